This is an optimization exercise on Yosys and OpenROAD, whose aim is small area, not a production implementation. Where RTL was checked, it was by simulation tests only, not by an equivalence proof against the original. Order is by start time. A run may have started before the one above it ended, and the first run may already hold edits. Some runs may be left out. An edit can pass the tests and still lose a function that they never use. The RTL of runs 6, 7 and 10 was laid out without a check of its function. In runs 7 to 10 the design's own scripts or RTL, not TritonCTS, make the clock network. The flow treats the clock pin as an ideal source. Dropping or thinning the clock tree relies on that and would not hold on a real chip. No activity file was given, so power comes from the tool's default toggle rates.

--- flow/run.sh ---
#!/bin/bash
# synth_recipe.tcl (not shown) runs the flow's synth.tcl, then flattens the netlist and writes it again
# the make line also repeats each setting of config.mk as NAME=value (left out here)
make -C /OpenROAD-flow-scripts/flow DESIGN_CONFIG=/design/flow/config.mk WORK_HOME=/design/flow/orfs CLKGATE_MAP_FILE= SYNTH_SCRIPT=/design/flow/synth_recipe.tcl finish
--- flow/config.mk ---
export PLATFORM = sky130hd
export DESIGN_NAME = spi_regbank
export DESIGN_NICKNAME = spi_regbank
export VERILOG_FILES = /design/flow/design.v
export SDC_FILE = /design/flow/constraint.sdc
export NUM_CORES = 4
export LEC_CHECK = 0
export CAP_MARGIN = 20
export CORE_MARGIN = 2
export CORE_UTILIZATION = 40
export PLACE_DENSITY = 0.6
export SLEW_MARGIN = 20
--- flow/constraint.sdc ---
create_clock -name core_clock -period 5.0 [get_ports {spi_clk}]
set_input_delay 1.0000 -clock core_clock [delete_from_list [all_inputs] [get_ports {spi_clk}]]
set_output_delay 1.0000 -clock core_clock [all_outputs]
set_load 0.01 [all_outputs]
--- flow/design.v ---
module regfile
(
    input clk,
    input rst_n,
    input cs,
    input wren,
    input[4:0] reg_addr,
    input[15:0] data_in,
    output reg [15:0] data_out
);
    reg  [15:0] reg0;
    reg  [15:0] reg1;
    reg  [15:0] reg2;
    reg  [15:0] reg3;
    reg  [15:0] reg4;
    reg  [15:0] reg5;
    wire  [1:0] byte_cs;
    assign byte_cs = 2'b11;
always @(posedge clk or negedge rst_n)
begin
    if(~rst_n) reg0<= 16'h0000;
    else
	if((cs==1'b1)&& (reg_addr==5'h00) && (wren==1'b1))  
        begin
            if(byte_cs[0]==1'b1)  reg0[7:0]<= data_in[7:0];
            if(byte_cs[1]==1'b1)  reg0[15:8]<= data_in[15:8];
	end 
end	 
always @(posedge clk or negedge rst_n)
begin
    if(~rst_n) reg1<= 16'h0000;
    else
	if((cs==1'b1)&& (reg_addr==5'h01) && (wren==1'b1))  
        begin
            if(byte_cs[0]==1'b1)  reg1[7:0]<= data_in[7:0];
            if(byte_cs[1]==1'b1)  reg1[15:8]<= data_in[15:8];
	end 
end	 
always @(posedge clk or negedge rst_n)
begin
    if(~rst_n) reg2<= 16'h0000;
    else
	if((cs==1'b1)&& (reg_addr==5'h02) && (wren==1'b1))  
        begin
            if(byte_cs[0]==1'b1)  reg2[7:0]<= data_in[7:0];
            if(byte_cs[1]==1'b1)  reg2[15:8]<= data_in[15:8];
	end 
end	
always @(posedge clk or negedge rst_n)
begin
    if(~rst_n) reg3<= 16'h0000;
    else
	if((cs==1'b1)&& (reg_addr==5'h03) && (wren==1'b1))  
        begin
            if(byte_cs[0]==1'b1)  reg3[7:0]<= data_in[7:0];
            if(byte_cs[1]==1'b1)  reg3[15:8]<= data_in[15:8];
	end 
end	
always @(posedge clk or negedge rst_n)
begin
    if(~rst_n) reg4<= 16'h0000;
    else
	if((cs==1'b1)&& (reg_addr==5'h04) && (wren==1'b1))  
        begin
            if(byte_cs[0]==1'b1)  reg4[7:0]<= data_in[7:0];
            if(byte_cs[1]==1'b1)  reg4[15:8]<= data_in[15:8];
	end 
end	
always @(posedge clk or negedge rst_n)
begin
    if(~rst_n) reg5<= 16'h0000;
    else
	if((cs==1'b1)&& (reg_addr==5'h05) && (wren==1'b1))  
        begin
            if(byte_cs[0]==1'b1)  reg5[7:0]<= data_in[7:0];
            if(byte_cs[1]==1'b1)  reg5[15:8]<= data_in[15:8];
	end 
end	
always @(posedge clk or negedge rst_n)
begin
    if(~rst_n) data_out<= 16'h0000;
    else
	if((cs==1'b1) && (wren==1'b0))
	begin
            case(reg_addr)
	 	5'h0:	data_out<= reg0;
	 	5'h1:	data_out<= reg1;
	 	5'h2:	data_out<= reg2;
	 	5'h3:	data_out<= reg3;
	 	5'h4:	data_out<= reg4;
	 	5'h5:	data_out<= reg5;
		default:data_out<= 16'h0;
	    endcase
	end
end	 
endmodule
module spi_s2p
(
   input                                  spi_clk                   ,
   input                                  rst_n                     ,
   input                                  spi_ss_n                  ,
   input                                  spi_di                    ,
   output reg                             spi_do                    ,
   output      [4            : 0]         reg_addr                  ,
   input       [15           : 0]         data_in                   ,
   output      [15           : 0]         data_out                  ,
   output reg                             cs                        ,
   output                                 wren
);
   parameter                              WIDTH_DATA    = 'd16      ;
   parameter                              WIDTH_ADDR    = 'd17      ;
   parameter                              IDLE_NUM      = 'd6       ;
   parameter                              COMMAND_NUM   = 'd1       ;
   parameter                              RST           = 'd1       ;
   reg          [14           : 0]        spi_sspsr_in              ;
   reg          [18           : 0]        spi_sspsr_out             ;
   reg          [6            : 0]        r_scl_cnt                 ;
   reg          [4            : 0]        address                   ;
   reg                                    command                   ;
   reg          [15           : 0]        wdata                     ;
   reg                                    rd_begin                  ;
   wire load_wr_rst       = r_scl_cnt   == 0                                                    ;
   wire load_command1     = r_scl_cnt   == WIDTH_ADDR                                           ;
   wire load_rd_rst       = r_scl_cnt   == WIDTH_ADDR + COMMAND_NUM + RST                       ;
   wire load_wdata1       = r_scl_cnt   == WIDTH_ADDR + COMMAND_NUM + IDLE_NUM + WIDTH_DATA - 1 ;
always @(posedge spi_clk or negedge rst_n)
begin
    if (!rst_n)
        r_scl_cnt        <= 0                                   ;
    else if (!spi_ss_n)
        r_scl_cnt        <= r_scl_cnt + 1'b1                    ;
    else
        r_scl_cnt        <= 0                                   ;
end
always @(posedge spi_clk ) begin
    if( !spi_ss_n) begin
        spi_sspsr_in     <= {spi_sspsr_in[13:0], spi_di}        ;
    end
end
always @(posedge spi_clk or negedge rst_n) begin
    if (!rst_n) begin
        cs               <= 1'b0                                ;
        rd_begin         <= 1'b0                                ;
        command          <= 1'b0                                ;
    end
    else if (!spi_ss_n) begin
        if (load_wr_rst) begin
            cs           <= 1'b0                                ;
            rd_begin     <= 1'b0                                ;
        end
        else if (load_command1) begin
            command      <= spi_di                              ;
            cs           <= 1'b1                                ;
        end
        else if (load_rd_rst && command) begin
            rd_begin     <= 1'b1                                ;
            cs           <= 1'b0                                ;
        end
    end
end
always @(posedge spi_clk ) begin
    if (!spi_ss_n && load_wr_rst) begin
    end
    else if (!spi_ss_n && load_command1) begin
        address          <= spi_sspsr_in [4:0]                  ;
    end
    else if (!spi_ss_n && load_rd_rst && command) begin
        spi_sspsr_out    <= {3'b0,data_in[15:0]}                ;
    end
    else begin
        spi_sspsr_out    <= {spi_sspsr_out [17:0],1'b0}         ;
        if (!spi_ss_n && load_wdata1) begin
        wdata            <= {spi_sspsr_in [14:0], spi_di}       ;
        end
    end
end
always @(posedge spi_clk or negedge rst_n) begin
    if (!rst_n)
        spi_do           <= 1'b0                                ;
    else if( !spi_ss_n && rd_begin) begin
        spi_do           <= spi_sspsr_out [18]                  ;
    end else
        spi_do           <= 1'b0                                ;
end
assign data_out = wdata        ;
assign wren     = !command      ;
assign reg_addr = address       ;
endmodule
module spi_regbank
(
    input  spi_clk,
    input  rst_n,
    input  spi_ss_n,
    input  spi_di,
    output spi_do
);
    wire        cs;
    wire        wren;
    wire [4:0]  reg_addr;
    wire [15:0] wr_data;
    wire [15:0] rd_data;
    regfile regfile_top
    (
        .clk(spi_clk),
        .rst_n(rst_n),
        .cs(cs),
        .wren(wren),
        .reg_addr(reg_addr),
        .data_in(wr_data),
        .data_out(rd_data)
    );
    spi_s2p spi_stp
    (
        .spi_clk  (spi_clk),
        .rst_n    (rst_n),
        .spi_ss_n (spi_ss_n),
        .spi_di   (spi_di),
        .spi_do   (spi_do),
        .reg_addr (reg_addr),
        .data_in  (rd_data),
        .data_out (wr_data),
        .cs       (cs),
        .wren     (wren)
    );
endmodule
==> results of run 1 <==
final cells by class:
type	count	area, sq um	area share
Clock inverter	14	209	0.0253
Multi-Input combinational cell	261	2490	0.302
Clock buffer	18	439	0.0532
Inverter	5	18.8	0.00227
Sequential cell	178	4730	0.573
Tap cell	229	287	0.0347
Timing Repair Buffer	10	82.6	0.0100
path summary, 6_finish.rpt:
check | slack, ps | depth (start not counted) | from | endpoint
min in group asynchronous | 640 | 1 | rst_n | spi_stp.r_scl_cnt[4]$_DFF_PN0_
max in group asynchronous | 3380 | 2 | rst_n | regfile_top.reg2[15]$_DFFE_PN0P_
min | 430 | 0 | spi_stp.spi_sspsr_in[14]$_DFFE_PN_ | spi_stp.wdata[15]$_DFFE_PP_
max reg2reg | 1790 | 4 | spi_stp.address[2]$_DFFE_PP_ | regfile_top.reg3[9]$_DFFE_PN0P_
min reg2reg | 430 | 0 | spi_stp.spi_sspsr_in[14]$_DFFE_PN_ | spi_stp.wdata[15]$_DFFE_PP_
max | 1790 | 4 | spi_stp.address[2]$_DFFE_PP_ | regfile_top.reg3[9]$_DFFE_PN0P_
Yosys cell counts (all sizes together) (7+ instances only):
cell type	number
buf	18
mux2i	11
o21ai	14
a22o	7
nor2	16
mux4	9
clkbuf	8
edfxtp	55
dfrtp	123
a21oi	12
nand2	15
a221oi	7
mux2	119
cells by family after synthesis:
| family | share of synthesized area |
|---|---|
| adders and majority gates | 0.00508 |
| xor gates and xnor gates | 0.00356 |
| muxes | 0.229 |
| and+or+nand+nor | 0.0479 |
| buffers and inverters | 0.0229 |
| DFF | 0.640 |
| AOI/OAI and AO/OA | 0.0521 |
critical path, delay by kind of cell, from the launching register on:
| kind | cells | cell delay, ps |
|---|---|---|
| multiplexers | 1 | 420 |
| flip-flops | 1 | 670 |
| AND/OR/NAND/NOR | 3 | 1990 |
report_power, final:
part	switching [uW]	leakage [uW]	internal, uW
Clock	550	0.000308	898
Combinational	42.3	0.00116	31.1
Sequential	18.2	0.00225	1560
metrics by stage:
stage	total power [uW]	area, sq um	hold slack [ps]	cells
after CTS	3130	8260	427	715
after detailed placement	1680	7610	409	683
after floorplan	1640	7390	400	470
final	3100	8260	425	715
after global placement	1680	7610	405	683
after global routing	3210	8260	427	715
metal layers:
layer  wire [um]  GRT usage
met5           0          0
met4         187     0.0511
met3         458     0.0417
met2        7230      0.260
met1        6770      0.215
==> flow_summary.yaml, run 1 <==
die:
  die-area_sq_um: 19600
  ioPinCount: 5
  std_cell_rows: 49
  die_h_um: 140
  die_w_um: 140
  start_util: 0.410
  core_area_sq_um: 18000
clock_network:
  cts_sinks: 178
  cts-htree-levels: 4
  cts_hold_buf: 0
  clk_path_buf_depth: 2
  numCtsBuffers: 17
  root_buffer: "clkbuf_16"
  clock_latency_ps: 420
  cts_tree: "yes"
  cts.reportedPaths.clkPinSlew_ps: 60
  post_cts_buffers: 0
  ctsResizeCount: 0
power_and_ir_drop:
  p_per_area_nw_per_um2: 375
  p_leak_uw: 0.00372
  peakVddDrop_uv: 215
synth:
  async_flop_share: 0.691
  synth_nets: 477
  synth-edff-count: 55
  synth_area_sq_um: 7390
  synth_top_cell_area_share: 0.416
  ys_types: 43
  seq_area_frac_synth: 0.640
  avgSynthCellArea_sq_um: 15.7
  yosys_warnings: 2
  synth_seq_cells: 178
  synth-main-ff-cell: "dfrtp_1"
  synthCells: 470
  yosys-top-cells-area: "dfrtp_1, edfxtp_1, mux2_2"
  synth_top_area_cell: "dfrtp_1"
layout:
  fill_cells: 1557
  drive_above_1_share: 0.354
  layout_commonest_cell: "dfrtp_1"
  area_delta_synth_final_pct: 11.7
  largest_reg_flops: 19
  diodes: 0
  post-route-util: 0.458
  final_cell_mix: "dfrtp_1, mux2_2, edfxtp_1"
  regMostFlops: "spi_stp.spi_sspsr_out"
  nNetsFinal: 480
global_route:
  grt_first_pass_wirelength_um: 23900
  grt_pass1_vias: 4153
  gr-total-overflow: 0
  grt_use_total: 0.161
  grt_antenna_before_repair: 0
  grt_max_degree: 57
drt:
  ant_nets: 0
  drc: 0
  wl_per_cell_um: 20.5
  wirelength_um: 14600
  post_drt_via_cell_ratio: 5.49
  dr.pass1.iters: 4
  vias: 3928
  drtIter0Drc: 231
timing:
  fmax_ghz: 0.311
  tns_ps: 0
  grt_setup_unrepaired: "false"
  hold_viol: 0
  finalCritPeriodShare: 0.642
  maxSlewHeadroom: 0.282
  layout_min_cycle_time_ps: 3210
  worst_slack_ps: 1790
  fin_skew_ps: 11.8
  final-setup-viol-count: 0
  tightest_slew_ps: 1080
  finalMaxSlewViolations: 0
critical_path:
  critPathSlowestCell: "and3_1"
  crit_path_end_kind: "flop"
  critPathMaxFanout: 17
  critPathLaunchType: "flop"
  slowest_delay_ps: 910
  crit_type: "flop to flop"
  worstPathRequired_ps: 5300
  worstPathArrival_ps: 3510
  cp_cell_sequence: "nor3_4 -> and3b_1 -> and3_1 -> mux2_2"
min_path:
  min_path_type: "flop to flop"
placement:
  dp_slack_ps: 1500
  dp.final_hpwl_um: 9150
  place.port_buffers: 4
  place.gp.congestion: 0.723
run_status:
  outcome: "timing/DRC/antenna clean"
job:
  maxCapViolations: 0
==> run 2: changes to the inputs <==
==> flow/design.v (replaced) <==
module spi_regbank
(
    input  spi_clk,
    input  rst_n,
    input  spi_ss_n,
    input  spi_di,
    output spi_do
);
    localparam [5:0] CNT_OFS = 6'd8;
    reg  [5:0]  cnt;
    reg  [5:0]  hdr;           
    reg  [5:0]  valid;
    reg  [15:0] r0, r1, r2, r3, r4, r5;
    always @(posedge spi_clk or negedge rst_n)
        if (!rst_n)        cnt <= CNT_OFS;
        else if (spi_ss_n) cnt <= CNT_OFS;
        else               cnt <= cnt + 6'd1;
    wire data_ph = (cnt >= CNT_OFS + 6'd24) && (cnt <= CNT_OFS + 6'd39);
    wire hdr_ph  = (cnt <= CNT_OFS + 6'd17);
    always @(posedge spi_clk)
        if (hdr_ph) hdr <= {hdr[4:0], spi_di};
    wire [4:0] addr = hdr[5:1];
    wire       rd   = hdr[0];
    wire [5:0] sel;
    assign sel[0] = (addr == 5'd0);
    assign sel[1] = (addr == 5'd1);
    assign sel[2] = (addr == 5'd2);
    assign sel[3] = (addr == 5'd3);
    assign sel[4] = (addr == 5'd4);
    assign sel[5] = (addr == 5'd5);
    wire [5:0] top = {r5[15], r4[15], r3[15], r2[15], r1[15], r0[15]};
    wire       rbit = |(sel & valid & top);
    wire       d0   = rd ? rbit : spi_di;
    assign spi_do = data_ph & rd & rbit;
    always @(posedge spi_clk or negedge rst_n)
        if (!rst_n) valid <= 6'd0;
        else if (data_ph && !rd) valid <= valid | sel;
    always @(posedge spi_clk) if (data_ph && sel[0]) r0 <= {r0[14:0], d0};
    always @(posedge spi_clk) if (data_ph && sel[1]) r1 <= {r1[14:0], d0};
    always @(posedge spi_clk) if (data_ph && sel[2]) r2 <= {r2[14:0], d0};
    always @(posedge spi_clk) if (data_ph && sel[3]) r3 <= {r3[14:0], d0};
    always @(posedge spi_clk) if (data_ph && sel[4]) r4 <= {r4[14:0], d0};
    always @(posedge spi_clk) if (data_ph && sel[5]) r5 <= {r5[14:0], d0};
endmodule
--- a/flow/config.mk
+++ b/flow/config.mk
@@ -8,5 +8,6 @@
 export CAP_MARGIN = 20
 export CORE_MARGIN = 2
 export CORE_UTILIZATION = 40
+export CTS_BUF_LIST = sky130_fd_sc_hd__clkbuf_2 sky130_fd_sc_hd__clkbuf_4
 export PLACE_DENSITY = 0.6
 export SLEW_MARGIN = 20
==> run 2 against run 1 <==
Effect of this change: register-to-register slack better by 1000 ps; first-iteration DRC count is 68% lower; largest power group unchanged; critical endpoint is now spi_do; cell area is 48% lower.
==> flow_summary.yaml, run 2 <==
run_status:
  outcome: "timing/DRC/antenna clean"
global_route:
  use_met3: 0.0663
  grt.busiest_layer: "met1"
  grt_first_pass_wirelength_um: 7560
  grt_pass1_vias: 1519
  grt_max_degree: 17
  grt_antenna_before_repair: 0
  use_met2: 0.136
  grt_use_total: 0.106
  gr-total-overflow: 0
  grt_util_met1: 0.140
layout:
  final_cell_mix: "edfxtp_1, clkbuf_4, dfrtp_1"
  drive_above_1_share: 0.209
  diodes: 0
  multiInputGateArea_sq_um: 465
  layout_commonest_cell: "edfxtp_1"
  fill_cells: 768
  seqCellArea_sq_um: 3360
  area_delta_synth_final_pct: 13.0
  nNetsFinal: 201
clock_network:
  cts_sinks: 114
  cts_hold_buf: 0
  cts_tree: "yes"
  numCtsBuffers: 17
  clk_path_buf_depth: 2
  root_buffer: "clkbuf_4"
  cts-htree-levels: 4
  cts.reportedPaths.clkPinSlew_ps: 100
  clock_latency_ps: 490
  ctsResizeCount: 0
  post_cts_buffers: 0
power_and_ir_drop:
  p_per_area_nw_per_um2: 387
  p_leak_uw: 0.00143
  peakVddDrop_uv: 221
timing:
  grt_setup_unrepaired: "false"
  final-setup-viol-count: 0
  fin_skew_ps: 10.4
  hold_viol: 0
  fmax_ghz: 0.292
  worst_hold_slack_ps: 421
  finalMaxSlewViolations: 0
  maxSlewHeadroom: 0.431
  layout_min_cycle_time_ps: 3430
  tightest_slew_ps: 842
  tns_ps: 0
  finalCritPeriodShare: 0.686
drt:
  vias: 1541
  post_drt_via_cell_ratio: 4.60
  ant_nets: 0
  dr.pass1.iters: 4
  wirelength_um: 4770
  wl_per_cell_um: 14.2
  drtIter0Drc: 73
  drc: 0
synth:
  synth_seq_cells: 114
  async_flop_share: 0.105
  yosys_warnings: 1
  synthCells: 173
  synth-edff-count: 102
  synth.most_common_cell: "edfxtp_1"
  synth-main-ff-cell: "edfxtp_1"
  seq_area_frac_synth: 0.885
  yosys-top-cells-area: "edfxtp_1, dfrtp_1, nor4b_4"
  avgSynthCellArea_sq_um: 22.0
  synth_area_sq_um: 3800
  synth_nets: 180
  synthTopCellsByCount: "edfxtp_1, dfrtp_1, nor2_1, nor3_1"
  synth_top_cell_area_share: 0.806
  synth_top_area_cell: "edfxtp_1"
  ys_types: 30
die:
  die_w_um: 101
  start_util: 0.411
  ioPinCount: 5
  die-area_sq_um: 10300
  core_area_sq_um: 9240
  die_h_um: 101
  std_cell_rows: 35
placement:
  dp.final_hpwl_um: 2770
  place.gp.congestion: 0.778
  place.port_buffers: 4
critical_path:
  critPathSlowestCell: "edfxtp_1"
  slowest_delay_ps: 600
  crit_path_end_kind: "primary output"
  worstPathRequired_ps: 4000
  critPathLaunchType: "flop"
  cp_cell_sequence: "nor4b_4 -> o21ai_2 -> a311oi_2 -> clkdlybuf4s50_1"
  critPathMaxFanout: 11
  worstPathArrival_ps: 2430
  path_buf_inv: 1
  crit_type: "flop to primary output"
  r2r_slack_ps: 2810
  crit_family: "flip-flops"
job:
  maxCapViolations: 0
min_path:
  min_path_type: "flop to flop"
-- run 2: cell types whose count changed after synthesis, moves of 13 or more --
| cell | previous run | this run |
|---|---|---|
| dfrtp_1 | 123 | 11 |
| edfxtp_1 | 55 | 102 |
| mux2_2 | 109 | 0 |
| o21ai_0 | 14 | 1 |
-- run 2: final cells by class --
cell class                 instances  area share
sequential                       114       0.783
timing repair buffer               4     0.00932
inverter                           4     0.00349
tap                              129      0.0376
clock inverter                    14      0.0285
clock buffer                      17      0.0297
multi-input combinational         53       0.108
-- run 2: worst paths after layout --
kind,from,endpoint,cells past startpoint
hold reg to reg,r0[4]$_DFFE_PP_,r0[5]$_DFFE_PP_,0
setup / recovery,hdr[3]$_DFFE_PP_,spi_do,4
hold / removal,r0[4]$_DFFE_PP_,r0[5]$_DFFE_PP_,0
min in group asynchronous,rst_n,valid[5]$_DFFE_PN0P_,1
setup reg to reg,hdr[3]$_DFFE_PP_,r3[0]$_DFFE_PP_,3
max in group asynchronous,rst_n,cnt[4]$_DFF_PN0_,1
-- run 2: logic make-up after synthesis --
group | after synthesis | share of synthesized area
adders and majority gates | 3 | 0.00988
AOI/OAI and AO/OA | 15 | 0.0309
buffers and inverters | 6 | 0.00658
and+or+nand+nor | 32 | 0.0606
xor gates and xnor gates | 3 | 0.00691
DFF | 114 | 0.885
-- run 2: stage by stage --
step	power, uW	cells	setup WS, ps	util	instance area [sq um]
finish	1660	335	1570	0.465	4300
global route	1730	335	1410	0.465	4300
CTS	1680	335	1580	0.461	4260
detailed placement	1080	304	2150	0.434	4010
global placement	1080	304	2150	0.434	4010
floorplan	1070	173	2580	-	3800
-- run 2: report_power, final --
part	leakage [uW]	internal (uW)	switching, uW	total [uW]
Clock	0.000133	282	321	603
Combinational	0.000207	8.91	11.0	19.9
Sequential	0.00109	1030	9.73	1040
-- run 2: routing by layer --
metal | up-vias | part of all wire
met1 | 790 | 0.51
li1 | 725 | -
met2 | 22 | 0.43
met5 | - | 0
met4 | 0 | 0.0080
met3 | 4 | 0.046
-- run 2: worst register-to-register path: stages, from the launching register on --
cell and delay (ps):
edfxtp_1 600, nor4b_4 410, o21ai_2 130, a41oi_1 730
==> run 3: changes to the inputs <==
--- a/flow/config.mk
+++ b/flow/config.mk
@@ -8,6 +8,5 @@
 export CAP_MARGIN = 20
 export CORE_MARGIN = 2
 export CORE_UTILIZATION = 40
-export CTS_BUF_LIST = sky130_fd_sc_hd__clkbuf_2 sky130_fd_sc_hd__clkbuf_4
 export PLACE_DENSITY = 0.6
 export SLEW_MARGIN = 20
==> run 3 against run 2 <==
Effect of this change: hold slack got worse by 9.0 ps; clock-buffer cell count unchanged; non-clock buffer count did not move; sequential power is essentially flat; cell area rose by 6.7%; largest cell class unchanged; die area unchanged; clock power is 77% higher; critical path type unchanged; worst setup slack gained 4.5 ps; still clean on timing, DRC and antenna; combinational power barely moved.
==> flow_summary.yaml, run 3 <==
critical_path:
  critPathSlowestCell: "edfxtp_1"
  cp_cell_sequence: "nor4b_4 -> o21ai_2 -> a311oi_2 -> clkdlybuf4s50_1"
  worstPathArrival_ps: 2430
  crit_path_end_kind: "primary output"
  worstPathRequired_ps: 4000
  critPathMaxFanout: 11
  worst-path-stages: 4
  path_buf_inv: 1
  slowest_delay_ps: 590
  crit_family: "flip-flops"
  crit_type: "flop to primary output"
  critPathLaunchType: "flop"
  reg2reg_depth: 3
synth:
  synthCells: 173
  yosys-top-cells-area: "edfxtp_1, dfrtp_1, nor4b_4"
  async_flop_share: 0.105
  synth-main-ff-cell: "edfxtp_1"
  synth.most_common_cell: "edfxtp_1"
  yosys_warnings: 1
  synth_compound_area_frac: 0.0309
  ys_types: 30
  synth_xor_area_frac: 0.00691
  synth_top_area_cell: "edfxtp_1"
  synthTopCellsByCount: "edfxtp_1, dfrtp_1, nor2_1, nor3_1"
  avgSynthCellArea_sq_um: 22.0
  synth_area_sq_um: 3800
  synth-edff-count: 102
  seq_area_frac_synth: 0.885
  synth_top_family_by_area: "simple AND/OR/NAND/NOR gates"
  synth_top_cell_area_share: 0.806
  synth_nets: 180
  synth_seq_cells: 114
  synth-simple-area-share: 0.0606
  synthAdderAreaFrac: 0.00987
  synthMuxAreaShare: 0
placement:
  place_inst: 304
  dp_slack_ps: 2150
  place.port_buffers: 4
  place.gp.congestion: 0.778
  dp.final_hpwl_um: 2770
layout:
  fill_cells: 732
  drive_above_1_share: 0.209
  area_delta_synth_final_pct: 20.6
  layout.cells.non_filler: 335
  diodes: 0
  nNetsFinal: 201
  final_cell_mix: "edfxtp_1, clkbuf_16, dfrtp_1"
  layout_commonest_cell: "edfxtp_1"
clock_network:
  cts_tree: "yes"
  numCtsBuffers: 17
  root_buffer: "clkbuf_8"
  clock_latency_ps: 500
  cts.reportedPaths.clkPinSlew_ps: 60
  cts-htree-levels: 4
  ctsResizeCount: 0
  post_cts_buffers: 0
  cts_sinks: 114
  cts_hold_buf: 0
  clk_path_buf_depth: 2
global_route:
  grt_pass1_vias: 1543
  grt_max_degree: 17
  grt_first_pass_wirelength_um: 7730
  grt_use_total: 0.108
  gr-total-overflow: 0
  grt_antenna_before_repair: 0
power_and_ir_drop:
  combinationalPowerShare: 0.009
  pwr-share-seq: 0.488
  p_sw_uw: 404
  p_int_uw: 1730
  p_clk_frac: 0.503
  peakVddDrop_uv: 281
  p_leak_uw: 0.00155
  p_per_area_nw_per_um2: 466
  switching_share: 0.189
drt:
  met1Wirelength_um: 2510
  post_drt_via_cell_ratio: 4.57
  wirelength_um: 4800
  vias: 1531
  ant_nets: 0
  drc: 0
  dr.pass1.iters: 4
  wl_per_cell_um: 14.3
  drtIter0Drc: 86
  route.met2.wl_um: 2050
  dr_wl_met3_um: 175
  top_layer: "met4"
timing:
  worst_slack_ps: 1570
  maxSlewHeadroom: 0.443
  final-setup-viol-count: 0
  finalMaxSlewViolations: 0
  tns_ps: 0
  fmax_ghz: 0.292
  worst_hold_slack_ps: 412
  hold_viol: 0
  finalCritPeriodShare: 0.685
  layout_min_cycle_time_ps: 3430
  grt_setup_unrepaired: "false"
  fin_skew_ps: 6.54
  tightest_slew_ps: 825
die:
  core_area_sq_um: 9240
  ioPinCount: 5
  die_h_um: 101
  start_util: 0.411
  die_w_um: 101
  std_cell_rows: 35
  die-area_sq_um: 10300
min_path:
  hold_depth: 0
  min_path_type: "flop to flop"
job:
  maxCapViolations: 0
run_status:
  outcome: "timing/DRC/antenna clean"
run 3: cell counts after synthesis:
Identical to the previous run, type by type.
run 3: metrics by stage:
step                total power (uW)   util  area (sq um)
global placement                1080  0.434          4010
floorplan                       1070      -          3800
CTS                             2160  0.492          4550
finish                          2140  0.496          4580
global route                    2210  0.496          4580
detailed placement              1080  0.434          4010
run 3: worst paths after layout:
path / startpoint / slack, ps / endpoint
setup / recovery: hdr[3]$_DFFE_PP_ / 1570 / spi_do
hold / removal: r0[4]$_DFFE_PP_ / 410 / r0[5]$_DFFE_PP_
setup reg to reg: hdr[3]$_DFFE_PP_ / 2840 / r3[0]$_DFFE_PP_
hold reg to reg: r0[4]$_DFFE_PP_ / 410 / r0[5]$_DFFE_PP_
max in group asynchronous: rst_n / 3740 / cnt[2]$_DFF_PN0_
min in group asynchronous: rst_n / 880 / valid[3]$_DFFE_PN0P_
run 3: logic make-up (layout without fill, tap and decap cells):
group	Yosys count	after routing
adders and majority gates	3	3
and+or+nand+nor	32	32
xor gates and xnor gates	3	3
buffers and inverters	6	39
AOI/OAI and AO/OA	15	15
DFF	114	114
run 3: cell type report:
class | instances | area, sq um | area share
Clock buffer | 17 | 414 | 0.0904
Multi-Input combinational cell | 53 | 465 | 0.102
Tap cell | 129 | 161 | 0.0352
Timing Repair Buffer | 4 | 40.0 | 0.00874
Sequential cell | 114 | 3360 | 0.734
Inverter | 4 | 15.0 | 0.00328
Clock inverter | 14 | 123 | 0.0268
run 3: worst register-to-register path: cells and delay by family (launching register included):
family	cells	cell delay (ps)
flops	1	590
simple gates	1	410
compound gates	2	850
run 3: power by group through the flow:
stage	logic, uW	registers [uW]	clock network, uW
6_report	19.8	1040	1070
3_3_place_gp	19.0	1060	0
5_1_grt	22.4	1040	1150
4_1_cts	19.5	1040	1100
3_5_place_dp	19.4	1060	0
2_1_floorplan	13.3	1060	0
run 3: layer usage:
layer | track usage | up-vias
met3 | 0.0518 | 7
li1 | - | 723
met1 | 0.143 | 782
met2 | 0.138 | 19
met4 | 0.0748 | 0
met5 | 0 | -
==> run 4: changes to the inputs <==
--- a/flow/config.mk
+++ b/flow/config.mk
@@ -5,8 +5,12 @@
 export SDC_FILE = /design/flow/constraint.sdc
 export NUM_CORES = 4
 export LEC_CHECK = 0
+export ABC_AREA = 1
 export CAP_MARGIN = 20
 export CORE_MARGIN = 2
 export CORE_UTILIZATION = 40
+export CTS_BUF_LIST = sky130_fd_sc_hd__clkbuf_4
+export CTS_CLUSTER_DIAMETER = 100
+export CTS_CLUSTER_SIZE = 30
 export PLACE_DENSITY = 0.6
 export SLEW_MARGIN = 20
==> run 4 against run 3 <==
Effect of this change: clock skew increased by 9.5 ps; synthesized area fell by 0.72%; sequential share of layout area grew 4.9 points; global-route usage down 0.42 points; register-to-register slack better by 270 ps.
==> flow_summary.yaml, run 4 <==
drt:
  drtIter0Drc: 57
  dr.pass1.iters: 4
  wirelength_um: 4640
  drc: 0
  vias: 1612
  post_drt_via_cell_ratio: 4.66
  wl_per_cell_um: 13.4
  ant_nets: 0
clock_network:
  cts.reportedPaths.clkPinSlew_ps: 110
  post_cts_buffers: 0
  cts-htree-levels: 4
  clock_latency_ps: 490
  ctsResizeCount: 0
  clk_path_buf_depth: 2
  numCtsBuffers: 17
  cts_tree: "yes"
  cts_sinks: 114
  cts_hold_buf: 0
  root_buffer: "clkbuf_4"
die:
  die_h_um: 101
  core_area_sq_um: 9200
  die-area_sq_um: 10200
  start_util: 0.410
  die_w_um: 101
  std_cell_rows: 35
  ioPinCount: 5
timing:
  worst_hold_slack_ps: 409
  hold_viol: 0
  finalMaxSlewViolations: 0
  finalCritPeriodShare: 0.643
  layout_min_cycle_time_ps: 3210
  maxSlewHeadroom: 0.478
  tns_ps: 0
  final-setup-viol-count: 0
  fmax_ghz: 0.311
  fin_skew_ps: 16.1
  grt_setup_unrepaired: "false"
  tightest_slew_ps: 783
global_route:
  grt_first_pass_wirelength_um: 7650
  grt_antenna_before_repair: 0
  grt_max_degree: 17
  grt_use_total: 0.104
  gr-total-overflow: 0
  grt_pass1_vias: 1552
synth:
  synth_nets: 204
  yosys-top-cells-area: "edfxtp_1, dfrtp_1, nand2_1"
  ys_types: 17
  synth-main-ff-cell: "edfxtp_1"
  synthCells: 197
  synth_seq_cells: 114
  seq_area_frac_synth: 0.892
  yosys_warnings: 1
  synth.most_common_cell: "edfxtp_1"
  synthTopCellsByCount: "edfxtp_1, nand2_1, nor2_1, inv_1, dfrtp_1"
  synth_area_sq_um: 3770
  synth-edff-count: 102
  synth_top_area_cell: "edfxtp_1"
  avgSynthCellArea_sq_um: 19.2
  async_flop_share: 0.105
  synth_top_cell_area_share: 0.812
power_and_ir_drop:
  power_uw: 1790
  peakVddDrop_uv: 222
  p_leak_uw: 0.00147
  p_per_area_nw_per_um2: 416
critical_path:
  crit_type: "flop to primary output"
  r2r_start: "hdr[4]$_DFFE_PP_"
  critPathLaunchType: "flop"
  worstReg2RegEnd: "r0[3]$_DFFE_PP_"
  reg2reg_depth: 3
  worstPathRequired_ps: 4000
  r2r_slack_ps: 3110
  critPathMaxFanout: 6
  crit_path_end_kind: "primary output"
  worstPathArrival_ps: 2210
  crit_path_start: "hdr[2]$_DFFE_PP_"
layout:
  nNetsFinal: 229
  fill_cells: 775
  layout_commonest_cell: "edfxtp_1"
  area_delta_synth_final_pct: 13.8
  final_cell_mix: "edfxtp_1, clkbuf_4, nand2_1"
  diodes: 0
  drive_above_1_share: 0.179
min_path:
  min_from: "r2[5]$_DFFE_PP_"
  hold-path-endpoint: "r2[6]$_DFFE_PP_"
  min_path_type: "flop to flop"
  hold_depth: 0
placement:
  place.gp.congestion: 0.810
  place.port_buffers: 4
  dp.final_hpwl_um: 2650
job:
  maxCapViolations: 0
run_status:
  outcome: "timing/DRC/antenna clean"
-- run 4: cell count changes after synthesis, sizes merged, moves of 4 or more --
cell | previous run | this run
nand4 | 0 | 4
nand3 | 2 | 7
a31o | 5 | 1
nor2 | 5 | 20
o21bai | 2 | 7
inv | 4 | 15
nor3 | 5 | 0
nand2 | 4 | 18
-- run 4: routing by layer --
layer,routed length [um],global-route usage
met3,198,0.0455
met5,0,0
met1,2500,0.145
met2,1860,0.129
met4,80,0.0686
-- run 4: final cells by class --
cell class              count  area [sq um]  area share
clock buffers              20           150      0.0350
clock inverters            12           166      0.0388
inverters                  15          56.3      0.0131
multi-input cells          68           363      0.0845
flip-flops and latches    114          3360       0.784
well taps                 111           139      0.0323
repair buffers              6          55.1      0.0128
-- run 4: where the power goes --
part	leakage (uW)	switching [uW]	total (uW)	internal (uW)
logic	0.000228	11.6	18.1	6.54
clock network	0.000158	327	735	408
registers	0.00109	5.74	1030	1030
-- run 4: cell families after synthesis --
kind of cell    after synthesis  synth area share
flops                       114             0.892
fa+ha+maj                     3           0.00995
buf+inv                      15            0.0149
simple gates                 49            0.0564
compound gates               16            0.0272
-- run 4: through the flow --
| stage | setup WS [ps] | instance area, sq um | instances | utilization |
|---|---|---|---|---|
| detailed placement | 2310 | 3970 | 314 | 0.432 |
| global route | 1590 | 4290 | 346 | 0.467 |
| floorplan | 2890 | 3770 | 197 | - |
| global placement | 2370 | 3960 | 313 | 0.431 |
| CTS | 1750 | 4290 | 346 | 0.466 |
| finish | 1790 | 4290 | 346 | 0.467 |
-- run 4: how the worst max path moves through the flow --
stage	endpoint	depth (start not counted)
after floorplan	spi_do	5
after global placement	spi_do	6
after detailed placement	spi_do	6
after CTS	spi_do	6
after global routing	spi_do	6
final	spi_do	6
-- run 4: critical path, stage by stage (launching register included) --
cell and delay, ps:
edfxtp_1 480, nor2_1 230, nand3_1 160, nor2_1 110
nor2_1 60, a21oi_1 140, clkdlybuf4s50_1 550
==> run 5: changes to the inputs <==
--- a/flow/config.mk
+++ b/flow/config.mk
@@ -9,8 +9,8 @@
 export CAP_MARGIN = 20
 export CORE_MARGIN = 2
 export CORE_UTILIZATION = 40
-export CTS_BUF_LIST = sky130_fd_sc_hd__clkbuf_4
-export CTS_CLUSTER_DIAMETER = 100
-export CTS_CLUSTER_SIZE = 30
+export CTS_BUF_LIST = sky130_fd_sc_hd__clkbuf_8
+export CTS_CLUSTER_DIAMETER = 200
+export CTS_CLUSTER_SIZE = 50
 export PLACE_DENSITY = 0.6
 export SLEW_MARGIN = 20
==> run 5 against run 4 <==
Effect of this change: sequential cell count unchanged; via count unchanged; critical path type unchanged; largest power group unchanged; critical endpoint unchanged; synthesized cell count unchanged; still clean; synthesized area unchanged.
==> flow_summary.yaml, run 5 <==
drt:
  route.met2.wl_um: 1950
  top_layer: "met4"
  post_drt_via_cell_ratio: 4.66
  dr.pass1.iters: 4
  ant_nets: 0
  dr_wl_met3_um: 204
  drtIter0Drc: 89
  wl_per_cell_um: 13.5
  wirelength_um: 4670
  drc: 0
  met1Wirelength_um: 2460
  vias: 1612
clock_network:
  cts.reportedPaths.clkPinSlew_ps: 70
  clk_path_buf_depth: 2
  cts_hold_buf: 0
  clock_latency_ps: 420
  cts-htree-levels: 4
  post_cts_buffers: 0
  root_buffer: "clkbuf_8"
  cts_tree: "yes"
  ctsResizeCount: 0
  numCtsBuffers: 17
  cts_sinks: 114
timing:
  finalMaxSlewViolations: 0
  maxSlewHeadroom: 0.472
  layout_min_cycle_time_ps: 3130
  finalCritPeriodShare: 0.626
  grt_setup_unrepaired: "false"
  final-setup-viol-count: 0
  fin_skew_ps: 13.1
  hold_viol: 0
  tightest_slew_ps: 791
  tns_ps: 0
  fmax_ghz: 0.320
synth:
  ys_types: 17
  seq_area_frac_synth: 0.892
  synth-edff-count: 102
  synthTopCellsByCount: "edfxtp_1, nand2_1, nor2_1, inv_1, dfrtp_1"
  synthCells: 197
  yosys_warnings: 1
  synth-main-ff-cell: "edfxtp_1"
  synth.most_common_cell: "edfxtp_1"
  avgSynthCellArea_sq_um: 19.2
  async_flop_share: 0.105
  synth_top_cell_area_share: 0.812
  synth_area_sq_um: 3770
  synth_top_area_cell: "edfxtp_1"
  synth_seq_cells: 114
  yosys-top-cells-area: "edfxtp_1, dfrtp_1, nand2_1"
  synth_nets: 204
layout:
  final_area_sq_um: 4420
  fill_cells: 764
  layout.cells.non_filler: 346
  drive_above_1_share: 0.179
  final_cell_mix: "edfxtp_1, clkbuf_8, inv_1, nand2_1, nor2_1"
  layout_commonest_cell: "edfxtp_1"
  nNetsFinal: 229
  area_delta_synth_final_pct: 17.1
  multiInputGateArea_sq_um: 363
  post-route-util: 0.481
  seqCellArea_sq_um: 3360
  diodes: 0
placement:
  place.gp.congestion: 0.810
  dp.final_hpwl_um: 2650
  postPlaceCellArea_sq_um: 3970
  place.port_buffers: 4
  place_inst: 314
die:
  die_h_um: 101
  std_cell_rows: 35
  start_util: 0.410
  die_w_um: 101
  core_area_sq_um: 9200
  ioPinCount: 5
  die-area_sq_um: 10200
run_status:
  outcome: "timing/DRC/antenna clean"
critical_path:
  reg2reg_depth: 3
  crit_type: "flop to primary output"
  crit_path_end_kind: "primary output"
  worstPathArrival_ps: 2130
  worstPathRequired_ps: 4000
  critPathMaxFanout: 6
  critPathLaunchType: "flop"
global_route:
  grt_first_pass_wirelength_um: 7800
  gr-total-overflow: 0
  grt_max_degree: 17
  grt_antenna_before_repair: 0
  grt_pass1_vias: 1561
  grt_use_total: 0.106
power_and_ir_drop:
  p_per_area_nw_per_um2: 448
  p_leak_uw: 0.00154
  power_uw: 1980
  peakVddDrop_uv: 248
job:
  maxCapViolations: 0
min_path:
  hold_depth: 0
  min_path_type: "flop to flop"
[run 5: worst paths after layout]
| kind | start | slack, ps | endpoint |
|---|---|---|---|
| worst max-delay path | hdr[2]$_DFFE_PP_ | 1870 | spi_do |
| worst min-delay path | r2[5]$_DFFE_PP_ | 400 | r2[6]$_DFFE_PP_ |
| worst max register to register | hdr[4]$_DFFE_PP_ | 3110 | r0[0]$_DFFE_PP_ |
| worst min register to register | r2[5]$_DFFE_PP_ | 400 | r2[6]$_DFFE_PP_ |
| max in group asynchronous | rst_n | 3680 | valid[4]$_DFFE_PN0P_ |
| min in group asynchronous | rst_n | 950 | cnt[0]$_DFF_PN0_ |
[run 5: cell type report]
cell class / instances / area share
inverter: 15 / 0.0127
sequential: 114 / 0.761
clock inverter: 12 / 0.0377
timing repair buffer: 6 / 0.0125
clock buffer: 20 / 0.0623
multi-input combinational: 68 / 0.0821
tap: 111 / 0.0314
[run 5: power by group]
| part | leakage [uW] | switching, uW | internal (uW) |
|---|---|---|---|
| Combinational | 0.000228 | 11.5 | 6.54 |
| Sequential | 0.00109 | 5.68 | 1030 |
| Clock | 0.000221 | 351 | 577 |
[run 5: kinds of logic (layout without fill, tap and decap cells)]
kind of cell,after synthesis,count (layout),synth area share
fa+ha+maj,3,3,0.00995
compound gates,16,16,0.0272
buf+inv,15,53,0.0149
flops,114,114,0.892
simple gates,49,49,0.0564
[run 5: through the flow]
stage | hold slack, ps | setup WS [ps]
2_1_floorplan | 400 | 2890
3_3_place_gp | 402 | 2370
3_5_place_dp | 405 | 2310
4_1_cts | 407 | 1850
5_1_grt | 409 | 1680
6_report | 405 | 1870
[run 5: metal layers]
metal / GRT usage / up-vias
met5: 0 / -
met4: 0.0655 / 0
met3: 0.0559 / 4
met2: 0.131 / 20
met1: 0.146 / 811
li1: - / 777
[run 5: critical path, cell delays in order (launching register included)]
cell and delay, ps:
edfxtp_1 470, nor2_1 230, nand3_1 160, nor2_1 110
nor2_1 60, a21oi_1 140, clkdlybuf4s50_1 550
==> run 6: changes to the inputs <==
==> flow/design.v (replaced) <==
module spi_regbank
(
    input  spi_clk,
    input  rst_n,
    input  spi_ss_n,
    input  spi_di,
    output spi_do
);
    reg  [5:0]  cnt;
    reg         clr;
    reg  [5:0]  hdr;           
    reg  [15:0] r0, r1, r2, r3, r4, r5;
    always @(posedge spi_clk or negedge rst_n)
        if (!rst_n)        cnt <= 6'd8;
        else if (spi_ss_n) cnt <= 6'd8;
        else               cnt <= cnt + 6'd1;
    wire data_ph = cnt[5] & ~cnt[4];
    wire hold    = cnt[5] | (cnt[4] & cnt[3] & (cnt[2] | cnt[1]));
    always @(posedge spi_clk or negedge rst_n)
        if (!rst_n) clr <= 1'b1;
        else if (hold) clr <= 1'b0;
    always @(posedge spi_clk)
        if (!hold) hdr <= {hdr[4:0], spi_di};
    wire [4:0] a  = hdr[5:1];
    wire       rd = hdr[0];
    wire g = data_ph & ~a[4] & ~a[3];
    wire [5:0] m;
    assign m[0] = ~a[2] & ~a[1] & ~a[0];
    assign m[1] = ~a[2] & ~a[1] &  a[0];
    assign m[2] = ~a[2] &  a[1] & ~a[0];
    assign m[3] = ~a[2] &  a[1] &  a[0];
    assign m[4] =  a[2] & ~a[1] & ~a[0];
    assign m[5] =  a[2] & ~a[1] &  a[0];
    wire [5:0] en = ({6{g}} & m) | {6{clr}};
    wire t03 = a[1] ? (a[0] ? r3[15] : r2[15]) : (a[0] ? r1[15] : r0[15]);
    wire t45 = ~a[1] & (a[0] ? r5[15] : r4[15]);
    wire top = a[2] ? t45 : t03;
    assign spi_do = rd & g & top;
    wire d0 = ~clr & (rd ? top : spi_di);
    always @(posedge spi_clk) if (en[0]) r0 <= {r0[14:0], d0};
    always @(posedge spi_clk) if (en[1]) r1 <= {r1[14:0], d0};
    always @(posedge spi_clk) if (en[2]) r2 <= {r2[14:0], d0};
    always @(posedge spi_clk) if (en[3]) r3 <= {r3[14:0], d0};
    always @(posedge spi_clk) if (en[4]) r4 <= {r4[14:0], d0};
    always @(posedge spi_clk) if (en[5]) r5 <= {r5[14:0], d0};
endmodule
==> flow/flow/run.sh (new file) <==
#!/bin/bash
export PRE_CTS_TCL=$PWD/flow/mycts.tcl
export MY_CTS_LEAF=sky130_fd_sc_hd__clkbuf_8
export MY_CTS_ROOT=sky130_fd_sc_hd__clkbuf_4
export MY_CTS_GROUP=18
bash standard.sh > standard.log 2>&1
==> flow/flow/mycts.tcl (new file) <==
# Hooked in before clock tree synthesis (PRE_CTS_TCL). Replaces
# clock_tree_synthesis with a small two-level buffer tree: the sinks are split
# into a grid of groups of about CTS_GROUP sinks, each driven by one
# CTS_LEAF buffer at the group's centre; one CTS_ROOT buffer at the clock
# port drives the leaf buffers.
rename clock_tree_synthesis orig_clock_tree_synthesis
proc clock_tree_synthesis {args} {
  set leaf $::env(MY_CTS_LEAF)
  set root $::env(MY_CTS_ROOT)
  set gsize $::env(MY_CTS_GROUP)
  set block [ord::get_db_block]
  set clk_port [lindex [get_ports -of_objects [get_clocks *]] 0]
  set clk_name [get_name $clk_port]
  set pins {}
  foreach it [[$block findNet $clk_name] getITerms] {
    set inst [$it getInst]
    set bb [$inst getBBox]
    lappend pins [list [$inst getName] [$it getMTerm] \
      [expr {([$bb xMin]+[$bb xMax])/2}] [expr {([$bb yMin]+[$bb yMax])/2}]]
  }
  set n [llength $pins]
  set ng [expr {int(ceil(double($n)/$gsize))}]
  # grid: gx columns, gy rows, gx*gy >= ng, following the sink region's shape
  set xs [lmap p $pins {lindex $p 2}]
  set ys [lmap p $pins {lindex $p 3}]
  set w [expr {max(1.0, [tcl::mathfunc::max {*}$xs] - [tcl::mathfunc::min {*}$xs])}]
  set h [expr {max(1.0, [tcl::mathfunc::max {*}$ys] - [tcl::mathfunc::min {*}$ys])}]
  set gx [expr {max(1, int(round(sqrt($ng * $w / $h))))}]
  set gy [expr {int(ceil(double($ng)/$gx))}]
  puts "mycts: $n sinks, $gx x $gy groups of $leaf, root $root"
  set sorted [lsort -integer -index 2 $pins]
  set per [expr {int(ceil(double($n)/$gx))}]
  set k 0
  for {set c 0} {$c < $gx} {incr c} {
    set col [lsort -integer -index 3 [lrange $sorted [expr {$c*$per}] [expr {($c+1)*$per-1}]]]
    set m [llength $col]
    if {$m == 0} continue
    set per2 [expr {int(ceil(double($m)/$gy))}]
    for {set r 0} {$r < $gy} {incr r} {
      set grp [lrange $col [expr {$r*$per2}] [expr {($r+1)*$per2-1}]]
      if {[llength $grp] == 0} continue
      set sx 0; set sy 0; set lp {}
      foreach p $grp {
        set sx [expr {$sx + [lindex $p 2]}]; set sy [expr {$sy + [lindex $p 3]}]
        lappend lp [get_pins "[lindex $p 0]/[[lindex $p 1] getName]"]
      }
      set cx [expr {$sx/[llength $grp]/1000.0}]; set cy [expr {$sy/[llength $grp]/1000.0}]
      insert_buffer -buffer_cell $leaf -load_pins $lp -location [list $cx $cy] \
        -buffer_name clkleaf_$k -net_name clknet_leaf_$k
      incr k
    }
  }
  insert_buffer -buffer_cell $root -net $clk_name -buffer_name clkroot -net_name clknet_root
  set_propagated_clock [all_clocks]
  puts "mycts: inserted $k leaf buffers"
}
==> flow/standard.sh (new file) <==
#!/bin/bash
# synth_recipe.tcl (not shown) runs the flow's synth.tcl, then flattens the netlist and writes it again
# the make line also repeats each setting of config.mk as NAME=value (left out here)
make -C /OpenROAD-flow-scripts/flow DESIGN_CONFIG=/design/flow/config.mk WORK_HOME=/design/flow/orfs CLKGATE_MAP_FILE= SYNTH_SCRIPT=/design/flow/synth_recipe.tcl "${@:-finish}"
--- a/flow/config.mk
+++ b/flow/config.mk
@@ -9,8 +9,5 @@
 export CAP_MARGIN = 20
 export CORE_MARGIN = 2
 export CORE_UTILIZATION = 40
-export CTS_BUF_LIST = sky130_fd_sc_hd__clkbuf_8
-export CTS_CLUSTER_DIAMETER = 200
-export CTS_CLUSTER_SIZE = 50
 export PLACE_DENSITY = 0.6
 export SLEW_MARGIN = 20
removed: flow/run.sh
==> run 6 against run 5 <==
Effect of this change: the run now fails in 4_1_cts; synthesized cell count shrank 15%; synthesized area is 6.3% lower.
==> flow_summary.yaml, run 6 <==
run_status:
  outcome: "aborted with a tool error"
  stop_stage: "4_1_cts"
  tool.error: "[ERROR STA-2204] get_property  is not an object."
synth:
  synth_top_cell_area_share: 0.867
  synthTopCellsByCount: "edfxtp_1, inv_1, nor2_1, nand2_1"
  seq_area_frac_synth: 0.917
  ys_types: 18
  yosys_warnings: 1
  synth-edff-count: 102
  synth_top_area_cell: "edfxtp_1"
  synth_area_sq_um: 3530
  yosys-top-cells-area: "edfxtp_1, dfrtp_1, dfstp_2"
  synth.most_common_cell: "edfxtp_1"
  synth_seq_cells: 109
  avgSynthCellArea_sq_um: 21.0
  synth_nets: 173
  async_flop_share: 0.0642
  synth-main-ff-cell: "edfxtp_1"
  synthCells: 168
placement:
  dp.final_hpwl_um: 2520
  place.gp.congestion: 0.733
  place.port_buffers: 4
die:
  start_util: 0.409
  ioPinCount: 5
  die_h_um: 98.0
  die_w_um: 98.0
  std_cell_rows: 34
-- run 6: cell types whose count changed after synthesis, sizes merged --
cell    before  now
a31o         1    0
a31oi        1    0
dfrtp       11    5
dfstp        1    2
ha           3    1
nand2       18    9
nand3        7    6
nand4        4    3
nor2        20   10
nor3         0    1
o21ai        3    4
o21bai       7    0
o31ai        0    4
o41ai        0    2
-- run 6: how the worst max path moves through the flow --
| stage | start | to | slack [ps] | depth (start not counted) |
|---|---|---|---|---|
| after detailed placement | hdr[1]$_DFFE_PN_ | spi_do | 2420 | 6 |
| after global placement | hdr[1]$_DFFE_PN_ | spi_do | 2460 | 6 |
| after floorplan | hdr[4]$_DFFE_PN_ | r2[0]$_DFFE_PP_ | 2220 | 3 |
-- run 6: logic make-up after synthesis --
kind of cell | synth area share
buf+inv | 0.0159
compound gates | 0.0269
fa+ha+maj | 0.00354
simple gates | 0.0368
flops | 0.917
-- run 6: power by group through the flow --
stage          combinational, uW  sequential [uW]  clock (uW)
3_3_place_gp                16.3             1010           0
3_5_place_dp                17.2             1010           0
2_1_floorplan               9.35             1010           0
-- run 6: per-stage QoR --
stage	instance area [sq um]	worst slack, ps	total power, uW	cells
floorplan	3530	2220	1020	168
global placement	3790	2460	1030	286
detailed placement	3790	2420	1030	286
==> run 7: changes to the inputs <==
--- a/flow/design.v
+++ b/flow/design.v
@@ -8,7 +8,7 @@
 );
     reg  [5:0]  cnt;
     reg         clr;
-    reg  [5:0]  hdr;           
+    reg  [3:0]  hdr;           
     reg  [15:0] r0, r1, r2, r3, r4, r5;
     always @(posedge spi_clk or negedge rst_n)
         if (!rst_n)        cnt <= 6'd8;
@@ -16,14 +16,16 @@
         else               cnt <= cnt + 6'd1;
     wire data_ph = cnt[5] & ~cnt[4];
     wire hold    = cnt[5] | (cnt[4] & cnt[3] & (cnt[2] | cnt[1]));
+    wire a21_ph  = cnt[4] & ~cnt[3] & cnt[2] & cnt[1];
     always @(posedge spi_clk or negedge rst_n)
         if (!rst_n) clr <= 1'b1;
         else if (hold) clr <= 1'b0;
+    wire hi  = hdr[1] | (cnt[0] ? hdr[2] : hdr[0]);
+    wire ins = spi_di | (a21_ph & hi);
     always @(posedge spi_clk)
-        if (!hold) hdr <= {hdr[4:0], spi_di};
-    wire [4:0] a  = hdr[5:1];
+        if (!hold) hdr <= {hdr[2:0], ins};
+    wire [2:0] a  = hdr[3:1];
     wire       rd = hdr[0];
-    wire g = data_ph & ~a[4] & ~a[3];
     wire [5:0] m;
     assign m[0] = ~a[2] & ~a[1] & ~a[0];
     assign m[1] = ~a[2] & ~a[1] &  a[0];
@@ -31,11 +33,11 @@
     assign m[3] = ~a[2] &  a[1] &  a[0];
     assign m[4] =  a[2] & ~a[1] & ~a[0];
     assign m[5] =  a[2] & ~a[1] &  a[0];
-    wire [5:0] en = ({6{g}} & m) | {6{clr}};
+    wire [5:0] en = ({6{data_ph}} & m) | {6{clr}};
     wire t03 = a[1] ? (a[0] ? r3[15] : r2[15]) : (a[0] ? r1[15] : r0[15]);
     wire t45 = ~a[1] & (a[0] ? r5[15] : r4[15]);
     wire top = a[2] ? t45 : t03;
-    assign spi_do = rd & g & top;
+    assign spi_do = rd & data_ph & top;
     wire d0 = ~clr & (rd ? top : spi_di);
     always @(posedge spi_clk) if (en[0]) r0 <= {r0[14:0], d0};
     always @(posedge spi_clk) if (en[1]) r1 <= {r1[14:0], d0};
==> flow/flow/run.sh (replaced) <==
#!/bin/bash
export PRE_CTS_TCL=$PWD/flow/mycts.tcl
export MY_CTS_LEAF=sky130_fd_sc_hd__clkbuf_8
export MY_CTS_ROOT=sky130_fd_sc_hd__clkbuf_4
export MY_CTS_GROUP=20
bash standard.sh > standard.log 2>&1
--- a/flow/flow/mycts.tcl
+++ b/flow/flow/mycts.tcl
@@ -9,8 +9,7 @@
   set root $::env(MY_CTS_ROOT)
   set gsize $::env(MY_CTS_GROUP)
   set block [ord::get_db_block]
-  set clk_port [lindex [get_ports -of_objects [get_clocks *]] 0]
-  set clk_name [get_name $clk_port]
+  set clk_name [get_full_name [lindex [get_property [lindex [all_clocks] 0] sources] 0]]
   set pins {}
   foreach it [[$block findNet $clk_name] getITerms] {
     set inst [$it getInst]
--- a/flow/config.mk
+++ b/flow/config.mk
@@ -5,7 +5,6 @@
 export SDC_FILE = /design/flow/constraint.sdc
 export NUM_CORES = 4
 export LEC_CHECK = 0
-export ABC_AREA = 1
 export CAP_MARGIN = 20
 export CORE_MARGIN = 2
 export CORE_UTILIZATION = 40
==> run 7 against run 6 <==
Effect of this change: the run now finishes clean; synthesized cell count decreased by 10%; synthesized area shrank 1.1%.
==> flow_summary.yaml, run 7 <==
run_status:
  outcome: "timing/DRC/antenna clean"
placement:
  dp.final_hpwl_um: 2630
  postPlaceCellArea_sq_um: 3660
  place.gp.congestion: 0.775
  place.port_buffers: 4
power_and_ir_drop:
  power_uw: 1340
  p_leak_uw: 0.00118
  p_int_uw: 1100
  peakVddDrop_uv: 318
  p_per_area_nw_per_um2: 356
  p_sw_uw: 241
  pwr-share-seq: 0.730
  p_clk_frac: 0.257
  switching_share: 0.180
  combinationalPowerShare: 0.014
timing:
  tightest_slew_ps: 655
  maxSlewHeadroom: 0.563
  finalCritPeriodShare: 0.620
  grt_setup_unrepaired: "false"
  tns_ps: 0
  finalMaxSlewViolations: 0
  hold_viol: 0
  final-setup-viol-count: 0
  worst_hold_slack_ps: 416
  layout_min_cycle_time_ps: 3100
  fin_skew_ps: 13.1
  fmax_ghz: 0.323
synth:
  synth_top_area_cell: "edfxtp_1"
  ys_types: 29
  synth_nets: 156
  synth_seq_cells: 107
  synth-main-ff-cell: "edfxtp_1"
  synth_top_cell_area_share: 0.859
  yosys_warnings: 1
  synthTopCellsByCount: "edfxtp_1, nor2b_1, dfrtp_1, nor2_1"
  synthCells: 151
  yosys-top-cells-area: "edfxtp_1, dfrtp_1, dfstp_2"
  synth-edff-count: 100
  synth_area_sq_um: 3490
  seq_area_frac_synth: 0.910
  synth.most_common_cell: "edfxtp_1"
  avgSynthCellArea_sq_um: 23.1
  async_flop_share: 0.0654
drt:
  vias: 1318
  post_drt_via_cell_ratio: 4.90
  wirelength_um: 4340
  ant_nets: 0
  drc: 0
  wl_per_cell_um: 16.1
  dr.pass1.iters: 4
  drtIter0Drc: 80
critical_path:
  critPathSlowestCell: "edfxtp_1"
  worstPathRequired_ps: 4000
  critPathLaunchType: "flop"
  reg2reg_depth: 3
  slowest_delay_ps: 540
  worst-path-stages: 4
  crit_family: "flip-flops"
  worstPathArrival_ps: 2100
  crit_type: "flop to primary output"
  path_buf_inv: 1
  critPathMaxFanout: 9
  cp_cell_sequence: "mux2_4 -> a22oi_2 -> a21oi_1 -> clkdlybuf4s50_1"
  crit_path_end_kind: "primary output"
clock_network:
  post_cts_buffers: 0
  clock_latency_ps: 430
  cts_hold_buf: 0
  ctsResizeCount: 0
  cts.reportedPaths.clkPinSlew_ps: 110
layout:
  post-route-util: 0.437
  area_delta_synth_final_pct: 7.38
  layout_commonest_cell: "edfxtp_1"
  nNetsFinal: 168
  final_cell_mix: "edfxtp_1, nor2b_1, clkbuf_8"
  diodes: 0
  final_area_sq_um: 3750
  drive_above_1_share: 0.118
global_route:
  grt_first_pass_wirelength_um: 7220
  gr-total-overflow: 0
  grt_antenna_before_repair: 0
  grt_max_degree: 19
  grt_pass1_vias: 1372
  grt_use_total: 0.0903
die:
  die-area_sq_um: 9500
  die_h_um: 97.5
  std_cell_rows: 34
  start_util: 0.407
  core_area_sq_um: 8590
  ioPinCount: 5
  die_w_um: 97.5
min_path:
  min_path_type: "flop to flop"
  hold_depth: 0
job:
  maxCapViolations: 0
==> run 7: cell types whose count changed after synthesis, moves of 4 or more <==
| cell | delta |
|---|---|
| o31ai_1 | -4 |
| nand2_1 | -6 |
| nand3_1 | -4 |
| nor2b_1 | +6 |
| nor2_1 | -5 |
| inv_1 | -14 |
==> run 7: final timing paths <==
| check | startpoint | to | slack (ps) |
|---|---|---|---|
| setup / recovery | hdr[1]$_DFFE_PN_ | spi_do | 1900 |
| hold / removal | r4[11]$_DFFE_PP_ | r4[12]$_DFFE_PP_ | 420 |
| setup reg to reg | cnt[4]$_DFF_PN0_ | r4[6]$_DFFE_PP_ | 3020 |
| hold reg to reg | r4[11]$_DFFE_PP_ | r4[12]$_DFFE_PP_ | 420 |
| max in group asynchronous | rst_n | cnt[3]$_DFF_PN1_ | 3890 |
| min in group asynchronous | rst_n | cnt[0]$_DFF_PN0_ | 830 |
==> run 7: area by class of cell, without the clock buffers <==
type	instances	area [sq um]
Timing Repair Buffer	5	47.5
Multi-Input combinational cell	42	299
Fill cell	729	4840
Tap cell	108	135
Sequential cell	107	3180
==> run 7: per-stage QoR <==
| stage | setup WS [ps] | cells |
|---|---|---|
| 6_report | 1900 | 269 |
| 5_1_grt | 1770 | 269 |
| 4_1_cts | 1860 | 269 |
| 3_5_place_dp | 2370 | 262 |
| 3_3_place_gp | 2410 | 262 |
| 2_1_floorplan | 2890 | 151 |
==> run 7: power by group through the flow <==
stage / logic (uW) / registers (uW) / clock network (uW)
finish: 18.2 / 975 / 343
global route: 20.4 / 976 / 399
CTS: 18.6 / 975 / 369
detailed placement: 18.4 / 995 / 0
global placement: 16.9 / 994 / 0
floorplan: 11.6 / 993 / 0
==> run 7: per-layer routing <==
layer  global-route usage  part of all wire  vias up  routed length [um]
met3               0.0129             0.032        6                 141
met2                0.153              0.46       16                2020
met5                    0                 0        -                   0
met4               0.0139             0.014        0                  61
li1                     -                 -      604                   -
met1                0.129              0.49      692                2120
==> run 7: cell families after synthesis <==
kind of cell	Yosys count	synth area share
XOR/XNOR	3	0.00752
multiplexers	3	0.0107
flip-flops	107	0.910
AND/OR/NAND/NOR	21	0.0333
adder cells (fa/ha/maj)	1	0.00358
buffers and inverters	2	0.00430
AO/OA/AOI/OAI	14	0.0304
==> run 8: changes to the inputs <==
--- a/flow/design.v
+++ b/flow/design.v
@@ -10,16 +10,15 @@
     reg         clr;
     reg  [3:0]  hdr;           
     reg  [15:0] r0, r1, r2, r3, r4, r5;
-    always @(posedge spi_clk or negedge rst_n)
-        if (!rst_n)        cnt <= 6'd8;
-        else if (spi_ss_n) cnt <= 6'd8;
-        else               cnt <= cnt + 6'd1;
+    always @(posedge spi_clk)
+        if (spi_ss_n) cnt <= 6'd8;
+        else          cnt <= cnt + 6'd1;
     wire data_ph = cnt[5] & ~cnt[4];
     wire hold    = cnt[5] | (cnt[4] & cnt[3] & (cnt[2] | cnt[1]));
     wire a21_ph  = cnt[4] & ~cnt[3] & cnt[2] & cnt[1];
     always @(posedge spi_clk or negedge rst_n)
         if (!rst_n) clr <= 1'b1;
-        else if (hold) clr <= 1'b0;
+        else if (hold && !spi_ss_n) clr <= 1'b0;
     wire hi  = hdr[1] | (cnt[0] ? hdr[2] : hdr[0]);
     wire ins = spi_di | (a21_ph & hi);
     always @(posedge spi_clk)
@@ -37,7 +36,7 @@
     wire t03 = a[1] ? (a[0] ? r3[15] : r2[15]) : (a[0] ? r1[15] : r0[15]);
     wire t45 = ~a[1] & (a[0] ? r5[15] : r4[15]);
     wire top = a[2] ? t45 : t03;
-    assign spi_do = rd & data_ph & top;
+    assign spi_do = rd & data_ph & top & ~clr;
     wire d0 = ~clr & (rd ? top : spi_di);
     always @(posedge spi_clk) if (en[0]) r0 <= {r0[14:0], d0};
     always @(posedge spi_clk) if (en[1]) r1 <= {r1[14:0], d0};
==> run 8 against run 7 <==
Effect of this change: still clean on timing, DRC and antenna; highest routed layer unchanged; worst setup slack got worse by 16 ps; synthesized area shrank 0.86%; maximum frequency shrank 0.51%; sequential cell count unchanged; largest power group unchanged.
==> flow_summary.yaml, run 8 <==
run_status:
  outcome: "timing/DRC/antenna clean"
min_path:
  min_path_type: "flop to flop"
  hold_depth: 0
  min_from: "r2[13]$_DFFE_PP_"
  hold-path-endpoint: "r2[14]$_DFFE_PP_"
placement:
  place.port_buffers: 4
  dp_slack_ps: 2330
  place.gp.congestion: 0.790
  dp.final_hpwl_um: 2580
critical_path:
  r2r_slack_ps: 3050
  r2r_start: "hdr[1]$_DFFE_PN_"
  critPathLaunchType: "flop"
  cp_cell_sequence: "mux2_1 -> a22oi_2 -> a21oi_1 -> clkdlybuf4s50_1"
  path_buf_inv: 1
  crit_family: "flip-flops"
  worstReg2RegEnd: "r3[0]$_DFFE_PP_"
  slowest_delay_ps: 560
  worstPathArrival_ps: 2120
  critPathSlowestCell: "edfxtp_1"
  crit_type: "flop to primary output"
  reg2reg_depth: 3
  crit_path_end_kind: "primary output"
  critPathMaxFanout: 9
  worstPathRequired_ps: 4000
clock_network:
  cts.reportedPaths.clkPinSlew_ps: 110
  post_cts_buffers: 0
  ctsResizeCount: 0
  clock_latency_ps: 420
  cts_hold_buf: 0
layout:
  layout_commonest_cell: "edfxtp_1"
  drive_above_1_share: 0.0813
  area_delta_synth_final_pct: 7.11
  fill_cells: 682
  seqCellArea_sq_um: 3150
  diodes: 0
  nNetsFinal: 167
  multiInputGateArea_sq_um: 300
  post-route-util: 0.447
  final_cell_mix: "edfxtp_1, clkbuf_8, dfxtp_1"
synth:
  seq_area_frac_synth: 0.909
  synth_seq_cells: 107
  avgSynthCellArea_sq_um: 22.9
  synthTopCellsByCount: "edfxtp_1, dfxtp_1, nor2_1, nor2b_1, a21o_1"
  synth.most_common_cell: "edfxtp_1"
  synth-edff-count: 100
  yosys-top-cells-area: "edfxtp_1, dfxtp_1, nor2b_1"
  async_flop_share: 0.00935
  yosys_warnings: 1
  synthCells: 151
  synth_top_cell_area_share: 0.867
  ys_types: 32
  synth_nets: 156
  synth-main-ff-cell: "edfxtp_1"
  synth_top_area_cell: "edfxtp_1"
  synth_area_sq_um: 3460
global_route:
  grt_antenna_before_repair: 0
  grt_first_pass_wirelength_um: 7250
  grt_max_degree: 19
  gr-total-overflow: 0
  grt_use_total: 0.0929
  grt_pass1_vias: 1350
timing:
  worst_slack_ps: 1880
  hold_viol: 0
  tightest_slew_ps: 825
  grt_setup_unrepaired: "false"
  fmax_ghz: 0.321
  maxSlewHeadroom: 0.446
  finalMaxSlewViolations: 0
  worst_hold_slack_ps: 413
  final-setup-viol-count: 0
  finalCritPeriodShare: 0.623
  layout_min_cycle_time_ps: 3120
  fin_skew_ps: 12.8
  tns_ps: 0
die:
  start_util: 0.417
  die-area_sq_um: 9420
  die_w_um: 97.1
  std_cell_rows: 33
  ioPinCount: 5
  core_area_sq_um: 8300
  die_h_um: 97.1
power_and_ir_drop:
  peakVddDrop_uv: 221
  p_per_area_nw_per_um2: 359
  power_uw: 1330
  p_leak_uw: 0.00115
drt:
  dr.pass1.iters: 4
  post_drt_via_cell_ratio: 4.93
  wirelength_um: 4470
  vias: 1306
  ant_nets: 0
  drc: 0
  drtIter0Drc: 35
  wl_per_cell_um: 16.9
job:
  maxCapViolations: 0
run 8: stage by stage:
step / cell area, sq um / instances
floorplan: 3460 / 151
global placement: 3620 / 258
detailed placement: 3620 / 258
CTS: 3710 / 265
global route: 3710 / 265
finish: 3710 / 265
run 8: report_power, final:
part	switching (uW)	internal, uW	total, uW
Combinational	7.28	8.08	15.4
Sequential	5.64	969	974
Clock	226	117	343
Total	239	1090	1330
run 8: logic make-up after synthesis:
group / count (synthesis) / synth area share
flops: 107 / 0.909
simple gates: 20 / 0.0318
compound gates: 15 / 0.0329
xor+xnor: 3 / 0.00759
mux: 3 / 0.0108
buf+inv: 2 / 0.00433
fa+ha+maj: 1 / 0.00361
run 8: worst max-delay path by stage:
stage / start / end / cells after the start
finish: hdr[1]$_DFFE_PN_ / spi_do / 4
global route: hdr[1]$_DFFE_PN_ / spi_do / 4
CTS: hdr[1]$_DFFE_PN_ / spi_do / 4
detailed placement: hdr[1]$_DFFE_PN_ / spi_do / 4
global placement: hdr[1]$_DFFE_PN_ / spi_do / 4
floorplan: hdr[1]$_DFFE_PN_ / spi_do / 4
run 8: metal layers:
| metal | GRT usage | routed length, um |
|---|---|---|
| met5 | 0 | 0 |
| met4 | 0.0152 | 51 |
| met3 | 0.0151 | 165 |
| met2 | 0.142 | 2010 |
| met1 | 0.145 | 2240 |
run 8: cell type report, without the clock buffers:
type,count,area share
Tap cell,105,0.0354
Sequential cell,107,0.849
Timing Repair Buffer,4,0.0108
Multi-Input combinational cell,42,0.0809
run 8: worst reg2reg max path, delay by kind of cell (launching register included):
kind           cells  cell delay (ps)
AO/OA/AOI/OAI      2              790
multiplexers       1              310
flip-flops         1              550
==> run 9: changes to the inputs <==
==> flow/flow/run.sh (replaced) <==
#!/bin/bash
export PRE_CTS_TCL=$PWD/flow/mycts.tcl
export MY_CTS_LEAF=sky130_fd_sc_hd__clkbuf_8
export MY_CTS_ROOT=sky130_fd_sc_hd__clkbuf_4
export MY_CTS_GROUP=20
export BUFFER_PORTS_ARGS="-buffer_cell sky130_fd_sc_hd__buf_1"
bash standard.sh > standard.log 2>&1
==> run 9 against run 8 <==
Effect of this change: global-route usage shrank 0.80 points; sequential power is essentially flat; total power is essentially flat; cell count is the same; cell area shrank 0.67%; clock skew grew 4.1 ps; critical path type unchanged; critical endpoint unchanged; largest power group unchanged; highest routed layer unchanged.
==> flow_summary.yaml, run 9 <==
power_and_ir_drop:
  p_per_area_nw_per_um2: 361
  p_leak_uw: 0.00114
  peakVddDrop_uv: 201
drt:
  post_drt_via_cell_ratio: 4.95
  vias: 1311
  drc: 0
  ant_nets: 0
  dr.pass1.iters: 4
  wirelength_um: 4290
  drtIter0Drc: 75
  wl_per_cell_um: 16.2
job:
  maxCapViolations: 0
critical_path:
  critPathSlowestCell: "edfxtp_1"
  critPathMaxFanout: 9
  r2r_slack_ps: 3080
  reg2reg_depth: 3
  worstPathRequired_ps: 4000
  critPathLaunchType: "flop"
  worst-path-stages: 4
  critPathCapture: "spi_do"
  path_buf_inv: 1
  crit_family: "flip-flops"
  slowest_delay_ps: 540
  r2r_start: "hdr[1]$_DFFE_PN_"
  crit_type: "flop to primary output"
  worstPathArrival_ps: 1760
  crit_path_start: "hdr[1]$_DFFE_PN_"
  worstReg2RegEnd: "r5[0]$_DFFE_PP_"
  crit_path_end_kind: "primary output"
  cp_cell_sequence: "mux2_4 -> a22oi_2 -> a21oi_1 -> buf_1"
layout:
  diodes: 0
  layout.cells.non_filler: 265
  layout_commonest_cell: "edfxtp_1"
  final_cell_mix: "edfxtp_1, clkbuf_8, dfxtp_1"
  drive_above_1_share: 0.0813
  area_delta_synth_final_pct: 6.39
  nNetsFinal: 167
timing:
  tns_ps: 0
  final-setup-viol-count: 0
  grt_setup_unrepaired: "false"
  fmax_ghz: 0.363
  maxSlewHeadroom: 0.469
  finalCritPeriodShare: 0.551
  hold_viol: 0
  layout_min_cycle_time_ps: 2760
  finalMaxSlewViolations: 0
  fin_skew_ps: 16.9
  tightest_slew_ps: 791
clock_network:
  cts.reportedPaths.clkPinSlew_ps: 110
  cts_hold_buf: 0
  clock_latency_ps: 420
  post_cts_buffers: 0
  ctsResizeCount: 0
global_route:
  gr-total-overflow: 0
  grt_max_degree: 19
  grt_pass1_vias: 1288
  grt_use_total: 0.0849
  grt_antenna_before_repair: 0
  grt_first_pass_wirelength_um: 6670
run_status:
  outcome: "timing/DRC/antenna clean"
placement:
  place.gp.congestion: 0.795
  dp.final_hpwl_um: 2520
  place.port_buffers: 4
  place_inst: 258
synth:
  seq_area_frac_synth: 0.909
  synth_seq_cells: 107
  yosys-top-cells-area: "edfxtp_1, dfxtp_1, nor2b_1"
  synth_nets: 156
  async_flop_share: 0.00935
  synth_top_cell_area_share: 0.867
  synthCells: 151
  avgSynthCellArea_sq_um: 22.9
  synth-main-ff-cell: "edfxtp_1"
  yosys_warnings: 1
  synth.most_common_cell: "edfxtp_1"
  synth-edff-count: 100
  synth_top_area_cell: "edfxtp_1"
  synth_area_sq_um: 3460
  ys_types: 32
  synthTopCellsByCount: "edfxtp_1, dfxtp_1, nor2_1, nor2b_1, a21o_1"
min_path:
  hold_depth: 0
  min_path_type: "flop to flop"
die:
  die_h_um: 97.1
  core_area_sq_um: 8300
  ioPinCount: 5
  start_util: 0.417
  die-area_sq_um: 9420
  std_cell_rows: 33
  die_w_um: 97.1
## run 9: cell types whose count changed in the layout (fill, tap and decap cells not counted), sizes merged
cell           before  now
buf                 0    4
clkdlybuf4s50       4    0
## run 9: cell type report, without the clock buffers
| cell class | count | area, sq um |
|---|---|---|
| Fill cell | 685 | 4610 |
| Multi-Input combinational cell | 42 | 300 |
| Sequential cell | 107 | 3150 |
| Tap cell | 105 | 131 |
| Timing Repair Buffer | 4 | 15.0 |
## run 9: report_power, final
| part | internal (uW) | total (uW) | switching (uW) |
|---|---|---|---|
| Sequential | 969 | 974 | 5.48 |
| Clock | 118 | 344 | 227 |
| Combinational | 6.46 | 13.7 | 7.24 |
| Total | 1090 | 1330 | 239 |
## run 9: cell families after synthesis
logic type | share of synthesized area
mux | 0.0108
simple gates | 0.0318
flops | 0.909
fa+ha+maj | 0.00361
compound gates | 0.0329
xor+xnor | 0.00759
buf+inv | 0.00433
## run 9: through the flow
step	instance area [sq um]	total power (uW)	worst slack, ps	utilization	hold WS [ps]
finish	3690	1330	2240	0.444	415
global route	3690	1380	2150	0.444	437
CTS	3690	1350	2210	0.444	422
detailed placement	3600	1010	2710	0.433	405
global placement	3600	1010	2760	0.433	403
floorplan	3460	1000	2890	-	400
## run 9: worst reg2reg max path, delay by kind of cell (launching register included)
| kind | cells | cell delay, ps |
|---|---|---|
| DFF | 1 | 540 |
| and+or+nand+nor | 1 | 70 |
| AOI/OAI and AO/OA | 1 | 710 |
| muxes | 1 | 280 |
## run 9: routing by layer
| metal | track usage | part of all wire |
|---|---|---|
| met5 | 0 | 0 |
| met4 | 0.0163 | 0.021 |
| met3 | 0.00935 | 0.032 |
| met2 | 0.138 | 0.45 |
| met1 | 0.126 | 0.49 |
## run 9: how the worst min path moves through the flow
| stage | startpoint | to | slack (ps) |
|---|---|---|---|
| after detailed placement | r2[7]$_DFFE_PP_ | r2[8]$_DFFE_PP_ | 400 |
| after floorplan | r0[9]$_DFFE_PP_ | r0[10]$_DFFE_PP_ | 400 |
| after global placement | r5[11]$_DFFE_PP_ | r5[12]$_DFFE_PP_ | 400 |
| after CTS | r3[13]$_DFFE_PP_ | r3[14]$_DFFE_PP_ | 420 |
| final | r3[13]$_DFFE_PP_ | r3[14]$_DFFE_PP_ | 420 |
| after global routing | r3[4]$_DFFE_PP_ | r3[5]$_DFFE_PP_ | 440 |
==> run 10: changes to the inputs <==
--- a/flow/design.v
+++ b/flow/design.v
@@ -14,11 +14,12 @@
         if (spi_ss_n) cnt <= 6'd8;
         else          cnt <= cnt + 6'd1;
     wire data_ph = cnt[5] & ~cnt[4];
-    wire hold    = cnt[5] | (cnt[4] & cnt[3] & (cnt[2] | cnt[1]));
-    wire a21_ph  = cnt[4] & ~cnt[3] & cnt[2] & cnt[1];
+    wire hold    = ~cnt[4] | (cnt[3] & (cnt[2] | cnt[1]));
+    wire a21_ph  = cnt[1];
+    wire clr_end = cnt[4] & cnt[3];
     always @(posedge spi_clk or negedge rst_n)
         if (!rst_n) clr <= 1'b1;
-        else if (hold && !spi_ss_n) clr <= 1'b0;
+        else if (clr_end && !spi_ss_n) clr <= 1'b0;
     wire hi  = hdr[1] | (cnt[0] ? hdr[2] : hdr[0]);
     wire ins = spi_di | (a21_ph & hi);
     always @(posedge spi_clk)
==> run 10 against run 9 <==
Effect of this change: still clean; sequential power is 0.6% lower; register-to-register slack better by 40 ps; cell count stayed put; cell area is 0.14% higher; clock power hardly changed; maximum frequency is 0.90% lower; worst setup slack worse by 25 ps; sequential share of layout area is 0.12 points lower; first-iteration DRC count is 16% higher; hold slack better by 3.2 ps; via count is 2.0% higher; utilization is 0.060 points higher; critical path type unchanged.
==> flow_summary.yaml, run 10 <==
placement:
  place.port_buffers: 4
  dp.final_hpwl_um: 2670
  place_inst: 258
  dp_slack_ps: 2710
  place.gp.congestion: 0.778
job:
  maxCapViolations: 0
critical_path:
  crit_path_end_kind: "primary output"
  critPathMaxFanout: 9
  critPathSlowestCell: "edfxtp_1"
  slowest_delay_ps: 550
  worstPathArrival_ps: 1780
  worstPathRequired_ps: 4000
  path_buf_inv: 1
  crit_type: "flop to primary output"
  critPathLaunchType: "flop"
  cp_cell_sequence: "mux2_4 -> a22oi_2 -> a21oi_1 -> buf_1"
  crit_family: "flip-flops"
clock_network:
  cts_hold_buf: 0
  ctsResizeCount: 0
  clock_latency_ps: 420
  post_cts_buffers: 0
  cts.reportedPaths.clkPinSlew_ps: 110
global_route:
  gr-total-overflow: 0
  grt_use_total: 0.0909
  use_met2: 0.147
  grt_pass1_vias: 1360
  use_met3: 0.0108
  grt.busiest_layer: "met2"
  grt_first_pass_wirelength_um: 7100
  grt_util_met1: 0.136
  grt_max_degree: 19
  grt_antenna_before_repair: 0
drt:
  dr.pass1.iters: 4
  drc: 0
  ant_nets: 0
  drtIter0Drc: 87
  wirelength_um: 4440
  vias: 1337
  wl_per_cell_um: 16.8
  post_drt_via_cell_ratio: 5.05
min_path:
  min_path_type: "flop to flop"
synth:
  synth_top_area_cell: "edfxtp_1"
  synth.most_common_cell: "edfxtp_1"
  seq_area_frac_synth: 0.909
  synth-edff-count: 100
  async_flop_share: 0.00935
  synth_area_sq_um: 3470
  synth_nets: 155
  avgSynthCellArea_sq_um: 23.1
  ys_types: 27
  synth-main-ff-cell: "edfxtp_1"
  synthTopCellsByCount: "edfxtp_1, dfxtp_1, nor2_1, nor2b_1"
  yosys-top-cells-area: "edfxtp_1, dfxtp_1, mux2_2"
  synth_top_cell_area_share: 0.866
  synth_seq_cells: 107
  synthCells: 150
  yosys_warnings: 1
timing:
  layout_min_cycle_time_ps: 2780
  fmax_ghz: 0.360
  worst_slack_ps: 2220
  grt_setup_unrepaired: "false"
  tns_ps: 0
  hold_viol: 0
  maxSlewHeadroom: 0.577
  fin_skew_ps: 12.3
  finalCritPeriodShare: 0.556
  tightest_slew_ps: 634
  final-setup-viol-count: 0
  finalMaxSlewViolations: 0
power_and_ir_drop:
  power_uw: 1320
  p_per_area_nw_per_um2: 359
  peakVddDrop_uv: 261
  p_leak_uw: 0.00114
die:
  core_area_sq_um: 8300
  die-area_sq_um: 9430
  start_util: 0.418
  std_cell_rows: 33
  die_w_um: 97.1
  die_h_um: 97.1
  ioPinCount: 5
layout:
  layout_commonest_cell: "edfxtp_1"
  layout.cells.non_filler: 265
  area_delta_synth_final_pct: 6.50
  diodes: 0
  drive_above_1_share: 0.119
  final_cell_mix: "edfxtp_1, clkbuf_8, dfxtp_1"
  nNetsFinal: 167
run_status:
  outcome: "timing/DRC/antenna clean"
## run 10: cells by family (layout without fill, tap and decap cells)
group | after synthesis | in the layout | synth area share
xor gates and xnor gates | 3 | 3 | 0.00758
AOI/OAI and AO/OA | 14 | 14 | 0.0296
adders and majority gates | 1 | 1 | 0.00361
and+or+nand+nor | 19 | 19 | 0.0310
muxes | 4 | 4 | 0.0141
DFF | 107 | 107 | 0.909
buffers and inverters | 2 | 12 | 0.00542
## run 10: layout make-up, without the clock buffers
cell class / count / area [sq um]
Timing Repair Buffer: 5 / 22.5
Tap cell: 105 / 131
Fill cell: 675 / 4610
Sequential cell: 107 / 3150
Multi-Input combinational cell: 41 / 298
## run 10: through the flow
| stage | instance area (sq um) | hold WS, ps | util |
|---|---|---|---|
| 5_1_grt | 3690 | 434 | 0.445 |
| 2_1_floorplan | 3470 | 400 | - |
| 4_1_cts | 3690 | 424 | 0.445 |
| 6_report | 3690 | 418 | 0.445 |
| 3_5_place_dp | 3600 | 405 | 0.434 |
| 3_3_place_gp | 3600 | 403 | 0.434 |
## run 10: worst paths after layout
| check | start | to | slack [ps] | depth (start not counted) |
|---|---|---|---|---|
| worst max-delay path | hdr[1]$_DFFE_PN_ | spi_do | 2220 | 4 |
| worst min-delay path | r0[13]$_DFFE_PP_ | r0[14]$_DFFE_PP_ | 420 | 0 |
| worst max register to register | cnt[5]$_SDFF_PP0_ | r4[7]$_DFFE_PP_ | 3120 | 3 |
| worst min register to register | r0[13]$_DFFE_PP_ | r0[14]$_DFFE_PP_ | 420 | 0 |
| max in group asynchronous | rst_n | clr$_DFFE_PN1P_ | 4440 | 1 |
| min in group asynchronous | rst_n | clr$_DFFE_PN1P_ | 540 | 1 |
## run 10: power by group
| part | internal [uW] | switching, uW |
|---|---|---|
| clock | 118 | 230 |
| combinational | 4.11 | 4.42 |
| sequential | 965 | 3.26 |
## run 10: metal layers
metal / share of wire / wire length, um
met2: 0.46 / 2030
met4: 0.018 / 81
met3: 0.036 / 159
met5: 0 / 0
met1: 0.49 / 2170

## re-timing with driven ports
How much do the figures lean on ideal ports? The routed layouts below were timed once more, with nothing changed but the port constraints.
Step 1: set_driving_cell puts a clkbuf_16 on spi_clk and a buf_2 on each other input, an assumption about the parent block.
Step 2, shift: input delay + t, output delay - t, t = (earliest + latest rising clock arrival at the registers) / 2. This alone moves slack from input paths to output paths.
Three values: ideal ports, drivers, drivers and shift; two values: the first two.
run	t, ns	slack for setup (ns)	worst register clock-pin slew, ns
run 1	0.461	1.789 / 1.789 / 1.525	0.07 / 0.07
run 2	0.511	1.570 / 1.543 / 2.054	0.10 / 0.10
run 3	0.530	1.574 / 1.545 / 2.075	0.06 / 0.06
run 4	0.510	1.787 / 1.759 / 2.269	0.11 / 0.11
run 5	0.441	1.872 / 1.843 / 2.283	0.07 / 0.07
run 7	0.433	1.900 / 1.887 / 2.321	0.11 / 0.11
run 8	0.425	1.885 / 1.872 / 2.297	0.11 / 0.11
run 9	0.425	2.244 / 2.231 / 2.657	0.11 / 0.11
run 10	0.431	2.219 / 2.206 / 2.637	0.11 / 0.11
After both steps setup and hold are still met in every run listed. The setup slack of run 1, which loses most, moves by 0.000 ns with the drivers and by -0.264 ns with both steps.
